Background: an optimization exercise with open tools, aiming at small area and few clock cycles. Do not read the settings as production practice.
Function was checked by simulation only, so behaviour that the tests miss may differ from the original.
Order is by start time. A run may have started before the one above it ended, and the first run may already hold edits.
Not every run is shown, and edits may drop behaviour that the tests do not exercise.
Power is estimated from default activity; no workload was simulated.

<file path="design/flow/config.mk">
export PLATFORM = sky130hd
export DESIGN_NAME = cache
export DESIGN_NICKNAME = cache
export VERILOG_FILES = /design/flow/design.v
export SDC_FILE = /design/flow/constraint.sdc
export NUM_CORES = 4
export LEC_CHECK = 0
export CAP_MARGIN = 20
export CORE_MARGIN = 2
export CORE_UTILIZATION = 30
export PLACE_DENSITY = 0.5
export SLEW_MARGIN = 20
</file>
<file path="design/flow/constraint.sdc">
create_clock -name core_clock -period 10.0 [get_ports {clk}]
set_input_delay 2.0000 -clock core_clock [delete_from_list [all_inputs] [get_ports {clk}]]
set_output_delay 2.0000 -clock core_clock [all_outputs]
set_load 0.01 [all_outputs]
</file>
<file path="design/flow/design.v">
module cache(
    clk,
    proc_reset,
    proc_read,
    proc_write,
    proc_addr,
    proc_wdata,
    proc_stall,
    proc_rdata,
    mem_read,
    mem_write,
    mem_addr,
    mem_rdata,
    mem_wdata,
    mem_ready
);
    input          clk;
    input          proc_reset;
    input          proc_read, proc_write;
    input   [29:0] proc_addr;
    input   [31:0] proc_wdata;
    output 	reg        proc_stall;
    output  reg [31:0] proc_rdata;
    input  [127:0] mem_rdata;
    input          mem_ready;
    output   reg    mem_read, mem_write;
    output reg [27:0] mem_addr;
    output reg [127:0] mem_wdata;
    wire [1:0]read_and_write;
	assign read_and_write = {proc_read , proc_write};
	reg [127:0]block_0, block_1, block_2, block_3, block_4, block_5, block_6, block_7,block;
	reg [127:0]block_next_0, block_next_1, block_next_2, block_next_3, block_next_4, block_next_5, block_next_6, block_next_7, block_next;
	reg [7:0]dirty;
	reg [7:0]dirty_next;
	reg [7:0]valid;
	reg [7:0]valid_next;
	reg [24:0]tag_0, tag_1, tag_2, tag_3, tag_4, tag_5, tag_6, tag_7;
	reg [24:0]tag_next_0, tag_next_1, tag_next_2, tag_next_3, tag_next_4, tag_next_5, tag_next_6, tag_next_7;
	reg [31:0] block_to_read;
	reg [127:0]block_to_write;
	reg [24:0]tag;
	reg [1:0]block_offset;
	reg dirty_now;
	reg valid_now;
	reg [31:0] proc_wdata_place;
	reg [1:0] state, next_state;						 
	reg hit, stall;
	always@(*)							 
	begin
		case (proc_addr[4:2])
			3'b000:
				begin
					tag = tag_0;
					dirty_now = dirty[0];
					valid_now = valid[0];
					block = block_0;
				end
			3'b001:
				begin
					tag = tag_1;
					dirty_now = dirty[1];
					valid_now = valid[1];
					block = block_1;
				end
			3'b010:
				begin
					tag = tag_2;
					dirty_now = dirty[2];
					valid_now = valid[2];
					block = block_2;
				end
			3'b011:
				begin
					tag = tag_3;
					dirty_now = dirty[3];
					valid_now = valid[3];
					block = block_3;
				end
			3'b100:
				begin
					tag = tag_4;
					dirty_now = dirty[4];
					valid_now = valid[4];
					block = block_4;
				end
			3'b101:
				begin
					tag = tag_5;
					dirty_now = dirty[5];
					valid_now = valid[5];
					block = block_5;
				end
			3'b110:
				begin
					tag = tag_6;
					dirty_now = dirty[6];
					valid_now = valid[6];
					block = block_6;
				end
			3'b111:
				begin
					tag = tag_7;
					dirty_now = dirty[7];
					valid_now = valid[7];
					block = block_7;
				end
		endcase
	end
	always@(*)					 
	begin
		if (proc_read)
		begin
		case(proc_addr[1:0])
			2'b00:
				begin
					block_to_read = block[31:0];
				end
			2'b01:
				begin
					block_to_read = block[63:32];
				end
			2'b10:
				begin
					block_to_read = block[95:64];
				end
			2'b11:
				begin
					block_to_read = block[127:96];
				end
			endcase
		end
		else
		begin
			block_to_read = 32'b0;
		end
	end
	always@(*)					 
	begin
		if (proc_write)
		begin
			case (proc_addr[1:0])
			2'b00:
				begin
					block_to_write = {block[127:32], proc_wdata};
				end
			2'b01:
				begin
					block_to_write = {block[127:64], proc_wdata, block[31:0]};
				end
			2'b10:
				begin
					block_to_write = {block[127:96], proc_wdata, block[63:0]};
				end
			2'b11:
				begin
					block_to_write = {proc_wdata , block[95:0]};
				end
			endcase
		end
		else
		begin
			block_to_write = 128'd0;
		end
	end
	always@(*)					 
	begin
		if (valid_now && ~state[1] && ~state[0] && (proc_addr[29:5] == tag ))
			begin
				hit = 1'b1;
				stall = 1'b0;
			end
		else
			begin
				hit = 1'b0;
				stall = 1'b1;
			end
	end
	always@(*)					 
	begin
		case (state)
			2'b00:				 
				begin
					tag_next_0 = tag_0;
					tag_next_1 = tag_1;
					tag_next_2 = tag_2;
					tag_next_3 = tag_3;
					tag_next_4 = tag_4;
					tag_next_5 = tag_5;
					tag_next_6 = tag_6;
					tag_next_7 = tag_7;
					if (proc_write && hit)
						begin
							case(proc_addr[4:2])
								3'b000:
									begin
										valid_next = valid;
										dirty_next = dirty;
										valid_next[0] = 1'b1;
										dirty_next[0] = 1'b1;
										block_next_0 = block_to_write;
										block_next_1 = block_1;
										block_next_2 = block_2;
										block_next_3 = block_3;
										block_next_4 = block_4;
										block_next_5 = block_5;
										block_next_6 = block_6;
										block_next_7 = block_7;
									end
								3'b001:
									begin
										valid_next = valid;
										dirty_next = dirty;
										valid_next[1] = 1'b1;
										dirty_next[1] = 1'b1;
										block_next_0 = block_0;
										block_next_1 = block_to_write;
										block_next_2 = block_2;
										block_next_3 = block_3;
										block_next_4 = block_4;
										block_next_5 = block_5;
										block_next_6 = block_6;
										block_next_7 = block_7;
									end
								3'b010:
									begin
										valid_next = valid;
										dirty_next = dirty;
										valid_next[2] = 1'b1;
										dirty_next[2] = 1'b1;
										block_next_0 = block_0;
										block_next_1 = block_1;
										block_next_2 = block_to_write;
										block_next_3 = block_3;
										block_next_4 = block_4;
										block_next_5 = block_5;
										block_next_6 = block_6;
										block_next_7 = block_7;
									end
								3'b011:
									begin
										valid_next = valid;
										dirty_next = dirty;
										valid_next[3] = 1'b1;
										dirty_next[3] = 1'b1;
										block_next_0 = block_0;
										block_next_1 = block_1;
										block_next_2 = block_2;
										block_next_3 = block_to_write;
										block_next_4 = block_4;
										block_next_5 = block_5;
										block_next_6 = block_6;
										block_next_7 = block_7;
									end
								3'b100:
									begin
										valid_next = valid;
										dirty_next = dirty;
										valid_next[4] = 1'b1;
										dirty_next[4] = 1'b1;
										block_next_0 = block_0;
										block_next_1 = block_1;
										block_next_2 = block_2;
										block_next_3 = block_3;
										block_next_4 = block_to_write;
										block_next_5 = block_5;
										block_next_6 = block_6;
										block_next_7 = block_7;
									end
								3'b101:
									begin
										valid_next = valid;
										dirty_next = dirty;
										valid_next[5] = 1'b1;
										dirty_next[5] = 1'b1;
										block_next_0 = block_0;
										block_next_1 = block_1;
										block_next_2 = block_2;
										block_next_3 = block_3;
										block_next_4 = block_4;
										block_next_5 = block_to_write;
										block_next_6 = block_6;
										block_next_7 = block_7;
									end
								3'b110:
									begin
										valid_next = valid;
										dirty_next = dirty;
										valid_next[6] = 1'b1;
										dirty_next[6] = 1'b1;
										block_next_0 = block_0;
										block_next_1 = block_1;
										block_next_2 = block_2;
										block_next_3 = block_3;
										block_next_4 = block_4;
										block_next_5 = block_5;
										block_next_6 = block_to_write;
										block_next_7 = block_7;
									end
								3'b111:
									begin
										valid_next = valid;
										dirty_next = dirty;
										valid_next[7] = 1'b1;
										dirty_next[7] = 1'b1;
										block_next_0 = block_0;
										block_next_1 = block_1;
										block_next_2 = block_2;
										block_next_3 = block_3;
										block_next_4 = block_4;
										block_next_5 = block_5;
										block_next_6 = block_6;
										block_next_7 = block_to_write;
									end
								endcase
						end
					else
						begin
							valid_next = valid;
							dirty_next = dirty;
							block_next_0 = block_0;
							block_next_1 = block_1;
							block_next_2 = block_2;
							block_next_3 = block_3;
							block_next_4 = block_4;
							block_next_5 = block_5;
							block_next_6 = block_6;
							block_next_7 = block_7;
						end
				end
			2'b01:					 
				begin
					valid_next = valid;
					dirty_next = dirty;				
					tag_next_0 = tag_0;
					tag_next_1 = tag_1;
					tag_next_2 = tag_2;
					tag_next_3 = tag_3;
					tag_next_4 = tag_4;
					tag_next_5 = tag_5;
					tag_next_6 = tag_6;
					tag_next_7 = tag_7;
					block_next_0 = block_0;
					block_next_1 = block_1;
					block_next_2 = block_2;
					block_next_3 = block_3;
					block_next_4 = block_4;
					block_next_5 = block_5;
					block_next_6 = block_6;
					block_next_7 = block_7;
				end
			2'b10:			 
				begin
					case (proc_addr[4:2])
						3'b000:
							begin
							valid_next = valid;
							dirty_next = dirty;
							valid_next[0] = 1'b1;
							dirty_next[0] = 1'b0;
							tag_next_0 = proc_addr[29:5];
							tag_next_1 = tag_1;
							tag_next_2 = tag_2;
							tag_next_3 = tag_3;
							tag_next_4 = tag_4;
							tag_next_5 = tag_5;
							tag_next_6 = tag_6;
							tag_next_7 = tag_7;
							block_next_0 = mem_rdata;
							block_next_1 = block_1;
							block_next_2 = block_2;
							block_next_3 = block_3;
							block_next_4 = block_4;
							block_next_5 = block_5;
							block_next_6 = block_6;
							block_next_7 = block_7;
							end
						3'b001:
							begin
							valid_next = valid;
							dirty_next = dirty;
							valid_next[1] = 1'b1;
							dirty_next[1] = 1'b0;
							tag_next_0 = tag_0;
							tag_next_1 = proc_addr[29:5];
							tag_next_2 = tag_2;
							tag_next_3 = tag_3;
							tag_next_4 = tag_4;
							tag_next_5 = tag_5;
							tag_next_6 = tag_6;
							tag_next_7 = tag_7;
							block_next_0 = block_0;
							block_next_1 = mem_rdata;
							block_next_2 = block_2;
							block_next_3 = block_3;
							block_next_4 = block_4;
							block_next_5 = block_5;
							block_next_6 = block_6;
							block_next_7 = block_7;	
							end
						3'b010:
							begin
							valid_next = valid;
							dirty_next = dirty;
							valid_next[2] = 1'b1;
							dirty_next[2] = 1'b0;
							tag_next_0 = tag_0;
							tag_next_1 = tag_1;
							tag_next_2 = proc_addr[29:5];
							tag_next_3 = tag_3;
							tag_next_4 = tag_4;
							tag_next_5 = tag_5;
							tag_next_6 = tag_6;
							tag_next_7 = tag_7;
							block_next_0 = block_0;
							block_next_1 = block_1;
							block_next_2 = mem_rdata;
							block_next_3 = block_3;
							block_next_4 = block_4;
							block_next_5 = block_5;
							block_next_6 = block_6;
							block_next_7 = block_7;	
							end
						3'b011:
							begin
							valid_next = valid;
							dirty_next = dirty;
							valid_next[3] = 1'b1;
							dirty_next[3] = 1'b0;
							tag_next_0 = tag_0;
							tag_next_1 = tag_1;
							tag_next_2 = tag_2;
							tag_next_3 = proc_addr[29:5];
							tag_next_4 = tag_4;
							tag_next_5 = tag_5;
							tag_next_6 = tag_6;
							tag_next_7 = tag_7;
							block_next_0 = block_0;
							block_next_1 = block_1;
							block_next_2 = block_2;
							block_next_3 = mem_rdata;
							block_next_4 = block_4;
							block_next_5 = block_5;
							block_next_6 = block_6;
							block_next_7 = block_7;	
							end
						3'b100:
							begin
							valid_next = valid;
							dirty_next = dirty;
							valid_next[4] = 1'b1;
							dirty_next[4] = 1'b0;
							tag_next_0 = tag_0;
							tag_next_1 = tag_1;
							tag_next_2 = tag_2;
							tag_next_3 = tag_3;
							tag_next_4 = proc_addr[29:5];
							tag_next_5 = tag_5;
							tag_next_6 = tag_6;
							tag_next_7 = tag_7;
							block_next_0 = block_0;
							block_next_1 = block_1;
							block_next_2 = block_2;
							block_next_3 = block_3;
							block_next_4 = mem_rdata;
							block_next_5 = block_5;
							block_next_6 = block_6;
							block_next_7 = block_7;	
							end
						3'b101:
							begin
							valid_next = valid;
							dirty_next = dirty;
							valid_next[5] = 1'b1;
							dirty_next[5] = 1'b0;
							tag_next_0 = tag_0;
							tag_next_1 = tag_1;
							tag_next_2 = tag_2;
							tag_next_3 = tag_3;
							tag_next_4 = tag_4;
							tag_next_5 = proc_addr[29:5];
							tag_next_6 = tag_6;
							tag_next_7 = tag_7;
							block_next_0 = block_0;
							block_next_1 = block_1;
							block_next_2 = block_2;
							block_next_3 = block_3;
							block_next_4 = block_4;
							block_next_5 = mem_rdata;
							block_next_6 = block_6;
							block_next_7 = block_7;	
							end
						3'b110:
							begin
							valid_next = valid;
							dirty_next = dirty;
							valid_next[6] = 1'b1;
							dirty_next[6] = 1'b0;
							tag_next_0 = tag_0;
							tag_next_1 = tag_1;
							tag_next_2 = tag_2;
							tag_next_3 = tag_3;
							tag_next_4 = tag_4;
							tag_next_5 = tag_5;
							tag_next_6 = proc_addr[29:5];
							tag_next_7 = tag_7;
							block_next_0 = block_0;
							block_next_1 = block_1;
							block_next_2 = block_2;
							block_next_3 = block_3;
							block_next_4 = block_4;
							block_next_5 = block_5;
							block_next_6 = mem_rdata;
							block_next_7 = block_7;	
							end
						3'b111:
							begin
							valid_next = valid;
							dirty_next = dirty;
							valid_next[7] = 1'b1;
							dirty_next[7] = 1'b0;
							tag_next_0 = tag_0;
							tag_next_1 = tag_1;
							tag_next_2 = tag_2;
							tag_next_3 = tag_3;
							tag_next_4 = tag_4;
							tag_next_5 = tag_5;
							tag_next_6 = tag_6;
							tag_next_7 = proc_addr[29:5];
							block_next_0 = block_0;
							block_next_1 = block_1;
							block_next_2 = block_2;
							block_next_3 = block_3;
							block_next_4 = block_4;
							block_next_5 = block_5;
							block_next_6 = block_6;
							block_next_7 = mem_rdata;					
							end
					endcase
				end
			2'b11:					 
				begin
					valid_next = valid;
					dirty_next = dirty;				
					tag_next_0 = tag_0;
					tag_next_1 = tag_1;
					tag_next_2 = tag_2;
					tag_next_3 = tag_3;
					tag_next_4 = tag_4;
					tag_next_5 = tag_5;
					tag_next_6 = tag_6;
					tag_next_7 = tag_7;
					block_next_0 = block_0;
					block_next_1 = block_1;
					block_next_2 = block_2;
					block_next_3 = block_3;
					block_next_4 = block_4;
					block_next_5 = block_5;
					block_next_6 = block_6;
					block_next_7 = block_7;
				end
			endcase	
	end
	always@(*)					 
	begin
		case(state)
			2'b00:				 
				begin
					proc_stall = stall;
					mem_read = 1'b0;
					mem_write= 1'b0;
					mem_addr = 28'b0;
					mem_wdata= 128'b0;
					if (proc_read && hit)
						begin
							proc_rdata = block_to_read;
						end
					else
						begin
							proc_rdata = 32'b0;
						end
				end
			2'b01:				 
				begin
					proc_stall = 1'b1;
					proc_rdata = 32'b0;
					mem_read = 1'b0;
					mem_write= 1'b1;
					mem_addr = {tag , proc_addr[4:2]};
					mem_wdata= block;
				end
			2'b10:				 
				begin
					proc_stall = 1'b1;
					proc_rdata = 32'b0;
					mem_read = 1'b1;
					mem_write= 1'b0;
					mem_addr = proc_addr[29:2];					
					mem_wdata=128'b0;
				end
			2'b11:
				begin
					proc_stall = 1'b1;
					proc_rdata = 32'b0;
					mem_read = 1'b1;
					mem_write= 1'b0;
					mem_addr = proc_addr[29:2];					
					mem_wdata=128'b0;
				end
		endcase
	end
	always@(*)						 
	begin
		case(state)
			2'b00:					 
				begin
					if (hit)
						begin
							next_state = 2'b00;
						end
					else if (dirty_now)
						begin
							next_state = 2'b01;
						end
					else
						begin
							next_state = 2'b10;
						end
				end
			2'b01:					 
				begin
					if (mem_ready)
						begin
						next_state = 2'b10;
						end
					else
						begin
						next_state = 2'b01;
						end
				end
			2'b10:					 
				begin
					if (mem_ready)
						begin
							next_state = 2'b00;
						end
					else
						begin
							next_state = 2'b10;
						end
				end
			2'b11:
				begin
					next_state = 2'b11;
				end
			endcase
	end
always@( posedge clk or posedge proc_reset ) begin
    if( proc_reset ) begin
			state <= 2'b00;
			block_0 <= 128'b0;
			block_1 <= 128'b0;
			block_2 <= 128'b0;
			block_3 <= 128'b0;
			block_4 <= 128'b0;
			block_5 <= 128'b0;
			block_6 <= 128'b0;
			block_7 <= 128'b0;
			valid <= 8'd0;
			dirty <= 8'd0;
			tag_0 <= 25'd0;
			tag_1 <= 25'd0;
			tag_2 <= 25'd0;
			tag_3 <= 25'd0;
			tag_4 <= 25'd0;
			tag_5 <= 25'd0;
			tag_6 <= 25'd0;
			tag_7 <= 25'd0;
    end
    else begin
		valid <= valid_next;
		dirty <= dirty_next;
		tag_0 <= tag_next_0;
		tag_1 <= tag_next_1;
		tag_2 <= tag_next_2;
		tag_3 <= tag_next_3;
		tag_4 <= tag_next_4;
		tag_5 <= tag_next_5;
		tag_6 <= tag_next_6;
		tag_7 <= tag_next_7;
		state <= next_state;
		block_0 <= block_next_0;
		block_1 <= block_next_1;
		block_2 <= block_next_2;
		block_3 <= block_next_3;
		block_4 <= block_next_4;
		block_5 <= block_next_5;
		block_6 <= block_next_6;
		block_7 <= block_next_7;
    end
end
endmodule
</file>
<file path="design/flow/run.sh">
#!/bin/bash
# synth_recipe.tcl (not shown) runs the flow's synth.tcl, then flattens the netlist and writes it again
# the make line also repeats each setting of config.mk as NAME=value (left out here)
make -C /OpenROAD-flow-scripts/flow DESIGN_CONFIG=/design/flow/config.mk WORK_HOME=/design/flow/orfs CLKGATE_MAP_FILE= SYNTH_SCRIPT=/design/flow/synth_recipe.tcl finish
</file>
==> results.tsv, run 1 <==
stage	metric	value	unit
outcome	run_status	no timing/DRC/antenna violations	
cts	clockBufferDepth	3	
synthesis	synth_area_per_cell	12.0	sq um
synthesis	synth_edf_count	0	
routing	remaining_drc_errors	0	
global_route	grt_overflow	0	
floorplan	die-area	206000	sq um
timing	rsz0062_at_grt	false	
routing	wl_per_cell	30.4	microns
cts	clkTransAtPathRegs	60	ps
power	internal-power	0.0136	W
timing	finalCritPeriodShare	0.859	
power	pwr-share-clk	0.262	
power	power_density	285	nW/um^2
cts	htree_levels	4	
cts	cts.sinks	1242	
timing	fmax	116	MHz
final_layout	nFillCells	19784	
final_layout	syn2layout_area_growth	18.6	%
timing	timing.slew.headroom	0.223	
timing	hold_viol	0	
floorplan	chipHeight	454	microns
floorplan	start_util	0.301	
placed_design	hpwl	156000	microns
timing	report.final.slew_viol_count	0	
final_layout	register_area	31100	sq um
power	p_sw_frac	0.341	
cts	ctsHoldBuffers	0	
synthesis	netlist_area	60800	sq um
timing	finalClockSkew	33.0	ps
cts	cts_tree	yes	
global_route	antenna_found_initial	14	
final_layout	fin_area	72100	sq um
timing	setup_viol	0	
power	seq_power_share	0.411	
synthesis	yosys_warnings	1	
flow_run	drv_cap	0	
setup_path	crit_arrival	6590	ps
cts	cts_setup_buffers	0	
final_layout	fin_util	0.358	
global_route	grt_pass1_vias	44802	
floorplan	ioPinCount	386	
final_layout	multi_input_area	27600	sq um
synthesis	synth.net_count	5269	
floorplan	rows	165	
placed_design	globalplace.congestion	0.852	
power	combPwrFrac	0.327	
global_route	grt_first_pass_wirelength	349000	microns
floorplan	fp.dieW	454	microns
timing	post-route-min-period	8590	ps
routing	avgViaCountPerCell	5.46	
synthesis	ys_seq_area_frac	0.511	
setup_path	critPathLaunchType	input port	
routing	highest_layer	met5	
setup_path	required	8000	ps
final_layout	final_cell_mix	dfrtp_1, mux2_2, clkdlybuf4s50_1, nor2_1, o21ai_0	
worst_hold_path	hold_class	flip-flop to flip-flop	
placed_design	port_buffers	385	
routing	vias	44277	
final_layout	final_common_cell	dfrtp_1	
cts	clkLatencyLatePin	800	ps
synthesis	ys_types	70	
setup_path	critPathMaxFanout	67	
routing	drt_iter0_drc	3558	
power	irDropWorstVdd	0.220	mV
routing	m1WireLength	104000	microns
synthesis	async_flop_share	1.00	
synthesis	synth_seq_cells	1242	
setup_path	setup.worst_path.end_class	output pin	
cts	numCtsBuffers	148	
synthesis	yosys_most_used_dff	dfrtp_1	
timing	setup_tns	0	ps
timing	tightestPinTransition	1150	ps
routing	dr.pass1.iters	5	
floorplan	fp.coreArea	202000	sq um
final_layout	num-nets-final	5514	
final_layout	drive_gt1_frac	0.264	
routing	wl_met2	114000	microns
global_route	grt_max_degree	167	
routing	ant_nets	0	
global_route	grt.total_usage	0.235	
setup_path	path_class	input port to output pin	
synthesis	syn-instance-count	5074	
routing	route.met3.wl	12100	microns
routing	totalWireLength	247000	microns
cts	cts_root_buf	clkbuf_16	
power	switchingPower	0.00701	W
placed_design	place_area	67300	sq um
cts	cts-resized-gates	0	
power	p_leak	31.0	nW
## state kept, by name, summed over array words and instances (netlist names), 8 cells and up, named ones only
signal   flops
tag_4       25
block_6    128
block_4    128
block_2    128
dirty        8
tag_5       25
tag_6       25
block_7    128
block_3    128
block_5    128
block_0    128
valid        8
tag_7       25
tag_0       25
tag_1       25
tag_3       25
tag_2       25
block_1    128
## cells in the mapped netlist, types with 6 or more instances
cell type	number	area share
buf_6	30	0.0056
o21ai_0	343	0.028
dfrtp_1	1242	0.51
nand2b_1	13	0.0013
mux2i_1	202	0.033
a22o_1	40	0.0058
mux2_1	316	0.059
buf_1	39	0.0024
o21a_1	18	0.0022
o221ai_1	13	0.0019
clkbuf_1	216	0.013
a21boi_0	27	0.0033
mux2_2	943	0.17
a211oi_1	29	0.0036
nor2b_1	64	0.0066
buf_2	70	0.0058
a221oi_1	64	0.0092
nor3_1	86	0.0071
nor2_1	355	0.022
inv_1	26	0.0016
a21oi_1	246	0.020
mux4_2	48	0.018
a22oi_1	15	0.0019
o22ai_1	130	0.013
buf_4	76	0.0094
o32a_1	6	0.00099
nand2_1	256	0.016
xnor2_1	10	0.0014
o2bb2ai_1	9	0.0013
o221a_2	24	0.0044
or2_2	8	0.00082
o22a_1	12	0.0017
and2_1	22	0.0023
xor2_1	10	0.0014
a222oi_1	6	0.00099
## area by class of cell
class / count / share of cell area
flip-flops and latches: 1242 / 0.431
inverters: 27 / 0.00167
multi-input cells: 3374 / 0.382
well taps: 2672 / 0.0464
clock inverters: 32 / 0.00515
clock buffers: 226 / 0.0612
diodes: 16 / 0.000555
repair buffers: 526 / 0.0717
## routing by layer
layer | track usage | up-vias
li1 | - | 18872
met1 | 0.303 | 23563
met2 | 0.373 | 1421
met3 | 0.0358 | 415
met4 | 0.139 | 6
met5 | 0 | -
## worst paths after layout
check,cells past startpoint,slack (ps),end,from
min reg2reg,1,470,valid[5],valid[5]
min,1,470,valid[5],valid[5]
max,13,1410,proc_rdata[23],proc_addr[3]
max reg2reg,11,5370,block_2[72],tag_3[10]
min in group asynchronous,2,1820,tag_2[5],proc_reset
max in group asynchronous,4,5990,dirty[0],proc_reset
## critical path: stages
cell	delay (ps)
buf_8	490
and2_1	950
a221oi_1	210
o22a_1	340
xnor2_1	150
nor4_1	280
and3_1	300
and4_1	340
nand3_2	100
buf_4	350
a211oi_1	290
buf_4	150
clkdlybuf4s50_1	520
## through the flow
stage,hold WS (ps),setup WS (ps),std cells,total power (W)
3_5_place_dp,455,1450,7840,0.0152
4_1_cts,468,1430,8098,0.0207
2_1_floorplan,433,-9160,5074,0.0127
6_report,470,1410,8115,0.0206
5_1_grt,486,1270,8105,0.0216
3_3_place_gp,450,1470,7840,0.0150
## power groups by stage
stage	clock network, W	registers (W)	logic (W)
2_1_floorplan	0	0.00825	0.00445
3_3_place_gp	0	0.00843	0.00660
3_5_place_dp	0	0.00851	0.00672
4_1_cts	0.00548	0.00843	0.00674
5_1_grt	0.00570	0.00873	0.00721
6_report	0.00539	0.00845	0.00673
## cell families (layout without fill, tap and decap cells)
| family | count (synthesis) | count (layout) | share of synthesized area |
|---|---|---|---|
| muxes | 1509 | 1509 | 0.284 |
| DFF | 1242 | 1242 | 0.511 |
| AOI/OAI and AO/OA | 1009 | 1009 | 0.103 |
| and+or+nand+nor | 836 | 836 | 0.0599 |
| buffers and inverters | 458 | 811 | 0.0381 |
| xor gates and xnor gates | 20 | 20 | 0.00288 |
| other | 0 | 16 | 0 |
Testbench counts, summed over its fixed seeds: cycles 96,831.
==> run 2: changes to the inputs <==
==> design/flow/design.v (replaced) <==
module cache(
    clk,
    proc_reset,
    proc_read,
    proc_write,
    proc_addr,
    proc_wdata,
    proc_stall,
    proc_rdata,
    mem_read,
    mem_write,
    mem_addr,
    mem_rdata,
    mem_wdata,
    mem_ready
);
    input          clk;
    input          proc_reset;
    input          proc_read, proc_write;
    input   [29:0] proc_addr;
    input   [31:0] proc_wdata;
    output reg         proc_stall;
    output reg  [31:0] proc_rdata;
    input  [127:0] mem_rdata;
    input          mem_ready;
    output reg         mem_read, mem_write;
    output reg  [27:0] mem_addr;
    output reg [127:0] mem_wdata;
    localparam S_IDLE = 2'd0;    
    localparam S_WB   = 2'd1;    
    localparam S_RD   = 2'd2;    
    reg [1:0]   state;
    reg [127:0] data [0:7];      
    reg [24:0]  tag  [0:7];
    reg [7:0]   valid, dirty;
    wire [2:0]  idx  = proc_addr[4:2];
    wire [1:0]  offs = proc_addr[1:0];
    wire        req  = proc_read | proc_write;
    wire [127:0] line   = data[idx];
    wire [24:0]  tag_i  = tag[idx];
    wire         hit    = valid[idx] && (tag_i == proc_addr[29:5]);
    wire         dirty_i = dirty[idx];
    wire idle = (state == S_IDLE);
    wire fill = (state == S_RD) && mem_ready;
    reg [127:0] din;
    integer w;
    always @(*) begin
        for (w = 0; w < 4; w = w + 1)
            din[32*w +: 32] = (proc_write && offs == w) ? proc_wdata : mem_rdata[32*w +: 32];
    end
    always @(*) begin
        mem_wdata  = line;
        mem_read   = 1'b0;
        mem_write  = 1'b0;
        mem_addr   = proc_addr[29:2];
        proc_stall = 1'b1;
        proc_rdata = line[32*offs +: 32];
        case (state)
            S_IDLE: begin
                proc_stall = ~hit;
                if (req && !hit) begin
                    if (dirty_i) begin
                        mem_write = 1'b1;
                        mem_addr  = {tag_i, idx};
                    end else
                        mem_read  = 1'b1;
                end
            end
            S_WB: begin
                mem_write = 1'b1;
                mem_addr  = {tag_i, idx};
            end
            default: begin
                mem_read   = 1'b1;
                proc_stall = ~mem_ready;
                proc_rdata = mem_rdata[32*offs +: 32];
            end
        endcase
    end
    always @(posedge clk or posedge proc_reset) begin
        if (proc_reset) begin
            state <= S_IDLE;
            valid <= 8'd0;
            dirty <= 8'd0;
        end else begin
            case (state)
                S_IDLE:
                    if (req && !hit)
                        state <= dirty_i ? S_WB : S_RD;
                    else if (proc_write)
                        dirty[idx] <= 1'b1;
                S_WB:
                    if (mem_ready)
                        state <= S_RD;
                default:
                    if (mem_ready) begin
                        state      <= S_IDLE;
                        valid[idx] <= 1'b1;
                        dirty[idx] <= proc_write;
                    end
            endcase
        end
    end
    integer l;
    always @(posedge clk) begin
        for (l = 0; l < 8; l = l + 1) begin
            if (fill && idx == l)
                tag[l] <= proc_addr[29:5];
            for (w = 0; w < 4; w = w + 1)
                if (idx == l && (fill || (idle && hit && proc_write && offs == w)))
                    data[l][32*w +: 32] <= din[32*w +: 32];
        end
    end
endmodule
==> run 2 against run 1 <==
Compared with the run above:
- still clean on timing, DRC and antenna
- combinational power decreased by about 70%
- sequential power fell by 29%
- non-clock buffer count is 45 lower
- maximum frequency fell by 8.1%
- clock skew grew 12 ps
- register-to-register slack lost 490 ps
- flip-flop and latch count is the same
- critical path depth is 1 higher
- clock power is about 10% lower
- die area shrank 18%
==> results.tsv, run 2 <==
stage	metric	value	unit	change
outcome	run_status	no timing/DRC/antenna violations		
synthesis	yosysTopAreaCell	edfxtp_1		
setup_path	startpoint	proc_addr[2]		
routing	vias	32329		-27%
power	combPwrFrac	0.156		-0.171
timing	report.final.slew_viol_count	0		unchanged
timing	rsz0062_at_grt	false		
cts	clkLatencyLatePin	780	ps	-20 ps
synthesis	yosys-top-cells-count	edfxtp_1, a222oi_1, a21oi_1, clkbuf_1, mux2_2		
final_layout	fin_util	0.368		+0.0108
setup_path	path_class	input port to output pin		
placed_design	port_buffers	385		unchanged
setup_path	r2r_slack	4880	ps	-490 ps
routing	dr.pass1.iters	8		+3
floorplan	chipHeight	412	microns	-9.3%
setup_path	reg2regPathDepth	11		unchanged
synthesis	synth_area_per_cell	16.6	sq um	+39%
power	p_sw_frac	0.267		-0.0739
power	pwr-share-clk	0.376		+0.114
flow_run	drv_cap	0		unchanged
timing	setup_viol	0		unchanged
synthesis	async_flop_share	0.0145		-0.986
setup_path	crit_end	mem_addr[12]		
routing	drt_iter0_drc	4987		+40%
setup_path	r2r-end	data[2][77]		
floorplan	start_util	0.302		+0.00105
timing	finalCritPeriodShare	0.936		+0.0762
cts	cts_setup_buffers	0		unchanged
timing	tightestPinTransition	1170	ps	+19.5 ps
synthesis	syn-instance-count	3000		-41%
final_layout	regMostFlops	data		
timing	post-route-min-period	9360	ps	+762 ps
cts	ctsHoldBuffers	0		unchanged
final_layout	largest_reg_flops	1024		
synthesis	synth_seq_cells	1242		unchanged
synthesis	synth.net_count	3201		-39%
synthesis	yosys_most_used_dff	edfxtp_1		
timing	finalClockSkew	45.3	ps	+12.4 ps
final_layout	final_cell_mix	edfxtp_1, clkdlybuf4s50_1, a222oi_1, a21oi_1, mux2_2		
timing	setup_tns	0	ps	unchanged
power	irDropWorstVdd	0.175	mV	-20%
synthesis	ys_types	69		-1.4%
final_layout	num-nets-final	3585		-35%
synthesis	ys_seq_area_frac	0.745		+0.234
global_route	grt_first_pass_wirelength	262000	microns	-25%
final_layout	drive_gt1_frac	0.158		-0.106
setup_path	critPathLaunchType	input port		
cts	cts-resized-gates	0		unchanged
setup_path	crit_arrival	7360	ps	+770 ps
routing	wl_per_cell	33.8	microns	+11%
worst_hold_path	hold_class	flip-flop to flip-flop		
routing	remaining_drc_errors	0		unchanged
setup_path	setup.worst_path.end_class	output pin		
global_route	antenna_found_initial	11		-3
synthesis	yosysTopAreaCellShare	0.736		+0.225
routing	totalWireLength	192000	microns	-22%
cts	cts_tree	yes		
timing	timing.slew.headroom	0.217		-0.00569
global_route	grt_overflow	0		unchanged
setup_path	rr_startpoint	tag[3][11]		
timing	hold_viol	0		unchanged
synthesis	synth.top_cells.by_area	edfxtp_1, a222oi_1, mux2_2		
synthesis	synth_edf_count	1224		+1224
final_layout	syn2layout_area_growth	21.8	%	
global_route	grt_max_degree	167		unchanged
power	power_density	211	nW/um^2	-26%
final_layout	fin_area	60800	sq um	-16%
power	internal-power	0.00943	W	-30%
final_layout	top_regs	data (1024), tag (200)		
worst_hold_path	hold_depth	1		unchanged
synthesis	yosysMostFrequentCell	edfxtp_1		
placed_design	place_area	56600	sq um	-16%
floorplan	die-area	170000	sq um	-18%
timing	fmax	107	MHz	-8.1%
floorplan	rows	149		-9.7%
cts	clockBufferDepth	3		unchanged
setup_path	critPathMaxFanout	27		-60%
cts	cts.sinks	1242		unchanged
power	switchingPower	0.00343	W	-51%
placed_design	globalplace.congestion	0.816		-4.1%
floorplan	fp.coreArea	165000	sq um	-18%
floorplan	fp.dieW	412	microns	-9.3%
cts	numCtsBuffers	134		-9.5%
routing	avgViaCountPerCell	5.70		+4.4%
cts	cts_root_buf	clkbuf_16		
power	seq_power_share	0.468		+0.057
cts	clkTransAtPathRegs	60	ps	about the same
global_route	grt_pass1_vias	30969		-31%
synthesis	netlist_area	49900	sq um	-18%
global_route	grt.total_usage	0.221		-0.0137
final_layout	nFillCells	15554		-21%
final_layout	final_common_cell	edfxtp_1		
synthesis	yosys_warnings	3		+2
cts	htree_levels	4		unchanged
power	p_leak	19.5	nW	-37%
setup_path	required	8000	ps	about the same
placed_design	hpwl	119000	microns	-23%
floorplan	ioPinCount	386		unchanged
routing	ant_nets	0		unchanged
==> run 2: cell count changes after synthesis, sizes merged, moves of 193 or more <==
| cell | delta |
|---|---|
| o21ai | -322 |
| dfrtp | -1224 |
| nor2 | -193 |
| a222oi | +216 |
| mux2 | -1086 |
| edfxtp | +1224 |
==> run 2: how the worst min path moves through the flow <==
stage	slack, ps	endpoint	startpoint
2_1_floorplan	420	valid[2]	valid[2]
3_3_place_gp	450	valid[5]	valid[5]
3_5_place_dp	450	valid[0]	valid[0]
4_1_cts	470	valid[5]	valid[5]
5_1_grt	490	valid[4]	valid[4]
6_report	460	valid[5]	valid[5]
==> run 2: logic make-up after synthesis <==
logic type / Yosys count / share of synthesized area
flip-flops: 1242 / 0.745
AO/OA/AOI/OAI: 788 / 0.122
AND/OR/NAND/NOR: 359 / 0.0317
multiplexers: 333 / 0.0758
buffers and inverters: 247 / 0.0200
XOR/XNOR: 25 / 0.00438
adder cells (fa/ha/maj): 6 / 0.00150
==> run 2: critical path, cell delays in order <==
cell	delay, ps
clkdlybuf4s50_1	530
buf_4	250
ha_4	440
or2_2	370
a21oi_1	120
o32ai_2	510
xor2_1	200
nand4_1	100
or4_1	580
or4b_1	620
buf_4	240
and2_1	460
o22ai_1	310
clkdlybuf4s50_1	590
==> run 2: area by class of cell <==
class                           instances  area (sq um)  area share
Tap cell                             2189          2740      0.0450
Clock buffer                          168          3540      0.0583
Timing Repair Buffer                  481          4650      0.0765
Multi-Input combinational cell       1511         11900       0.196
Inverter                               14          65.1     0.00107
Sequential cell                      1242         37200       0.612
Antenna cell                            2          5.00   0.0000823
Clock inverter                         69           693      0.0114
==> run 2: stage by stage <==
step	hold slack [ps]	cells	setup WS, ps	power (W)
3_5_place_dp	451	5437	655	0.00812
6_report	465	5676	644	0.0129
2_1_floorplan	423	3000	2530	0.00704
4_1_cts	468	5674	637	0.0129
3_3_place_gp	445	5437	641	0.00812
5_1_grt	489	5674	448	0.0132
==> run 2: power groups by stage <==
stage               logic [W]  clock network (W)  registers [W]
floorplan            0.000936                  0        0.00611
global placement      0.00199                  0        0.00613
detailed placement    0.00199                  0        0.00613
CTS                   0.00200            0.00490        0.00602
global route          0.00209            0.00510        0.00603
finish                0.00200            0.00484        0.00602
==> run 2: per-layer routing <==
metal,GRT usage,vias up,wire (microns)
met3,0.0456,221,18200
met2,0.339,1808,87000
met5,0,-,27
met4,0.0575,4,4560
met1,0.319,17068,82300
li1,-,13228,-
Testbench counts for the RTL of run 2, summed over its fixed seeds: cycles 82,961.
==> run 3: changes to the inputs <==
--- a/design/flow/config.mk
+++ b/design/flow/config.mk
@@ -9,4 +9,5 @@
 export CORE_MARGIN = 2
-export CORE_UTILIZATION = 30
-export PLACE_DENSITY = 0.5
+export CORE_UTILIZATION = 60
+export CTS_BUF_LIST = sky130_fd_sc_hd__clkbuf_4 sky130_fd_sc_hd__clkbuf_8
+export PLACE_DENSITY = 0.75
 export SLEW_MARGIN = 20
==> run 3 against run 2 <==
Compared with the run above:
- still clean
- flip-flop and latch count stayed put
- non-clock buffer count is 5 lower
- synthesized cell count is the same
- clock power decreased by 19%
- design area shrank 3.8%
- core utilization increased by 34 points
- combinational power fell by 3%
- worst hold slack better by 4.3 ps
- setup slack lost 170 ps
- clock skew is 2.4 ps lower
- critical path depth grew 2
- global-route usage grew 16 points
- critical path type unchanged
- critical endpoint is now mem_addr[21]
==> results.tsv, run 3 <==
stage	metric	value	unit	change
outcome	run_status	no timing/DRC/antenna violations		
setup_path	setup.worst_path.end_class	output pin		
timing	report.final.slew_viol_count	0		unchanged
final_layout	regMostFlops	data		
final_layout	final_common_cell	edfxtp_1		
placed_design	place_area	55100	sq um	-2.7%
floorplan	start_util	0.607		+0.305
timing	hold_ws	469	ps	+4.32 ps
setup_path	r2r_slack	4910	ps	+30 ps
setup_path	critPathTopFamily	buffers and inverters		
timing	setup_viol	0		unchanged
timing	finalClockSkew	42.9	ps	-2.43 ps
timing	hold_viol	0		unchanged
cts	clockBufferDepth	3		unchanged
placed_design	globalplace.congestion	0.919		+13%
synthesis	synth_edf_count	1224		unchanged
routing	vias	33700		+4.2%
power	p_leak	19.2	nW	-1.6%
timing	post-route-min-period	9530	ps	+174 ps
routing	ant_nets	0		unchanged
synthesis	synth.top_cells.by_area	edfxtp_1, a222oi_1, mux2_2		
timing	setup_tns	0	ps	unchanged
setup_path	crit_top_cell	buf_4		
global_route	grt.total_usage	0.382		+0.160
setup_path	r2r-end	data[4][73]		
synthesis	ys_types	69		unchanged
final_layout	syn2layout_area_growth	17.2	%	
final_layout	num-nets-final	3629		+1.2%
global_route	antenna_found_initial	11		unchanged
timing	fmax	105	MHz	-1.8%
synthesis	yosysMostFrequentCell	edfxtp_1		
final_layout	final_cell_mix	edfxtp_1, clkdlybuf4s50_1, a222oi_1, a21oi_1, clkbuf_8		
final_layout	fin_area	58500	sq um	-3.8%
synthesis	yosys_warnings	3		unchanged
final_layout	drive_gt1_frac	0.177		+0.0195
setup_path	reg2regPathDepth	10		-1
placed_design	hpwl	100000	microns	-16%
power	power_density	203	nW/um^2	-3.8%
global_route	grt_max_degree	167		unchanged
synthesis	async_flop_share	0.0145		unchanged
floorplan	chipHeight	293	microns	-29%
routing	avgViaCountPerCell	7.29		+28%
final_layout	nFillCells	5058		-67%
floorplan	ioPinCount	386		unchanged
cts	cts.sinks	1242		unchanged
setup_path	cpPeakStageDelay	860	ps	+240 ps
synthesis	yosys-top-cells-count	edfxtp_1, a222oi_1, a21oi_1, clkbuf_1, mux2_2		
synthesis	yosysTopAreaCell	edfxtp_1		
power	irDropWorstVdd	0.146	mV	-17%
setup_path	critPathMaxFanout	34		+26%
timing	tightestPinTransition	1260	ps	+89.3 ps
timing	rsz0062_at_grt	false		
cts	htree_levels	4		unchanged
floorplan	rows	105		-30%
routing	dr.pass1.iters	10		+2
synthesis	yosys_most_used_dff	edfxtp_1		
setup_path	slowest_stage	or4b_1		
setup_path	required	8000	ps	about the same
routing	wl_per_cell	35.8	microns	+5.7%
synthesis	syn-instance-count	3000		unchanged
setup_path	rr_startpoint	tag[3][11]		
cts	clkTransAtPathRegs	60	ps	about the same
floorplan	fp.dieW	293	microns	-29%
setup_path	path_class	input port to output pin		
setup_path	worstPathCellList	clkdlybuf4s50_1 -> buf_4 -> inv_1 -> ha_4 -> buf_4 -> a22oi_1 -> o22ai_1 -> o32ai_2 -> xor2_1 -> nand4_1 -> or4_1 -> or4b_1 -> a21boi_4 -> buf_4 -> o22ai_1 -> clkdlybuf4s50_1		
global_route	grt_overflow	0		unchanged
placed_design	port_buffers	385		unchanged
worst_hold_path	worstHoldStart	valid[2]		
cts	cts_root_buf	clkbuf_8		
timing	timing.slew.headroom	0.159		-0.0587
final_layout	largest_reg_flops	1024		unchanged
setup_path	critPathLaunchType	input port		
routing	remaining_drc_errors	0		unchanged
floorplan	die-area	85600	sq um	-50%
power	power	0.0119	W	-7.4%
synthesis	yosysTopAreaCellShare	0.736		unchanged
floorplan	fp.coreArea	82200	sq um	-50%
timing	finalCritPeriodShare	0.953		+0.0174
worst_hold_path	hold_class	flip-flop to flip-flop		
synthesis	netlist_area	49900	sq um	unchanged
cts	clkLatencyLatePin	860	ps	+80 ps
routing	totalWireLength	165000	microns	-14%
flow_run	drv_cap	0		unchanged
cts	ctsHoldBuffers	0		unchanged
setup_path	crit_arrival	7530	ps	+170 ps
synthesis	synth.net_count	3201		unchanged
cts	cts_setup_buffers	0		unchanged
cts	cts_tree	yes		
final_layout	top_regs	data (1024), tag (200)		
routing	drt_iter0_drc	6057		+21%
setup_path	cp.depth	16		+2
synthesis	ys_seq_area_frac	0.745		unchanged
worst_hold_path	hold_depth	1		unchanged
global_route	grt_first_pass_wirelength	231000	microns	-12%
setup_path	critPathBufInv	6		+2
cts	numCtsBuffers	183		+37%
synthesis	synth_seq_cells	1242		unchanged
worst_hold_path	holdPathEnd	valid[2]		
synthesis	synth_area_per_cell	16.6	sq um	unchanged
global_route	grt_pass1_vias	32702		+5.6%
cts	cts-resized-gates	0		unchanged
## run 3: changes by cell type in the layout (fill, tap and decap cells not counted), sizes merged
cell | previous run | this run
diode | 2 | 4
buf | 99 | 94
clkinvlp | 3 | 4
clkinv | 52 | 49
clkbuf | 168 | 241
bufinv | 8 | 5
## run 3: per-layer routing
layer	track usage	vias to the layer above	part of all wire	wire (microns)
met1	0.509	16591	0.34	55700
met5	0	-	0.00056	92
met2	0.569	3268	0.45	73600
met4	0.182	12	0.053	8720
met3	0.129	536	0.16	27200
li1	-	13293	-	-
## run 3: worst max-delay path by stage
stage                       startpoint           end  slack, ps
after floorplan           proc_addr[2]  mem_addr[13]       2530
after global placement    proc_addr[2]  mem_addr[21]        640
after detailed placement  proc_addr[2]  mem_addr[16]        530
after CTS                 proc_addr[2]  mem_addr[21]        520
after global routing      proc_addr[2]  mem_addr[21]        270
final                     proc_addr[2]  mem_addr[21]        470
## run 3: logic make-up after synthesis
logic type | after synthesis | share of synthesized area
AO/OA/AOI/OAI | 788 | 0.122
XOR/XNOR | 25 | 0.00438
adder cells (fa/ha/maj) | 6 | 0.00150
buffers and inverters | 247 | 0.0200
flip-flops | 1242 | 0.745
multiplexers | 333 | 0.0758
AND/OR/NAND/NOR | 359 | 0.0317
## run 3: layout make-up
type | instances | area [sq um] | area share
Inverter | 14 | 60.1 | 0.00103
Clock inverter | 64 | 467 | 0.00797
Sequential cell | 1242 | 37200 | 0.636
Timing Repair Buffer | 476 | 4560 | 0.0779
Multi-Input combinational cell | 1511 | 11900 | 0.204
Antenna cell | 4 | 10.0 | 0.000171
Clock buffer | 241 | 2970 | 0.0508
Tap cell | 1070 | 1340 | 0.0229
## run 3: power breakdown
part / total (W) / switching (W) / internal, W
registers: 0.00602 / 0.0000580 / 0.00596
clock network: 0.00394 / 0.00188 / 0.00206
logic: 0.00195 / 0.00123 / 0.000722
## run 3: metrics by stage
step,worst slack (ps),util,cells
finish,470,0.712,4622
global route,265,0.712,4620
CTS,516,0.712,4618
detailed placement,533,0.670,4313
global placement,640,0.670,4313
floorplan,2530,-,3000
==> run 4: changes to the inputs <==
--- a/design/flow/design.v
+++ b/design/flow/design.v
@@ -22,3 +22,3 @@
     output reg         proc_stall;
-    output reg  [31:0] proc_rdata;
+    output      [31:0] proc_rdata;
     input  [127:0] mem_rdata;
@@ -27,3 +27,3 @@
     output reg  [27:0] mem_addr;
-    output reg [127:0] mem_wdata;
+    output     [127:0] mem_wdata;
     localparam S_IDLE = 2'd0;    
@@ -38,8 +38,23 @@
     wire        req  = proc_read | proc_write;
-    wire [127:0] line   = data[idx];
-    wire [24:0]  tag_i  = tag[idx];
-    wire         hit    = valid[idx] && (tag_i == proc_addr[29:5]);
+    wire [7:0]  sel  = 8'd1 << idx;
+    wire [3:0]  wsel = 4'd1 << offs;
+    wire [127:0] line;
+    wire [24:0]  tag_i;
+    cache_sel8 #(.W(153)) u_line (
+        .d({data[7], tag[7], data[6], tag[6], data[5], tag[5], data[4], tag[4],
+            data[3], tag[3], data[2], tag[2], data[1], tag[1], data[0], tag[0]}),
+        .sel(sel),
+        .q({line, tag_i})
+    );
+    wire         hit     = valid[idx] && (tag_i == proc_addr[29:5]);
     wire         dirty_i = dirty[idx];
     wire idle = (state == S_IDLE);
-    wire fill = (state == S_RD) && mem_ready;
+    wire rd   = (state == S_RD);
+    wire fill = rd && mem_ready;
+    cache_sel8 #(.W(32)) u_word (
+        .d({mem_rdata, line}),
+        .sel({wsel & {4{rd}}, wsel & {4{~rd}}}),
+        .q(proc_rdata)
+    );
+    assign mem_wdata = line;
     reg [127:0] din;
@@ -48,6 +63,5 @@
         for (w = 0; w < 4; w = w + 1)
-            din[32*w +: 32] = (proc_write && offs == w) ? proc_wdata : mem_rdata[32*w +: 32];
+            din[32*w +: 32] = (proc_write && wsel[w]) ? proc_wdata : mem_rdata[32*w +: 32];
     end
     always @(*) begin
-        mem_wdata  = line;
         mem_read   = 1'b0;
@@ -56,3 +70,2 @@
         proc_stall = 1'b1;
-        proc_rdata = line[32*offs +: 32];
         case (state)
@@ -75,3 +88,2 @@
                 proc_stall = ~mem_ready;
-                proc_rdata = mem_rdata[32*offs +: 32];
             end
@@ -106,6 +118,6 @@
         for (l = 0; l < 8; l = l + 1) begin
-            if (fill && idx == l)
+            if (fill && sel[l])
                 tag[l] <= proc_addr[29:5];
             for (w = 0; w < 4; w = w + 1)
-                if (idx == l && (fill || (idle && hit && proc_write && offs == w)))
+                if (sel[l] && (fill || (idle && hit && proc_write && wsel[w])))
                     data[l][32*w +: 32] <= din[32*w +: 32];
@@ -114 +126,29 @@
 endmodule
+module cache_sel8 #(parameter W = 1) (
+    input  [8*W-1:0] d,
+    input  [7:0]     sel,
+    output [W-1:0]   q
+);
+    wire [W-1:0] n0, n1, n2;
+    cache_aoi3 #(.W(W)) u0 (.a(d[0*W +: W]), .b(d[1*W +: W]), .c(d[2*W +: W]),
+                            .sa(sel[0]), .sb(sel[1]), .sc(sel[2]), .y_n(n0));
+    cache_aoi3 #(.W(W)) u1 (.a(d[3*W +: W]), .b(d[4*W +: W]), .c(d[5*W +: W]),
+                            .sa(sel[3]), .sb(sel[4]), .sc(sel[5]), .y_n(n1));
+    cache_aoi2 #(.W(W)) u2 (.a(d[6*W +: W]), .b(d[7*W +: W]),
+                            .sa(sel[6]), .sb(sel[7]), .y_n(n2));
+    assign q = ~(n0 & n1 & n2);
+endmodule
+module cache_aoi3 #(parameter W = 1) (
+    input  [W-1:0] a, b, c,
+    input          sa, sb, sc,
+    output [W-1:0] y_n
+);
+    assign y_n = ~((a & {W{sa}}) | (b & {W{sb}}) | (c & {W{sc}}));
+endmodule
+module cache_aoi2 #(parameter W = 1) (
+    input  [W-1:0] a, b,
+    input          sa, sb,
+    output [W-1:0] y_n
+);
+    assign y_n = ~((a & {W{sa}}) | (b & {W{sb}}));
+endmodule
==> design/flow/flow/run.sh (new file) <==
#!/bin/bash
# Standard layout, except that the port buffers are the smallest buffer cell.
set -euo pipefail
EXTRA=(BUFFER_PORTS_ARGS="-buffer_cell sky130_fd_sc_hd__buf_1")
bash standard.sh synth > synth.log 2>&1
bash standard.sh "${EXTRA[@]}" floorplan > floorplan.log 2>&1
bash standard.sh "${EXTRA[@]}" place > place.log 2>&1
bash standard.sh "${EXTRA[@]}" cts > cts.log 2>&1
bash standard.sh "${EXTRA[@]}" route > route.log 2>&1
bash standard.sh "${EXTRA[@]}" finish > finish.log 2>&1
==> design/flow/standard.sh (new file) <==
#!/bin/bash
# synth_recipe.tcl (not shown) runs the flow's synth.tcl, then flattens the netlist and writes it again
# the make line also repeats each setting of config.mk as NAME=value (left out here)
make -C /OpenROAD-flow-scripts/flow DESIGN_CONFIG=/design/flow/config.mk WORK_HOME=/design/flow/orfs CLKGATE_MAP_FILE= SYNTH_SCRIPT=/design/flow/synth_recipe.tcl "${@:-finish}"
--- a/design/flow/config.mk
+++ b/design/flow/config.mk
@@ -10,4 +10,7 @@
 export CORE_UTILIZATION = 60
-export CTS_BUF_LIST = sky130_fd_sc_hd__clkbuf_4 sky130_fd_sc_hd__clkbuf_8
+export CTS_BUF_LIST = sky130_fd_sc_hd__clkbuf_8
+export CTS_CLUSTER_DIAMETER = 60
+export CTS_CLUSTER_SIZE = 15
 export PLACE_DENSITY = 0.75
 export SLEW_MARGIN = 20
+export SYNTH_HIERARCHICAL = 1
removed: design/flow/run.sh
==> run 4 against run 3 <==
Compared with the run above:
- clock power fell by 38%
- sequential share of layout area rose by 8.2 points
- core utilization fell by 5.5 points
- via count fell by 13%
- synthesized cell count fell by 16%
- clock skew rose by 4.0 ps
- global-route usage fell by 3.1 points
- routed wire length fell by 11%
- flip-flop and latch count did not move
- first-iteration DRC count rose by 8.4%
- non-clock buffer count fell by 33
- critical path depth did not move
- largest cell class unchanged
- largest power group unchanged
- highest routed layer unchanged
==> results.tsv, run 4 <==
stage	metric	value	unit	change
synthesis	synth.net_count	2723		-15%
power	p_leak	15.7	nW	-18%
global_route	met3_usage	0.121		-0.00799
global_route	grt.met1_usage	0.499		-0.00987
synthesis	async_flop_share	0.0145		unchanged
setup_path	r2r-end	data[7][25]		
global_route	grt_overflow	0		unchanged
synthesis	yosys_most_used_dff	edfxtp_1		
cts	cts-resized-gates	0		unchanged
worst_hold_path	worstHoldStart	valid[0]		
placed_design	hpwl	93200	microns	-6.8%
setup_path	crit_arrival	6950	ps	-580 ps
cts	htree_levels	3		-1
cts	clkLatencyLatePin	750	ps	-110 ps
timing	finalCritPeriodShare	0.895		-0.0578
timing	setup_viol	0		unchanged
cts	cts_root_buf	clkbuf_8		
global_route	busiest_layer	met2		
cts	cts_setup_buffers	0		unchanged
timing	tightestPinTransition	1220	ps	-46.8 ps
global_route	grt_first_pass_wirelength	204000	microns	-12%
setup_path	path_class	input port to output pin		
placed_design	port_buffers	385		unchanged
global_route	grt_max_degree	134		-20%
routing	avgViaCountPerCell	7.41		+1.6%
routing	vias	29323		-13%
timing	fin_ws	1050	ps	+578 ps
setup_path	r2r_slack	5500	ps	+590 ps
final_layout	multi_input_area	9780	sq um	-18%
floorplan	fp.dieW	287	microns	-2.0%
outcome	run_status	no timing/DRC/antenna violations		
power	p_sw_frac	0.270		+0.00433
timing	report.final.slew_viol_count	0		unchanged
final_layout	num-nets-final	3077		-15%
cts	ctsHoldBuffers	0		unchanged
timing	fmax	112	MHz	+6.5%
flow_run	drv_cap	0		unchanged
cts	numCtsBuffers	96		-48%
synthesis	synth.top_cells.by_area	edfxtp_1, a222oi_1, mux2_2		
final_layout	register_area	37200	sq um	about the same
power	seq_power_share	0.604		+0.098
global_route	grt_pass1_vias	27862		-15%
timing	hold_viol	0		unchanged
power	power_density	192	nW/um^2	-5.8%
synthesis	synth_area_per_cell	19.0	sq um	+14%
worst_hold_path	hold_depth	1		unchanged
global_route	antenna_found_initial	16		+5
final_layout	drive_gt1_frac	0.165		-0.0127
worst_hold_path	hold_class	flip-flop to flip-flop		
synthesis	yosys_warnings	9		+6
final_layout	syn2layout_area_growth	8.15	%	
synthesis	synth_edf_count	1224		unchanged
timing	timing.slew.headroom	0.188		+0.0293
power	combPwrFrac	0.149		-0.015
power	pwr-share-clk	0.247		-0.084
floorplan	start_util	0.607		about the same
routing	wl_per_cell	37.0	microns	+3.5%
floorplan	fp.coreArea	79000	sq um	-3.9%
setup_path	reg2regPathDepth	10		unchanged
routing	totalWireLength	146000	microns	-11%
floorplan	rows	103		-1.9%
final_layout	final_common_cell	edfxtp_1		
cts	cts_tree	yes		
cts	cts.sinks	1242		unchanged
routing	dr.pass1.iters	12		+2
placed_design	dp.cells	3826		-11%
worst_hold_path	holdPathEnd	valid[0]		
synthesis	synth_seq_cells	1242		unchanged
setup_path	rr_startpoint	tag[3][17]		
final_layout	final_cell_mix	edfxtp_1, buf_1, a222oi_1, nand3_1, mux2_2		
synthesis	ys_types	49		-29%
synthesis	syn-instance-count	2522		-16%
final_layout	regMostFlops	data		
synthesis	yosys-top-cells-count	edfxtp_1, a222oi_1, nand3_1, mux2_2, a22oi_1		
cts	clkTransAtPathRegs	90	ps	+30 ps
synthesis	yosysTopAreaCellShare	0.767		+0.0307
routing	ant_nets	0		unchanged
global_route	gr-usage-met2	0.511		-0.0588
synthesis	netlist_area	47900	sq um	-4.0%
final_layout	largest_reg_flops	1024		unchanged
timing	post-route-min-period	8950	ps	-578 ps
floorplan	die-area	82200	sq um	-3.9%
setup_path	required	8000	ps	about the same
final_layout	top_regs	data (1024), tag (200)		
power	power	0.00993	W	-17%
timing	finalClockSkew	46.9	ps	+4.01 ps
setup_path	critPathLaunchType	input port		
setup_path	setup.worst_path.end_class	output pin		
timing	rsz0062_at_grt	false		
routing	drt_iter0_drc	6567		+8.4%
power	irDropWorstVdd	0.105	mV	-28%
power	internal-power	0.00725	W	-17%
synthesis	yosysMostFrequentCell	edfxtp_1		
synthesis	yosysTopAreaCell	edfxtp_1		
floorplan	chipHeight	287	microns	-2.0%
power	switchingPower	0.00268	W	-15%
timing	setup_tns	0	ps	unchanged
final_layout	final-instance-count-excl-fill	3958		-14%
timing	hold_ws	469	ps	+0.156 ps
cts	clockBufferDepth	3		unchanged
synthesis	ys_seq_area_frac	0.776		+0.0311
floorplan	ioPinCount	386		unchanged
setup_path	critPathMaxFanout	67		+97%
global_route	grt.total_usage	0.351		-0.0308
placed_design	pre_cts_slack	1230	ps	+696 ps
routing	remaining_drc_errors	0		unchanged
final_layout	nFillCells	5178		+2.4%
placed_design	globalplace.congestion	1.02		+11%
## run 4: cell count changes in the layout (fill, tap and decap cells not counted), moves of 144 or more
cell / before / now
nor2_1: 155 / 11
buf_1: 0 / 385
nand3_1: 6 / 187
a222oi_1: 222 / 370
a21oi_1: 213 / 2
clkdlybuf4s50_1: 382 / 0
## run 4: logic make-up after synthesis
kind of cell,count (synthesis),synth area share
muxes,160,0.0384
and+or+nand+nor,296,0.0303
DFF,1242,0.776
adders and majority gates,6,0.00157
buffers and inverters,201,0.0288
xor gates and xnor gates,25,0.00457
AOI/OAI and AO/OA,592,0.120
## run 4: how the worst max path moves through the flow
| stage | startpoint | end | slack [ps] | cells after the start |
|---|---|---|---|---|
| floorplan | proc_addr[3] | mem_addr[27] | 2980 | 16 |
| global placement | proc_addr[3] | mem_addr[27] | 1310 | 16 |
| detailed placement | proc_addr[3] | mem_addr[27] | 1230 | 16 |
| CTS | proc_addr[3] | mem_addr[20] | 1230 | 16 |
| global route | proc_addr[3] | mem_addr[27] | 940 | 16 |
| finish | proc_addr[3] | mem_addr[20] | 1050 | 16 |
## run 4: final cells by class
type | instances | share of cell area
flip-flops and latches | 1242 | 0.717
multi-input cells | 1079 | 0.189
repair buffers | 443 | 0.0375
clock buffers | 99 | 0.0263
well taps | 1050 | 0.0253
clock inverters | 21 | 0.00285
inverters | 14 | 0.00154
diodes | 10 | 0.000483
## run 4: worst max-delay path: stages
cell and delay, ps:
buf_1 460, inv_1 140, ha_1 310, nand2_1 540
inv_6 400, a222oi_1 360, nand3_1 240, xor2_1 270
a311oi_1 600, nand4_1 350, nor3_2 180, buf_4 230
a211oi_4 80, buf_4 250, mux2_2 320, buf_1 130
## run 4: power groups by stage
stage / Clock [W] / Sequential, W / Combinational [W]
6_report: 0.00245 / 0.00600 / 0.00148
5_1_grt: 0.00264 / 0.00602 / 0.00152
4_1_cts: 0.00247 / 0.00600 / 0.00142
3_5_place_dp: 0 / 0.00612 / 0.00142
3_3_place_gp: 0 / 0.00611 / 0.00140
2_1_floorplan: 0 / 0.00610 / 0.000797
## run 4: metal layers
layer / part of all wire / vias to the layer above
li1: - / 11687
met5: 0.00030 / -
met4: 0.035 / 8
met1: 0.35 / 14704
met3: 0.17 / 269
met2: 0.45 / 2655
## run 4: stage by stage
stage                      util  area, sq um
after floorplan               -        47900
after global placement    0.636        50200
after detailed placement  0.637        50300
after CTS                 0.656        51800
after global routing      0.656        51900
final                     0.656        51900
Testbench counts for the RTL of run 4, summed over its fixed seeds: cycles 82,961.
==> run 5: changes to the inputs <==
--- a/design/flow/config.mk
+++ b/design/flow/config.mk
@@ -10,5 +10,5 @@
 export CORE_UTILIZATION = 60
-export CTS_BUF_LIST = sky130_fd_sc_hd__clkbuf_8
-export CTS_CLUSTER_DIAMETER = 60
-export CTS_CLUSTER_SIZE = 15
+export CTS_BUF_LIST = sky130_fd_sc_hd__clkbuf_16
+export CTS_CLUSTER_DIAMETER = 100
+export CTS_CLUSTER_SIZE = 30
 export PLACE_DENSITY = 0.75
==> run 5 against run 4 <==
Compared with the run above:
- still clean
- sequential share of layout area rose by 0.30 points
- first-iteration DRC count fell by 7.6%
- critical path depth did not move
- combinational power barely moved
- die area did not move
- synthesized area did not move
- clock power fell by 3%
- setup slack improved by 25 ps
- core utilization fell by 0.27 points
- flip-flop and latch count did not move
- largest power group unchanged
- highest routed layer unchanged
==> results.tsv, run 5 <==
stage	metric	value	unit	change
synthesis	ys_seq_area_frac	0.776		unchanged
global_route	met3_usage	0.123		+0.00199
cts	cts_setup_buffers	0		unchanged
synthesis	synth_compound_area_frac	0.120		unchanged
floorplan	fp.coreArea	79000	sq um	unchanged
routing	drt_iter0_drc	6067		-7.6%
power	p_leak	15.5	nW	-1.0%
synthesis	synthXorXnorAreaFrac	0.00457		unchanged
cts	cts_root_buf	clkbuf_16		
floorplan	chipHeight	287	microns	unchanged
final_layout	final-instance-count-excl-fill	3888		-1.8%
placed_design	port_buffers	385		unchanged
cts	clkTransAtPathRegs	110	ps	+20 ps
timing	fmax	112	MHz	+0.28%
synthesis	netlist_area	47900	sq um	unchanged
global_route	gr-usage-met2	0.507		-0.00374
floorplan	die-area	82200	sq um	unchanged
final_layout	nFillCells	5211		+0.64%
final_layout	final_cell_mix	edfxtp_1, buf_1, a222oi_1, nand3_1, mux2_2		
final_layout	fin_area	51600	sq um	-0.42%
final_layout	syn2layout_area_growth	7.70	%	
placed_design	hpwl	93200	microns	unchanged
synthesis	yosys-top-cells-count	edfxtp_1, a222oi_1, nand3_1, mux2_2, a22oi_1		
placed_design	place_area	50300	sq um	unchanged
placed_design	dp.cells	3826		unchanged
synthesis	synth_seq_cells	1242		unchanged
power	irDropWorstVdd	0.158	mV	+49%
worst_hold_path	worstHoldStart	valid[0]		
setup_path	rr_startpoint	tag[0][17]		
synthesis	synth_mux_area_frac	0.0384		unchanged
timing	setup_viol	0		unchanged
final_layout	num-nets-final	3029		-1.6%
routing	totalWireLength	146000	microns	-0.49%
synthesis	yosys_most_used_dff	edfxtp_1		
cts	cts-resized-gates	0		unchanged
final_layout	top_regs	data (1024), tag (200)		
synthesis	syn-instance-count	2522		unchanged
power	power_density	191	nW/um^2	-0.39%
cts	htree_levels	2		-1
synthesis	synth_area_per_cell	19.0	sq um	unchanged
global_route	busiest_layer	met2		
cts	clkLatencyLatePin	650	ps	-100 ps
synthesis	yosysTopAreaCellShare	0.767		unchanged
final_layout	drive_gt1_frac	0.148		-0.0170
floorplan	rows	103		unchanged
setup_path	setup.worst_path.end_class	output pin		
timing	report.final.slew_viol_count	0		unchanged
routing	dr.pass1.iters	11		-1
floorplan	start_util	0.607		unchanged
global_route	grt_pass1_vias	27446		-1.5%
routing	ant_nets	0		unchanged
placed_design	globalplace.congestion	1.02		unchanged
synthesis	synth_adder_area_share	0.00157		unchanged
setup_path	path_class	input port to output pin		
timing	tightestPinTransition	1190	ps	-26.2 ps
timing	post-route-min-period	8930	ps	-24.7 ps
final_layout	largest_reg_flops	1024		unchanged
timing	finalClockSkew	45.8	ps	-1.08 ps
synthesis	synth_simple_gate_area_share	0.0303		unchanged
floorplan	fp.dieW	287	microns	unchanged
timing	timing.slew.headroom	0.206		+0.0175
global_route	grt.met1_usage	0.494		-0.00480
floorplan	ioPinCount	386		unchanged
final_layout	regMostFlops	data		
synthesis	synth_edf_count	1224		unchanged
synthesis	yosysTopAreaCell	edfxtp_1		
setup_path	r2r_slack	5510	ps	about the same
global_route	grt_overflow	0		unchanged
global_route	grt_max_degree	134		unchanged
setup_path	critPathLaunchType	input port		
synthesis	synth.top_cells.by_area	edfxtp_1, a222oi_1, mux2_2		
setup_path	crit_arrival	6930	ps	-20 ps
global_route	grt.total_usage	0.348		-0.00298
outcome	run_status	no timing/DRC/antenna violations		
routing	avgViaCountPerCell	7.47		+0.89%
routing	remaining_drc_errors	0		unchanged
timing	setup_tns	0	ps	unchanged
timing	finalCritPeriodShare	0.893		-0.00247
routing	wl_per_cell	37.5	microns	+1.3%
timing	hold_viol	0		unchanged
synthesis	yosys_warnings	9		unchanged
cts	cts_tree	yes		
cts	clockBufferDepth	3		unchanged
cts	numCtsBuffers	48		-50%
flow_run	drv_cap	0		unchanged
global_route	grt_first_pass_wirelength	202000	microns	-0.80%
worst_hold_path	holdPathEnd	valid[0]		
cts	cts.sinks	1242		unchanged
synthesis	async_flop_share	0.0145		unchanged
worst_hold_path	hold_class	flip-flop to flip-flop		
final_layout	final_common_cell	edfxtp_1		
setup_path	critPathMaxFanout	67		unchanged
synthesis	synth.net_count	2723		unchanged
power	power	0.00985	W	-0.80%
synthesis	yosysMostFrequentCell	edfxtp_1		
synthesis	synth_top_family_by_area	compound AO/OA/AOI/OAI gates		
timing	rsz0062_at_grt	false		
worst_hold_path	hold_depth	1		unchanged
cts	ctsHoldBuffers	0		unchanged
global_route	antenna_found_initial	10		-6
routing	vias	29060		-0.90%
setup_path	r2r-end	data[2][19]		
setup_path	reg2regPathDepth	10		unchanged
synthesis	ys_types	49		unchanged
setup_path	required	8000	ps	about the same
## run 5: cell counts after synthesis
No cell type changed its count.
## run 5: how the worst max path moves through the flow
stage                 start  slack [ps]  cells after the start      endpoint
2_1_floorplan  proc_addr[3]        2980                     16  mem_addr[27]
3_3_place_gp   proc_addr[3]        1310                     16  mem_addr[27]
3_5_place_dp   proc_addr[3]        1230                     16  mem_addr[27]
4_1_cts        proc_addr[3]        1220                     16  mem_addr[20]
5_1_grt        proc_addr[3]         890                     16  mem_addr[27]
6_report       proc_addr[3]        1070                     16  mem_addr[20]
## run 5: area by class of cell
| class | count | area [sq um] | area share |
|---|---|---|---|
| flip-flops and latches | 1242 | 37200 | 0.720 |
| clock buffers | 48 | 1200 | 0.0233 |
| inverters | 14 | 80.1 | 0.00155 |
| repair buffers | 443 | 1940 | 0.0376 |
| clock inverters | 6 | 103 | 0.00199 |
| diodes | 6 | 15.0 | 0.000291 |
| well taps | 1050 | 1310 | 0.0254 |
| multi-input cells | 1079 | 9780 | 0.189 |
## run 5: power breakdown
group          internal, W  switching [W]  total [W]
clock             0.000911        0.00146    0.00237
sequential         0.00594      0.0000651    0.00600
combinational     0.000403        0.00108    0.00148
total              0.00725        0.00260    0.00985
## run 5: kinds of logic (layout without fill, tap and decap cells)
kind of cell | after synthesis | count (layout)
XOR/XNOR | 25 | 25
adder cells (fa/ha/maj) | 6 | 6
other | 0 | 6
multiplexers | 160 | 160
buffers and inverters | 201 | 511
AND/OR/NAND/NOR | 296 | 296
AO/OA/AOI/OAI | 592 | 592
flip-flops | 1242 | 1242
## run 5: worst max-delay path: stages
cell	delay [ps]
buf_1	450
inv_1	140
ha_1	310
nand2_1	530
inv_6	420
a222oi_1	360
nand3_1	250
xor2_1	270
a311oi_1	590
nand4_1	340
nor3_2	180
buf_4	240
a211oi_4	80
buf_4	250
mux2_2	320
buf_1	130
## run 5: through the flow
stage,hold WS [ps],setup WS (ps),util
after floorplan,423,2980,-
after global routing,482,887,0.654
after global placement,440,1310,0.636
after detailed placement,447,1230,0.637
final,474,1070,0.654
after CTS,472,1220,0.653
## run 5: routing by layer
| layer | wire length (microns) | vias to the layer above |
|---|---|---|
| met1 | 51300 | 14614 |
| met2 | 65100 | 2595 |
| met5 | 56 | - |
| met4 | 5140 | 8 |
| li1 | - | 11585 |
| met3 | 24200 | 258 |
==> run 6: changes to the inputs <==
--- a/design/flow/design.v
+++ b/design/flow/design.v
@@ -131,3 +131,3 @@
 );
-    wire [W-1:0] n0, n1, n2;
+    wire [W-1:0] n0, n1;
     cache_aoi3 #(.W(W)) u0 (.a(d[0*W +: W]), .b(d[1*W +: W]), .c(d[2*W +: W]),
@@ -136,5 +136,3 @@
                             .sa(sel[3]), .sb(sel[4]), .sc(sel[5]), .y_n(n1));
-    cache_aoi2 #(.W(W)) u2 (.a(d[6*W +: W]), .b(d[7*W +: W]),
-                            .sa(sel[6]), .sb(sel[7]), .y_n(n2));
-    assign q = ~(n0 & n1 & n2);
+    assign q = ~(n0 & n1 & ~((d[6*W +: W] & {W{sel[6]}}) | (d[7*W +: W] & {W{sel[7]}})));
 endmodule
@@ -147,8 +145 @@
 endmodule
-module cache_aoi2 #(parameter W = 1) (
-    input  [W-1:0] a, b,
-    input          sa, sb,
-    output [W-1:0] y_n
-);
-    assign y_n = ~((a & {W{sa}}) | (b & {W{sb}}));
-endmodule
--- a/design/flow/config.mk
+++ b/design/flow/config.mk
@@ -7,3 +7,3 @@
 export LEC_CHECK = 0
-export CAP_MARGIN = 20
+export CAP_MARGIN = 10
 export CORE_MARGIN = 2
@@ -14,3 +14,3 @@
 export PLACE_DENSITY = 0.75
-export SLEW_MARGIN = 20
+export SLEW_MARGIN = 10
 export SYNTH_HIERARCHICAL = 1
==> run 6 against run 5 <==
Compared with the run above:
- still clean on timing, DRC and antenna
- cell count up 0.33%
- synthesized area down 0.82%
- critical path depth is 1 lower
- synthesized cell count did not move
- non-clock buffer count rose by 7
- die area fell by 0.80%
- first-iteration DRC count is 8.1% higher
- flip-flop and latch count is the same
- critical path type unchanged
- highest routed layer unchanged
==> results.tsv, run 6 <==
stage	metric	value	unit	change
synthesis	synth_edf_count	1224		unchanged
final_layout	nFillCells	5242		+0.59%
setup_path	critPathMaxFanout	48		-28%
global_route	grt_first_pass_wirelength	204000	microns	+0.93%
power	irDropWorstVdd	0.133	mV	-15%
routing	remaining_drc_errors	0		unchanged
final_layout	multi_input_area	9360	sq um	-4.3%
placed_design	port_buffers	385		unchanged
timing	post-route-min-period	8890	ps	-32.5 ps
final_layout	regMostFlops	data		
final_layout	num-nets-final	3035		+0.20%
final_layout	fin_util	0.650		-0.00376
setup_path	reg2regPathDepth	9		-1
synthesis	synth_compound_area_frac	0.113		-0.00743
synthesis	yosysMostFrequentCell	edfxtp_1		
synthesis	async_flop_share	0.0145		unchanged
floorplan	rows	103		unchanged
placed_design	globalplace.congestion	0.987		-3.0%
synthesis	synth_adder_area_share	0.00158		+0.0000129
routing	totalWireLength	148000	microns	+1.4%
power	p_leak	15.5	nW	about the same
final_layout	largest_reg_flops	1024		unchanged
final_layout	drive_gt1_frac	0.121		-0.0271
cts	clkTransAtPathRegs	100	ps	about the same
synthesis	ys_types	48		-2.0%
placed_design	pre_cts_slack	1250	ps	+16.4 ps
timing	finalClockSkew	24.4	ps	-21.5 ps
timing	hold_viol	0		unchanged
power	p_sw_frac	0.264		-0.000428
worst_hold_path	holdPathEnd	valid[0]		
worst_hold_path	worstHoldStart	valid[0]		
synthesis	yosysTopAreaCell	edfxtp_1		
final_layout	syn2layout_area_growth	7.61	%	about the same
timing	setup_tns	0	ps	unchanged
power	seq_power_share	0.612		+0.003
floorplan	ioPinCount	386		unchanged
power	power_density	191	nW/um^2	+0.30%
cts	cts_tree	yes		
setup_path	path_class	input port to output pin		
synthesis	synthXorXnorAreaFrac	0.00460		+0.0000376
synthesis	netlist_area	47600	sq um	-0.82%
setup_path	critPathLaunchType	input port		
cts	numCtsBuffers	47		-2.1%
setup_path	r2r_slack	5000	ps	-510 ps
cts	cts-resized-gates	0		unchanged
synthesis	yosys_warnings	9		unchanged
routing	ant_nets	0		unchanged
power	switchingPower	0.00258	W	-0.76%
timing	report.final.slew_viol_count	0		unchanged
power	pwr-share-clk	0.239		-0.002
timing	setup_viol	0		unchanged
power	internal-power	0.00721	W	-0.54%
synthesis	yosys_most_used_dff	edfxtp_1		
synthesis	ys_seq_area_frac	0.782		+0.00639
cts	ctsHoldBuffers	0		unchanged
timing	timing.slew.headroom	0.215		+0.00964
final_layout	final_common_cell	edfxtp_1		
global_route	antenna_found_initial	8		-2
cts	cts_setup_buffers	0		unchanged
synthesis	synth_seq_cells	1242		unchanged
routing	vias	29669		+2.1%
outcome	run_status	no timing/DRC/antenna violations		
synthesis	synth_area_per_cell	18.9	sq um	-0.82%
placed_design	hpwl	90800	microns	-2.5%
setup_path	startpoint	proc_addr[2]		
cts	clockBufferDepth	3		unchanged
global_route	grt_max_degree	70		-48%
synthesis	synth_top_family_by_area	compound AO/OA/AOI/OAI gates		
synthesis	synth_simple_gate_area_share	0.0306		+0.000250
synthesis	yosysTopAreaCellShare	0.773		+0.00631
flow_run	drv_cap	0		unchanged
timing	rsz0062_at_grt	false		
worst_hold_path	hold_depth	1		unchanged
synthesis	yosys-top-cells-count	edfxtp_1, a222oi_1, nand3_1, a22oi_1, mux2_2		
final_layout	final_cell_mix	edfxtp_1, buf_1, a222oi_1, nand3_1, a22oi_1		
floorplan	start_util	0.604		-0.00299
global_route	grt.total_usage	0.354		+0.00598
floorplan	chipHeight	286	microns	-0.40%
worst_hold_path	hold_class	flip-flop to flip-flop		
floorplan	die-area	81500	sq um	-0.80%
cts	clkLatencyLatePin	650	ps	about the same
synthesis	synth.top_cells.by_area	edfxtp_1, a222oi_1, mux2_2		
routing	wl_per_cell	37.9	microns	+1.1%
routing	drt_iter0_drc	6559		+8.1%
synthesis	syn-instance-count	2522		unchanged
routing	avgViaCountPerCell	7.61		+1.8%
setup_path	crit_arrival	6890	ps	-40 ps
timing	fmax	112	MHz	+0.37%
timing	tightestPinTransition	1170	ps	-15.4 ps
cts	cts.sinks	1242		unchanged
setup_path	required	8000	ps	about the same
routing	dr.pass1.iters	14		+3
power	combPwrFrac	0.149		about the same
final_layout	top_regs	data (1024), tag (200)		
global_route	grt_overflow	0		unchanged
setup_path	setup.worst_path.end_class	output pin		
cts	htree_levels	2		unchanged
global_route	grt_pass1_vias	28296		+3.1%
setup_path	r2r-end	data[4][64]		
final_layout	register_area	37200	sq um	unchanged
timing	fin_ws	1110	ps	+32.5 ps
setup_path	rr_startpoint	tag[3][21]		
timing	finalCritPeriodShare	0.889		-0.00325
synthesis	synth.net_count	2723		unchanged
synthesis	synth_mux_area_frac	0.0387		+0.000316
floorplan	fp.coreArea	78700	sq um	-0.33%
cts	cts_root_buf	clkbuf_16		
floorplan	fp.dieW	286	microns	-0.40%
[run 6: cell families (layout without fill, tap and decap cells)]
kind of cell | count (synthesis) | after routing
flops | 1242 | 1242
compound gates | 592 | 592
simple gates | 296 | 296
buf+inv | 201 | 525
mux | 160 | 160
xor+xnor | 25 | 25
fa+ha+maj | 6 | 6
other cells | 0 | 5
[run 6: cell type report]
| cell class | count | share of cell area |
|---|---|---|
| sequential | 1242 | 0.727 |
| multi-input combinational | 1079 | 0.183 |
| timing repair buffer | 450 | 0.0378 |
| tap | 1050 | 0.0257 |
| clock buffer | 48 | 0.0235 |
| inverter | 14 | 0.00156 |
| clock inverter | 13 | 0.00144 |
| antenna | 5 | 0.000244 |
[run 6: stage by stage]
step | area [sq um] | power [W] | cells | hold WS, ps
2_1_floorplan | 47600 | 0.00688 | 2522 | 423
3_3_place_gp | 49900 | 0.00747 | 3835 | 437
3_5_place_dp | 49900 | 0.00751 | 3835 | 440
4_1_cts | 51200 | 0.00973 | 3896 | 465
5_1_grt | 51200 | 0.0100 | 3896 | 478
6_report | 51200 | 0.00980 | 3901 | 472
[run 6: per-layer routing]
layer,GRT usage,wire length [microns],part of all wire
met5,0,70,0.00047
met4,0.164,7870,0.053
met3,0.120,25500,0.17
met2,0.523,66000,0.45
met1,0.481,48400,0.33
[run 6: worst max-delay path, cell delays in order]
cell      delay (ps)
buf_1            310
inv_1            230
ha_1             280
nand2_1          460
inv_6            320
a22oi_1          280
nand3_1          160
xor2_1           200
nor4_1           610
nand4_1          260
nor3_2           680
a211oi_4         260
buf_4            300
mux2_2           310
buf_1            130
[run 6: power groups by stage]
| stage | clock, W | sequential, W | combinational (W) |
|---|---|---|---|
| floorplan | 0 | 0.00609 | 0.000789 |
| global placement | 0 | 0.00610 | 0.00137 |
| detailed placement | 0 | 0.00612 | 0.00139 |
| CTS | 0.00234 | 0.00600 | 0.00140 |
| global route | 0.00250 | 0.00601 | 0.00149 |
| finish | 0.00234 | 0.00600 | 0.00146 |
[run 6: worst max path at each step]
stage | to | slack [ps]
floorplan | mem_addr[27] | 2980
detailed placement | mem_addr[13] | 1250
global route | mem_addr[20] | 850
CTS | mem_addr[20] | 1220
global placement | mem_addr[7] | 1330
finish | mem_addr[20] | 1110
Testbench counts for the RTL of run 6, summed over its fixed seeds: cycles 82,961.
==> run 7: changes to the inputs <==
--- a/design/flow/design.v
+++ b/design/flow/design.v
@@ -90,2 +90,6 @@
         endcase
+        if (proc_reset) begin
+            mem_read  = 1'b0;
+            mem_write = 1'b0;
+        end
     end
--- a/design/flow/config.mk
+++ b/design/flow/config.mk
@@ -9,3 +9,3 @@
 export CORE_MARGIN = 2
-export CORE_UTILIZATION = 60
+export CORE_UTILIZATION = 70
 export CTS_BUF_LIST = sky130_fd_sc_hd__clkbuf_16
@@ -13,3 +13,3 @@
 export CTS_CLUSTER_SIZE = 30
-export PLACE_DENSITY = 0.75
+export PLACE_DENSITY = 0.85
 export SLEW_MARGIN = 10
==> run 7 against run 6 <==
Compared with the run above:
- highest routed layer unchanged
- critical path type unchanged
- synthesized area about the same
- critical path depth fell by 1
- register-to-register slack worse by 180 ps
- die area fell by 14%
- count of clock-buffer cells in the layout rose by 1
- largest power group unchanged
==> results.tsv, run 7 <==
stage	metric	value	unit	change
synthesis	yosysMostFrequentCell	edfxtp_1		
global_route	met3_usage	0.187		+0.0668
timing	setup_tns	0	ps	unchanged
synthesis	synth_mux_area_frac	0.0259		-0.0129
routing	drt_iter0_drc	8038		+23%
final_layout	final_common_cell	edfxtp_1		
setup_path	critPathLaunchType	input port		
placed_design	dp.cells	3773		-1.6%
global_route	grt_pass1_vias	29301		+3.6%
final_layout	num-nets-final	3150		+3.8%
cts	clkTransAtPathRegs	110	ps	about the same
timing	report.final.slew_viol_count	0		unchanged
final_layout	top_regs	data (1024), tag (200)		
final_layout	final_cell_mix	edfxtp_1, buf_1, a222oi_1, nand2_1, nand3_1		
final_layout	syn2layout_area_growth	7.16	%	
cts	cts_setup_buffers	0		unchanged
placed_design	port_buffers	385		unchanged
power	p_leak	15.9	nW	+2.7%
global_route	grt.total_usage	0.416		+0.0620
floorplan	die-area	70100	sq um	-14%
floorplan	fp.coreArea	67300	sq um	-15%
setup_path	path_class	input port to output pin		
setup_path	critPathTopFamily	simple AND/OR/NAND/NOR gates		
final_layout	regMostFlops	data		
worst_hold_path	hold_depth	1		unchanged
global_route	gr-usage-met2	0.615		+0.0929
cts	cts.sinks	1242		unchanged
cts	cts-resized-gates	0		unchanged
timing	tightestPinTransition	1400	ps	+223 ps
final_layout	final-instance-count-excl-fill	3847		-1.4%
setup_path	setup.worst_path.end_class	output pin		
routing	vias	30896		+4.1%
flow_run	drv_cap	0		unchanged
global_route	antenna_found_initial	22		+14
setup_path	critPathMaxFanout	34		-29%
setup_path	crit_arrival	7020	ps	+130 ps
timing	hold_viol	0		unchanged
setup_path	cp.depth	14		-1
worst_hold_path	hold_class	flip-flop to flip-flop		
routing	remaining_drc_errors	0		unchanged
timing	timing.slew.headroom	0.0667		-0.149
setup_path	worstPathCellList	buf_1 -> inv_1 -> nand2_1 -> inv_4 -> a222oi_1 -> nand3_1 -> xor2_1 -> nor4_1 -> nand4_1 -> o22ai_1 -> o31a_2 -> buf_4 -> mux2_2 -> buf_1		
synthesis	synth_compound_area_frac	0.111		-0.00205
synthesis	synth.top_cells.by_area	edfxtp_1, a222oi_1, a22oi_1		
synthesis	yosys_warnings	9		unchanged
synthesis	synth_edf_count	1224		unchanged
cts	cts_tree	yes		
cts	clockBufferDepth	3		unchanged
global_route	grt.met1_usage	0.550		+0.0693
setup_path	slowest_stage	a222oi_1		
routing	ant_nets	0		unchanged
cts	clkLatencyLatePin	650	ps	about the same
routing	dr.pass1.iters	17		+3
setup_path	cpPeakStageDelay	580	ps	-100 ps
synthesis	synth.net_count	2844		+4.4%
synthesis	synth_simple_gate_area_share	0.0456		+0.0150
synthesis	yosys_most_used_dff	edfxtp_1		
floorplan	ioPinCount	386		unchanged
global_route	grt_overflow	0		unchanged
setup_path	reg2regPathDepth	10		+1
synthesis	synth_adder_area_share	0.00158		about the same
cts	ctsHoldBuffers	0		unchanged
floorplan	start_util	0.707		+0.103
placed_design	hpwl	92900	microns	+2.2%
synthesis	syn-instance-count	2643		+4.8%
synthesis	ys_seq_area_frac	0.782		about the same
synthesis	synth_seq_cells	1242		unchanged
floorplan	fp.dieW	265	microns	-7.3%
power	irDropWorstVdd	0.159	mV	+19%
routing	wl_per_cell	38.4	microns	+1.4%
global_route	grt_first_pass_wirelength	206000	microns	+0.97%
floorplan	rows	95		-7.8%
global_route	busiest_layer	met2		
floorplan	chipHeight	265	microns	-7.3%
global_route	grt_max_degree	128		+83%
synthesis	yosys-top-cells-count	edfxtp_1, a222oi_1, nand2_1, nand3_1, a22oi_1		
power	power_density	194	nW/um^2	+1.6%
synthesis	async_flop_share	0.0145		unchanged
synthesis	yosysTopAreaCellShare	0.773		about the same
cts	cts_root_buf	clkbuf_16		
timing	finalClockSkew	26.1	ps	+1.73 ps
timing	post-route-min-period	9020	ps	+124 ps
cts	htree_levels	2		unchanged
final_layout	largest_reg_flops	1024		unchanged
synthesis	yosysTopAreaCell	edfxtp_1		
timing	setup_viol	0		unchanged
placed_design	globalplace.congestion	1.08		+9.0%
cts	numCtsBuffers	47		unchanged
routing	avgViaCountPerCell	8.03		+5.6%
synthesis	ys_types	43		-10%
setup_path	crit_top_cell	buf_1		
synthesis	synth_top_family_by_area	compound AO/OA/AOI/OAI gates		
synthesis	synthXorXnorAreaFrac	0.00460		about the same
synthesis	synth_area_per_cell	18.0	sq um	-4.5%
setup_path	critPathBufInv	5		unchanged
timing	rsz0062_at_grt	false		
final_layout	drive_gt1_frac	0.0953		-0.0252
timing	fmax	111	MHz	-1.4%
outcome	run_status	no timing/DRC/antenna violations		
routing	totalWireLength	148000	microns	about the same
synthesis	netlist_area	47600	sq um	about the same
setup_path	required	8000	ps	about the same
timing	finalCritPeriodShare	0.902		+0.0124
-- run 7: final timing paths --
| kind | from | to | slack [ps] |
|---|---|---|---|
| hold / removal | valid[0] | valid[0] | 470 |
| setup / recovery | proc_addr[4] | mem_addr[26] | 980 |
| hold reg to reg | valid[0] | valid[0] | 470 |
| max in group asynchronous | proc_reset | valid[6] | 8050 |
| min in group asynchronous | proc_reset | state[0] | 1490 |
| setup reg to reg | tag[3][24] | data[2][25] | 4820 |
-- run 7: worst register-to-register path, delay by kind of cell, from the launching register on --
| family | cells | cell delay, ps |
|---|---|---|
| buf+inv | 2 | 660 |
| simple gates | 5 | 2690 |
| flops | 1 | 450 |
| compound gates | 2 | 840 |
| xor+xnor | 1 | 230 |
-- run 7: per-stage QoR --
stage | total power (W) | area, sq um | setup slack, ps | util | hold WS [ps]
global placement | 0.00754 | 49700 | 1510 | 0.738 | 447
global route | 0.0101 | 51000 | 811 | 0.758 | 491
detailed placement | 0.00760 | 49700 | 1200 | 0.738 | 448
floorplan | 0.00696 | 47600 | 2900 | - | 423
CTS | 0.00980 | 50900 | 1190 | 0.757 | 474
finish | 0.00991 | 51000 | 981 | 0.758 | 472
-- run 7: cells by family (layout without fill, tap and decap cells) --
logic type	after synthesis	count (layout)
DFF	1242	1242
AOI/OAI and AO/OA	581	581
and+or+nand+nor	482	482
buffers and inverters	208	524
muxes	99	99
xor gates and xnor gates	25	25
adders and majority gates	6	6
other	0	15
-- run 7: report_power, final --
group	leakage [nW]	switching, W	total [W]	internal, W
Combinational	4.01	0.00111	0.00151	0.000400
Sequential	11.3	0.0000775	0.00606	0.00598
Clock	0.658	0.00145	0.00234	0.000892
-- run 7: cell type report --
type	instances	area, sq um
sequential	1242	37200
fill	3693	16300
multi-input combinational	1193	9330
timing repair buffer	449	1950
clock buffer	49	1230
tap	873	1090
inverter	16	87.6
clock inverter	10	51.3
antenna	15	37.5
-- run 7: metal layers --
metal,up-vias,wire [microns],share of wire
li1,11879,-,-
met5,-,166,0.0011
met2,3641,65400,0.44
met3,543,29800,0.20
met4,18,6910,0.047
met1,14815,45500,0.31
Testbench counts for the RTL of run 7, summed over its fixed seeds: cycles 82,961.
==> run 8: changes to the inputs <==
--- a/design/flow/config.mk
+++ b/design/flow/config.mk
@@ -7,5 +7,5 @@
 export LEC_CHECK = 0
-export CAP_MARGIN = 10
+export CAP_MARGIN = 20
 export CORE_MARGIN = 2
-export CORE_UTILIZATION = 70
+export CORE_UTILIZATION = 60
 export CTS_BUF_LIST = sky130_fd_sc_hd__clkbuf_16
@@ -13,4 +13,4 @@
 export CTS_CLUSTER_SIZE = 30
-export PLACE_DENSITY = 0.85
-export SLEW_MARGIN = 10
+export PLACE_DENSITY = 0.75
+export SLEW_MARGIN = 20
 export SYNTH_HIERARCHICAL = 1
==> run 8 against run 7 <==
Compared with the run above:
- via count fell by 2.7%
- design area rose by 0.65%
- core utilization fell by 11 points
- clock skew rose by 8.5 ps
- critical path depth fell by 1
- largest power group unchanged
- critical endpoint is now mem_addr[12]
- synthesized area did not move
- combinational power barely moved
- sequential power barely moved
- global-route usage fell by 5.7 points
==> results.tsv, run 8 <==
stage	metric	value	unit	change
synthesis	ys_types	43		unchanged
cts	cts-resized-gates	0		unchanged
setup_path	setup.worst_path.end_class	output pin		
power	power	0.00990	W	-0.11%
final_layout	drive_gt1_frac	0.0975		+0.00217
floorplan	rows	103		+8.4%
power	p_leak	16.0	nW	+0.33%
outcome	run_status	no timing/DRC/antenna violations		
final_layout	top_regs	data (1024), tag (200)		
synthesis	synth_area_per_cell	18.0	sq um	unchanged
timing	hold_viol	0		unchanged
worst_hold_path	holdPathEnd	valid[0]		
timing	rsz0062_at_grt	false		
flow_run	drv_cap	0		unchanged
setup_path	r2r_slack	5380	ps	+560 ps
synthesis	yosysTopAreaCellShare	0.773		unchanged
setup_path	path_class	input port to output pin		
synthesis	ys_seq_area_frac	0.782		unchanged
final_layout	final-instance-count-excl-fill	4025		+4.6%
synthesis	synth.top_cells.by_area	edfxtp_1, a222oi_1, a22oi_1		
timing	setup_viol	0		unchanged
timing	report.final.slew_viol_count	0		unchanged
cts	ctsHoldBuffers	0		unchanged
global_route	grt_max_degree	129		+0.78%
floorplan	fp.coreArea	78700	sq um	+17%
final_layout	final_common_cell	edfxtp_1		
routing	remaining_drc_errors	0		unchanged
worst_hold_path	worstHoldStart	valid[0]		
final_layout	largest_reg_flops	1024		unchanged
routing	totalWireLength	149000	microns	+0.95%
floorplan	chipHeight	286	microns	+7.9%
final_layout	final_cell_mix	edfxtp_1, buf_1, a222oi_1, nand2_1, nand3_1		
global_route	grt_overflow	0		unchanged
global_route	antenna_found_initial	18		-18%
timing	setup_tns	0	ps	unchanged
timing	tightestPinTransition	1230	ps	-169 ps
routing	avgViaCountPerCell	7.47		-7.0%
synthesis	yosysMostFrequentCell	edfxtp_1		
routing	wl_per_cell	37.1	microns	-3.5%
cts	cts.sinks	1242		unchanged
placed_design	hpwl	93400	microns	+0.60%
routing	ant_nets	0		unchanged
synthesis	async_flop_share	0.0145		unchanged
cts	clkLatencyLatePin	670	ps	+20 ps
timing	finalClockSkew	34.6	ps	+8.47 ps
cts	clkTransAtPathRegs	110	ps	about the same
final_layout	regMostFlops	data		
final_layout	num-nets-final	3157		+0.22%
synthesis	syn-instance-count	2643		unchanged
cts	cts_root_buf	clkbuf_16		
final_layout	syn2layout_area_growth	7.85	%	
synthesis	yosys-top-cells-count	edfxtp_1, a222oi_1, nand2_1, nand3_1, a22oi_1		
synthesis	netlist_area	47600	sq um	unchanged
final_layout	fin_util	0.652		-0.106
cts	numCtsBuffers	47		unchanged
placed_design	port_buffers	385		unchanged
cts	cts_tree	yes		
placed_design	dp.cells	3956		+4.9%
synthesis	synth.net_count	2844		unchanged
timing	finalCritPeriodShare	0.917		+0.0148
power	power_density	193	nW/um^2	-0.75%
global_route	grt_pass1_vias	28621		-2.3%
setup_path	critPathMaxFanout	70		+110%
worst_hold_path	hold_depth	1		unchanged
floorplan	start_util	0.604		-0.103
setup_path	rr_startpoint	tag[0][5]		
cts	htree_levels	2		unchanged
routing	vias	30060		-2.7%
synthesis	yosys_most_used_dff	edfxtp_1		
floorplan	fp.dieW	286	microns	+7.9%
cts	clockBufferDepth	3		unchanged
setup_path	startpoint	proc_addr[2]		
timing	fmax	109	MHz	-1.6%
synthesis	synth_seq_cells	1242		unchanged
floorplan	ioPinCount	386		unchanged
setup_path	required	8000	ps	about the same
power	irDropWorstVdd	0.160	mV	+0.49%
routing	drt_iter0_drc	6895		-14%
cts	cts_setup_buffers	0		unchanged
setup_path	crit_arrival	7170	ps	+150 ps
timing	hold_ws	475	ps	+2.79 ps
synthesis	yosysTopAreaCell	edfxtp_1		
timing	post-route-min-period	9170	ps	+148 ps
setup_path	reg2regPathDepth	10		unchanged
synthesis	yosys_warnings	9		unchanged
floorplan	die-area	81600	sq um	+16%
setup_path	critPathLaunchType	input port		
synthesis	synth_edf_count	1224		unchanged
placed_design	globalplace.congestion	1.02		-5.1%
global_route	grt_first_pass_wirelength	208000	microns	+0.96%
setup_path	r2r-end	data[3][26]		
routing	dr.pass1.iters	10		-7
global_route	grt.total_usage	0.359		-0.0566
worst_hold_path	hold_class	flip-flop to flip-flop		
timing	timing.slew.headroom	0.177		+0.110
## run 8: cell counts after synthesis
Identical to the previous run, type by type.
## run 8: power breakdown
part / total [W] / switching, W / internal [W] / leakage [nW]
clock network: 0.00232 / 0.00145 / 0.000869 / 0.650
registers: 0.00605 / 0.0000707 / 0.00598 / 11.3
logic: 0.00152 / 0.00111 / 0.000415 / 4.07
## run 8: worst max path at each step
stage	end	slack, ps	cells after the start
finish	mem_addr[12]	830	13
global route	mem_addr[26]	440	13
CTS	mem_addr[12]	940	13
detailed placement	mem_addr[12]	940	13
global placement	mem_addr[12]	1220	13
floorplan	mem_addr[15]	2900	16
## run 8: final cells by class
cell class	count	area (sq um)
Antenna cell	10	25.0
Clock buffer	47	1180
Clock inverter	11	98.8
Fill cell	5308	27400
Inverter	16	90.1
Multi-Input combinational cell	1193	9330
Sequential cell	1242	37200
Tap cell	1050	1310
Timing Repair Buffer	456	2070
## run 8: layer usage
layer	part of all wire	vias up	GRT usage
met5	0.00072	-	0
met1	0.34	14778	0.498
met4	0.045	18	0.133
met2	0.44	2931	0.530
met3	0.17	432	0.128
li1	-	11901	-
## run 8: critical path, stage by stage
cell and delay [ps]:
buf_1 520, ha_1 450, nand2_1 400, inv_6 750, a222oi_1 250, nand3_1 240
xor2_1 190, nor4_1 530, nand4_2 220, o22ai_1 250, o31a_2 770, mux2_2 420
buf_1 130
## run 8: stage by stage
stage	cell area [sq um]	setup WS, ps
floorplan	47600	2900
detailed placement	50000	940
global placement	49900	1220
global route	51300	440
finish	51300	833
CTS	51300	937
## run 8: cells by family (layout without fill, tap and decap cells)
logic type | Yosys count | after routing | share of synthesized area
and+or+nand+nor | 482 | 482 | 0.0456
AOI/OAI and AO/OA | 581 | 581 | 0.111
xor gates and xnor gates | 25 | 25 | 0.00460
buffers and inverters | 208 | 530 | 0.0295
DFF | 1242 | 1242 | 0.782
other | 0 | 10 | 0
muxes | 99 | 99 | 0.0259
adders and majority gates | 6 | 6 | 0.00158

static timing again, ports no longer ideal:
No port has a modelled driver above. Below, the same layouts with a new extraction and two added sets of constraints.
Step 1 sets driving cells, clkbuf_16 on the clock port and buf_2 on the other inputs (assumed; they add their load-dependent delay and slew).
Step 2 adds t to the input delays and takes it off the output delays; t is the mean of the earliest and latest rising clock arrival at the registers after step 1. Input paths then give back, and output paths get back, about the clock's delay inside the block.
a / b / c = ideal / step 1 / step 2; a / b = the first two.
run | t, ns | setup slack, ns | cell pins on the clock port's net
run 1 | 0.873 | 1.405 / 1.353 / 1.353 | 1
run 2 | 0.836 | 0.644 / 0.622 / 0.622 | 1
run 3 | 0.904 | 0.470 / 0.444 / 0.444 | 1
run 4 | 0.795 | 1.048 / 1.013 / 1.013 | 1
run 5 | 0.710 | 1.073 / 1.038 / 1.038 | 1
run 6 | 0.716 | 1.106 / 1.073 / 1.073 | 1
run 7 | 0.700 | 0.981 / 0.954 / 0.954 | 1
run 8 | 0.713 | 0.833 / 0.809 / 0.809 | 1
After both steps setup and hold are still met in every run listed. For run 1, which loses most, drivers alone change the setup slack by -0.052 ns; drivers and shift together by -0.052 ns.
